This design comes from an exercise in tuning for small area on the open sky130 flow, not from production work.
Where RTL was checked, it was by simulation tests only, not by an equivalence proof against the original.
Order is by start time. A run may have started before the one above it ended, and the first run may already hold edits.
The series may have gaps, and a smaller design here may also do less where the tests do not look.
Only the layout flow was run in runs 9 and 10; the RTL was not checked for function there.
The flow treats the clock pin as an ideal source, which a real chip does not have.
No activity file was given, so power comes from the tool's default toggle rates.

## design/flow/run.sh

```bash
#!/bin/bash
# synth_recipe.tcl (not shown) runs the flow's synth.tcl, then flattens the netlist and writes it again
# the make line also repeats each setting of config.mk as NAME=value (left out here)
make -C /OpenROAD-flow-scripts/flow DESIGN_CONFIG=/design/flow/config.mk WORK_HOME=/design/flow/orfs CLKGATE_MAP_FILE= SYNTH_SCRIPT=/design/flow/synth_recipe.tcl finish
```

## design/flow/config.mk

```make
export PLATFORM = sky130hd
export DESIGN_NAME = top
export DESIGN_NICKNAME = top
export VERILOG_FILES = /design/flow/design.v
export SDC_FILE = /design/flow/constraint.sdc
export NUM_CORES = 8
export LEC_CHECK = 0
export CAP_MARGIN = 20
export CORE_MARGIN = 2
export CORE_UTILIZATION = 40
export SLEW_MARGIN = 20
```

## design/flow/constraint.sdc

```tcl
create_clock -name core_clock -period 10.0 [get_ports {clk}]
set_input_delay 2.0000 -clock core_clock [delete_from_list [all_inputs] [get_ports {clk}]]
set_output_delay 2.0000 -clock core_clock [all_outputs]
set_load 0.01 [all_outputs]
```

## design/flow/design.v

```verilog
`timescale 1ns / 1ps
module secondTest(
input clk,
input rst,
output ledtest, pulse
    );
    reg [7:0] pwm;
    reg[28:0] count;
    reg pwmm;
    reg flag;
    always @(posedge clk)
    if (rst)
    begin
      count <= 0;
      pwm <= 0;
      pwmm <= 0;
      flag <= 0;
    end
    else
    begin
      count <= count+3;
      if(0 <   count && count <5_000)
     begin
      pwmm <= (pwm < 2)? 1:0;
      end 
      else if(5_001 <   count && count <10_000)
          begin
      pwmm <= (pwm < 4)? 1:0;
      end 
        else if(10_001 <   count && count <15_000)
          begin
      pwmm <= (pwm < 6)? 1:0;
      end 
            else if(15_001 <   count && count <20_000)
          begin
      pwmm <= (pwm < 8)? 1:0;
      end 
            else if(20_001 <   count && count <25_000)
          begin
      pwmm <= (pwm < 10)? 1:0;
      end 
          else if(25_001 <   count && count <30_000)
          begin
      pwmm <= (pwm < 12)? 1:0;
      end 
          else if(30_001 <   count && count <35_000)
          begin
      pwmm <= (pwm < 15)? 1:0;
      end 
          else if(35_001 <   count && count <40_000)
          begin
      pwmm <= (pwm < 17)? 1:0;
      end 
          else if(40_001 <   count && count <45_000)
          begin
      pwmm <= (pwm < 20)? 1:0;
      end 
          else if(45_001 <   count && count <50_000)
          begin
      pwmm <= (pwm < 23)? 1:0;
      end 
          else if(50_001 <   count && count <55_000)
          begin
      pwmm <= (pwm < 25)? 1:0;
      end 
          else if(55_001 <   count && count <60_000)
          begin
      pwmm <= (pwm < 35)? 1:0;
      end 
          else if(60_001 <   count && count <65_000)
          begin
      pwmm <= (pwm < 45)? 1:0;
      end 
          else if(65_001 <   count && count <70_000)
          begin
      pwmm <= (pwm < 55)? 1:0;
      end 
          else if(70_001 <   count && count <75_000)
          begin
      pwmm <= (pwm < 65)? 1:0;
      end 
          else if(75_001 <   count && count <80_000)
          begin
      pwmm <= (pwm < 75)? 1:0;
      end 
          else if(80_001 <   count && count <85_000)
          begin
      pwmm <= (pwm < 85)? 1:0;
      end 
          else if(85_001 <   count && count <90_000)
          begin
      pwmm <= (pwm < 95)? 1:0;
      end 
          else if(90_001 <   count && count <95_000)
          begin
      pwmm <= (pwm < 99)? 1:0;
      end 
          else if(95_001 <   count && count <100_000)
          begin
      pwmm <= (pwm < 99)? 1:0;
      end 
          else if(100_001 <   count && count <105_000)
          begin
      pwmm <= (pwm < 95)? 1:0;
      end 
          else if(105_001 <   count && count <110_000)
          begin
      pwmm <= (pwm < 85)? 1:0;
      end 
          else if(110_001 <   count && count <115_000)
          begin
      pwmm <= (pwm < 75)? 1:0;
      end 
          else if(115_001 <   count && count <120_000)
          begin
      pwmm <= (pwm < 65)? 1:0;
      end 
          else if(120_001 <   count && count <125_000)
          begin
      pwmm <= (pwm < 55)? 1:0;
      end
           else if(125_001 <   count && count <130_000)
          begin
      pwmm <= (pwm < 45)? 1:0;
      end 
          else if(130_001 <   count && count <135_000)
          begin
      pwmm <= (pwm < 35)? 1:0;
      end 
          else if(135_001 <   count && count <140_000)
          begin
      pwmm <= (pwm < 25)? 1:0;
      end 
          else if(140_001 <   count && count <145_000)
          begin
      pwmm <= (pwm < 22)? 1:0;
      end     
      else if(145_001 <   count && count <150_000)
          begin
      pwmm <= (pwm < 20)? 1:0;
      end 
          else if(150_001 <   count && count <155_000)
          begin
      pwmm <= (pwm < 17)? 1:0;
      end
           else if(155_001 <   count && count <160_000)
          begin
      pwmm <= (pwm < 15)? 1:0;
      end    
       else if(160_001 <   count && count <165_000)
          begin
      pwmm <= (pwm < 13)? 1:0;
      end     else if(165_001 <   count && count <170_000)
          begin
      pwmm <= (pwm < 10)? 1:0;
      end     else if(170_001 <   count && count <175_000)
          begin
      pwmm <= (pwm < 7)? 1:0;
      end     else if(175_001 <   count && count <180_000)
          begin
      pwmm <= (pwm < 5)? 1:0;
      end     else if(180_001 <   count && count <185_000)
          begin
      pwmm <= (pwm < 4)? 1:0;
      end     else if(185_001 <   count && count <190_000)
          begin
      pwmm <= (pwm < 2)? 1:0;
      end 
          else if(190_001 <   count && count <195_000)
          begin
      pwmm <= (pwm < 1)? 1:0;
      end 
      else
      begin
      pwmm <= 0;
      end
    if(count == 300_000)
    begin
    count <= 0;
    flag <= 1;
    end
    else 
    begin
     flag <= 0;
    end 
    if(pwm < 100) pwm <= pwm+1;
    else pwm <= 0;
    end
    assign ledtest=pwmm;
   assign pulse = flag;
endmodule
`timescale 1ns / 1ps
module Temp(
input clk, rst,
input pulse, minplus, hrplus,
output [3:0] min, min2, hr1, hr2, plustest
    );
  reg [6:0]seg;
  reg [3:0]interiorMin;
  reg [3:0]interiorMinDos;
  reg [3:0]interiorHour;
  reg [3:0]interiorHourDos;
  reg flag;
  wire mintest = 1'b0;
  reg flag3;
  wire [6:0]segNext = seg+1;
  reg [4:0]hour;
  reg [1:0]hourInc;
  wire step = (flag | minplus) & ~flag3;
  always@(posedge clk)
  begin
  if (rst)
  begin
  seg <= 0;
  flag <= 0;
  end
  else if (pulse)
  begin
  if (segNext == 60)
  begin
 seg  <=0;
  flag <=1;
  end
else
begin
seg <= segNext;
flag <=0;
end
  end
  end
  always@(posedge clk)
  begin
  if (rst)
  flag3 <= 1;
  else
  flag3 <= flag | minplus;
  end
  always@(*)
  begin
  hourInc = {1'b0, hrplus};
  if(interiorMinDos == 5 && interiorMin == 9 )
  hourInc = hourInc + 1;
  hour = interiorHourDos*10 + interiorHour + hourInc;
  if (hour > 12)
  hour = hour - 12;
  end
   always@(posedge clk)
  begin
  if (rst)
  begin
  interiorMin <= 0;
  interiorMinDos <= 0;
  interiorHour <= 1;
  interiorHourDos <= 0;
  end
  else if (step)
  begin
  interiorMin <= interiorMin +1;
  if(interiorMin == 9)
  begin
interiorMin <= 0;
  interiorMinDos <= interiorMinDos +1;
  end
  if(interiorMinDos == 5 && interiorMin == 9 )
  begin
interiorMinDos <= 0;
interiorMin <=0;
end
 if(hour >= 10 )
  begin
interiorHour<= hour - 10;
  interiorHourDos <= 1;
  end
 else
  begin
interiorHour<= hour;
interiorHourDos<= 0;
  end
 end
 end
  assign min = interiorMin;
assign min2 = interiorMinDos;
  assign hr1 = interiorHour;
assign hr2 = interiorHourDos;
assign  plustest = mintest;
endmodule
`timescale 1ns / 1ps
module SevenSegDrive(
input [3:0]min, min2, hr1, hr2,
output [6:0]seg, seg2, seg3, seg4
    );
    reg [6:0]disp;
    reg [6:0]disp2;
      reg [6:0]disp3;
    reg [6:0]disp4;
       always @(*)
    begin
    case(min)
    4'b0000: disp=7'b0000001;  
    4'b0001: disp=7'b1001111;  
    4'b0010: disp=7'b0010010; 
           4'b0011: disp=7'b0000110; 
               4'b0100: disp=7'b1001100; 
                4'b0101: disp=7'b0100100; 
                 4'b0110: disp=7'b0100000; 
                  4'b0111: disp=7'b0001111; 
                   4'b1000: disp=7'b0000000; 
                    4'b1001: disp=7'b0001100; 
       default : disp= 7'b0110000;
                    endcase
                    end
        always @(*)
    begin
    case(min2)
    4'b0000: disp2 =7'b0000001;  
    4'b0001: disp2 =7'b1001111;  
    4'b0010: disp2 =7'b0010010; 
           4'b0011: disp2 =7'b0000110; 
               4'b0100: disp2 =7'b1001100; 
                4'b0101: disp2 =7'b0100100; 
                 4'b0110: disp2 =7'b0100000; 
                       4'b0111: disp2 =7'b0001111; 
                   4'b1000: disp2 =7'b0000000; 
                    4'b1001: disp2 =7'b0001100; 
  default : disp2= 7'b0110000;
                    endcase
                    end    
           always @(*)
    begin
    case(hr1)
    4'b0000: disp3=7'b0000001;  
    4'b0001: disp3=7'b1001111;  
    4'b0010: disp3=7'b0010010; 
           4'b0011: disp3=7'b0000110; 
               4'b0100: disp3=7'b1001100; 
                4'b0101: disp3=7'b0100100; 
                 4'b0110: disp3=7'b0100000; 
                  4'b0111: disp3=7'b0001111; 
                   4'b1000: disp3=7'b0000000; 
                    4'b1001: disp3=7'b0001100; 
       default : disp3= 7'b0110000;
                    endcase
                    end
              always @(*)
    begin
    case(hr2)
    4'b0000: disp4=7'b0000001;  
    4'b0001: disp4=7'b1001111;  
    4'b0010: disp4=7'b0010010; 
           4'b0011: disp4=7'b0000110; 
               4'b0100: disp4=7'b1001100; 
                4'b0101: disp4=7'b0100100; 
                 4'b0110: disp4=7'b0100000; 
                  4'b0111: disp4=7'b0001111; 
                   4'b1000: disp4=7'b0000000; 
                    4'b1001: disp4=7'b0001100; 
       default : disp4= 7'b0110000;
                    endcase
                    end
    assign seg = disp;
     assign seg2 = disp2;
        assign seg3 = disp3;
     assign seg4 = disp4;
endmodule
`timescale 1ns / 1ps
module Habilitador(
input clk,
input rst,
output [3:0]out
    );
    reg [26:0]count;
    reg [0:1]mov;
    reg [0:3]mov2;
   always@(posedge clk)
  begin
   if (rst)
   begin
   count <= 0;
   mov <= 0;
   end
   else if(count + 1 == 100)
   begin
   mov <= mov+1;
   count <= 0;
   end
   else
   count <= count+1;
   end
   always@(*)
   begin
   case(mov)
   2'b00 : mov2 = 7;
    2'b01 : mov2 = 11;
  2'b10 : mov2 = 13;
    2'b11 : mov2 = 14;
default : mov2 = 7;
  endcase
  end
    assign out = mov2;
endmodule
`timescale 1ns / 1ps
module EnableDisplay(
input [3:0]out,
input [6:0]seg1, seg2, seg3, seg4,
output [6:0]Display
    );
    reg [6:0]Interior;
     always@(*)
   begin
   case(out)
 14 : Interior = seg3;  
    13: Interior = seg2 ;  
11 : Interior = seg1;   
   7 : Interior = seg4;  
    default : Interior = 7'b0110000;
    endcase
   end
    assign Display = Interior;
endmodule
`timescale 1ns / 1ps
module top(
input clk,
input rst,
input minplus, hrplus,
output [3:0]out,
output [6:0]Display,
output ledtest,
output plustest
    );
 wire [3:0]min, min2, hr1, hr2;
 wire [6:0]seg, seg2, seg3, seg4;
 wire pulse;
 secondTest u_second(clk, rst, ledtest, pulse);
 Temp u_temp(clk, rst, pulse, minplus, hrplus,  min, min2, hr1, hr2, plustest);
 SevenSegDrive u_sevenseg(min, min2, hr1, hr2,  seg, seg2, seg3, seg4);
 Habilitador u_habil(clk, rst, out);
 EnableDisplay u_enable(out,seg, seg2, seg3, seg4, Display);
endmodule
```

==> summary.txt, run 1 <==
Buffers on Ports = 15
Root Buffer = clkbuf_16
most common library cells after synthesis = nor2_1, dfxtp_1, nand2_1
layout filler cell count = 2,156
crit path from = hrplus
Worst Skew = 15.0 ps
Via density = 6.06
Pwr per Cell Area = 102 mW/mm2
slew margin rel. = 0.352
Async SR Flop Fraction = 0
worst endpoint data arrival time = 6720 ps
critical path cell sequence = clkdlybuf4s50_1, ha_1, fa_1, ha_1, inv_1, fa_1, xor2_1, inv_1, ha_1, inv_1, a32oi_1, nand2_1, a21oi_1, a21oi_1, a211oi_1, inv_1, ha_1, nand2b_1, o31ai_1
Starting Density = 0.404
RR Startpoint = u_temp.interiorMinDos[1]
final net count = 1,153
# IOs = 17
CP required = 10,270 ps
Net Switching = 0.250 mW
first-pass GRT wire length = 41,400 um
warnings from Yosys = 6
Clk network pwr share = 0.401
Setup-failing EPs final = 0
combinational share of power = 0.089
Slowest cell on crit path = a211oi_1
dpl ws = 3230 ps
number of diodes = 0
CP Max Fanout = 6
DR pass1 iterations = 6
Sink Count = 112
Row Count = 53
worst hold path type = flop to flop
share of power burned in registers = 0.510
initial antenna violation count = 0
vias in the first global route = 7,813
main flop type after synthesis = dfxtp_1
nature of the critical path endpoint = flop
Post-synth EDFFs = 0
Hold Path Origin = u_second.count[0]
Design Power = 0.919 mW
postcts setup bufs = 0
Synth area leader = dfxtp_1
Slew Limit Fails = 0
setup_tns = 0 ps
slowest stage delay, CP = 660 ps
cell with the most instances after synthesis = nor2_1
total number of vias = 8,408
CTS tree = yes
syn_area_per_cell = 7.36 um2
gr usage total = 0.231
residual DRC count = 0
Max clock buf depth = 2
Buf/Inv on CP = 5
Routability Congestion = 1.04
Routed WL = 25,400 um
DR WL/cell = 18.3 um
final count of hold timing violations = 0
sw frac = 0.272
Layout Area Growth over Synthesis = 6.57%
worst vdd ir = 0.0000707 V
Crit Path Category = primary input to flop
#FFs+latches synth = 112
largest net degree at the start of global routing = 48
fin crit period = 6450 ps
Die Width = 149 um
clock latency on the worst-skew pair = 360 ps
CP delay by family, top = adder cells
Seq. cell area = 0.00224 mm2
synthesized area = 0.00844 mm2
Internal = 0.669 mW
Max-Cap Viols = 0
outcome = no timing/DRC/antenna violations
DRT iter0 DRCs = 882
fin crit share = 0.645
Leak Pwr = 3.20 nW
cells taking the most area after synthesis = dfxtp_1, nor2_1, ha_1
Synth cell types = 86
core area = 0.0209 mm2
CTS clk-pin slew, worst paths = 80 ps
Post-Syn Instances = 1,146
H-Tree Depth = 3
register area share after synthesis = 0.266
die height = 149 um
share of cells above drive strength 1 = 0.0486
cts repair resizes = 0
fmax = 155 MHz
GR Overflow Total = 0
Yosys top cell area share = 0.266
multi-input logic area = 0.00566 mm2
Final WS setup = 3550 ps
Die Area = 0.0223 mm2
hold buffer count at cts = 0
RSZ-0062 raised after global routing = false
Worst setup SP type = primary input
CTS buffer count = 9
Least-Margin Pin Slew = 969 ps
Antenna Nets Post-Route = 0
Detail Placement HPWL = 18,300 um
==> worst reg2reg max path: stages (launching register included) <==
cell	delay, ps
dfxtp_1	390
inv_1	60
ha_1	170
and3b_1	210
nor3b_1	160
ha_1	190
fa_1	480
ha_1	190
inv_1	60
fa_1	370
xor2_1	310
inv_1	100
ha_1	300
inv_1	40
a32oi_1	380
nand2_1	100
a21oi_1	150
a21oi_1	70
a211oi_1	660
inv_1	210
ha_1	320
nand2b_1	160
o31ai_1	210
==> final timing paths <==
path         cells after the start           endpoint  slack (ps)
min                              1  u_second.count[0]         450
min reg2reg                      1  u_second.count[0]         450
max                             19   u_enable.seg3[3]        3550
max reg2reg                     22   u_enable.seg3[3]        4620
==> cells in the final DEF (no fill, tap or decap), types with 6 or more instances in the layout <==
master and n:
clkbuf_16 9, nor3_1 34, or2_2 6, nor2b_1 13, nand2_1 91, clkdlybuf4s50_1 15, nand3_1 52, o211ai_1 17
o311ai_0 6, nor4_1 18, a2111oi_0 7, dfxtp_1 112, a21oi_1 78, xnor2_1 29, a22oi_1 7, buf_4 13
xor2_1 29, ha_1 40, nand2b_1 16, o21ai_0 62, a211oi_1 16, o21a_1 8, o31ai_1 12, inv_1 50
o22ai_1 6, or3_1 15, nand4_1 21, and3_1 22, mux2i_1 7, nor2_1 157, a21o_1 7, a31oi_1 15
==> sequential cells by signal, indices dropped and copies added, names as in the netlist, 2 cells and up <==
register               count
u_temp.seg                 7
u_second.pwm               8
u_temp.interiorMinDos      4
u_enable.seg3              7
u_habil.count             27
u_temp.interiorMin         4
u_enable.seg2              7
u_temp.interiorHour        4
u_habil.mov                2
u_second.count            29
u_enable.seg1              7
==> power groups by stage <==
stage / clock network (mW) / logic [mW] / registers [mW]
after CTS: 0.385 / 0.0802 / 0.468
after global placement: 0 / 0.0800 / 0.479
after global routing: 0.400 / 0.0917 / 0.470
final: 0.369 / 0.0821 / 0.469
after detailed placement: 0 / 0.0797 / 0.479
after floorplan: 0 / 0.0633 / 0.471
==> routing by layer <==
metal / vias to the layer above / part of all wire / global-route usage
li1: 4065 / - / -
met2: 418 / 0.43 / 0.362
met1: 3829 / 0.44 / 0.307
met4: 0 / 0.050 / 0.102
met3: 96 / 0.084 / 0.0480
met5: - / 0 / 0
==> cell families after synthesis <==
kind of cell,count (synthesis),share of synthesized area
AOI/OAI and AO/OA,296,0.233
and+or+nand+nor,500,0.301
xor gates and xnor gates,58,0.0602
other,1,0.000444
buffers and inverters,129,0.0645
muxes,8,0.0110
DFF,112,0.266
adders and majority gates,42,0.0640
==> stage by stage <==
stage               std cells   util  hold slack [ps]  instance area, um2
floorplan                1147      -              409                8440
global placement         1371  0.415              420                8680
detailed placement       1371  0.415              433                8680
CTS                      1387  0.430              450                8990
global route             1387  0.431              459                8990
finish                   1387  0.431              449                8990
==> area by class of cell <==
type | count | area share
flip-flops and latches | 112 | 0.249
clock inverters | 6 | 0.00779
multi-input cells | 906 | 0.630
inverters | 50 | 0.0209
clock buffers | 10 | 0.0266
repair buffers | 28 | 0.0275
well taps | 275 | 0.0383
==> inputs of run 2 (changes only) <==
==> design/flow/design.v (replaced) <==
`timescale 1ns / 1ps
module secondTest(
input clk,
input rst,
output ledtest, pulse
    );
    localparam [10:0] M    = 11'b01010101010;
    localparam [10:0] PREV = 11'd137;     
    localparam [10:0] POS0 = 11'd275;     
    localparam [10:0] POS1 = 11'd550;     
    localparam [10:0] LAST = 11'd1467;    
    localparam [10:0] M0   = 11'b01111110111;  
    localparam [10:0] ML   = 11'b10110111011;  
    reg [5:0] k;
    reg [10:0] y;
    reg [6:0] q;
    wire [10:0] b = y ^ M;
    wire [10:0] bn = {b[9:0], ~(b[10] ^ b[8])};
    wire at0 = (b & M0) == (POS0 & M0);
    wire segend = (b & ML) == (LAST & ML);
    wire kend = k[5] & k[4] & k[3] & k[2];    
    localparam [63:0] T0 = 64'h0000004dcffffec0;
    localparam [63:0] T1 = 64'h00000026955eaa55;
    localparam [63:0] T2 = 64'h0000001db3333366;
    localparam [63:0] T3 = 64'h000000038a529478;
    localparam [63:0] T4 = 64'h0000000079332780;
    localparam [63:0] T5 = 64'h00000000070c3800;
    localparam [63:0] T6 = 64'h0000000000ffc000;
    localparam [63:0] GS = 64'hb6db6db6db6db6db;  
    localparam [63:0] NN = 64'h2492492492492492;  
    wire [6:0] t = {T6[k], T5[k], T4[k], T3[k], T2[k], T1[k], T0[k]};
    wire gapseg = GS[k];
    wire nextnogap = NN[k];
    wire [5:0] kc = {k[4:0] & kc[4:0], segend};
    wire [5:0] kn = k ^ kc;
    wire qw = q[6] & q[5] & q[2];
    wire [6:0] qc = {q[5:0] & qc[5:0], 1'b1};
    wire [6:0] qn = q ^ qc;
    always @(posedge clk)
      if (rst) begin
        k <= 6'd0;
        y <= PREV ^ M;
        q <= 7'd100;
      end else begin
        k <= kend ? 6'd0 : kn;
        if (kend) y <= POS0 ^ M;
        else if (segend) y <= (nextnogap ? POS1 : POS0) ^ M;
        else y <= bn ^ M;
        q <= qw ? 7'd0 : qn;
      end
    function lt7(input [6:0] a, input [6:0] c);
      integer i;
      reg r;
      begin
        r = 1'b0;
        for (i = 0; i < 7; i = i + 1)
          r = (~a[i] & c[i]) | (~(a[i] ^ c[i]) & r);
        lt7 = r;
      end
    endfunction
    assign ledtest = ~(at0 & gapseg) & lt7(q, t);
    assign pulse = kend;
endmodule
`timescale 1ns / 1ps
module Temp(
input clk, rst,
input pulse, minplus, hrplus,
output reg [3:0] mu,
output reg [2:0] mt,
output reg [3:0] hr
    );
  reg [5:0] s;
  reg r;
  wire flag = s[5] & s[4] & s[3] & s[2];  
  wire src = flag | minplus;
  wire step = src & ~r;
  wire [5:0] sc = {s[4:0] & sc[4:0], pulse};
  wire [5:0] sn = s ^ sc;
  wire sclr = pulse & flag;
  wire mu9 = mu[3] & mu[0];
  wire mt5 = mt[2] & mt[0];
  wire e = step & mu9;
  wire [3:0] mun = {mu[3] ? ~(step & mu[0]) : (step & mu[0] & mu[1] & mu[2]),
                    mu[2] ^ (step & mu[0] & mu[1]),
                    mu[1] ^ (step & mu[0] & ~mu[3]),
                    mu[0] ^ step};
  wire [2:0] mtn = {mt[2] ? ~(e & mt[0]) : (e & mt[0] & mt[1]),
                    mt[1] ^ (e & mt[0] & ~mt[2]),
                    mt[0] ^ e};
  wire c1 = mu9 & mt5;
  reg [3:0] hn;
  always @(*)
    case ({hrplus, c1})
      2'b00: hn = hr;
      2'b11:
        case (hr)
          4'd11: hn = 4'd1;
          4'd12: hn = 4'd2;
          default: hn = {hr[3:1] + 3'd1, hr[0]};
        endcase
      default:
        case (hr)
          4'd12: hn = 4'd1;
          default: hn = hr + 4'd1;
        endcase
    endcase
  always @(posedge clk)
    if (rst) begin
      s <= 6'd0;
      r <= 1'b1;
      mu <= 4'd0;
      mt <= 3'd0;
      hr <= 4'd1;
    end else begin
      s <= {sn[5:2] & {4{~sclr}}, sn[1:0]};
      r <= src;
      mu <= mun;
      mt <= mtn;
      if (step) hr <= hn;
    end
endmodule
`timescale 1ns / 1ps
module SevenSegDrive(
input [3:0] d,
output reg [6:0] seg
    );
    always @(*)
      case (d)
        4'd0, 4'd10: seg = 7'b0000001;
        4'd1, 4'd11: seg = 7'b1001111;
        4'd2, 4'd12: seg = 7'b0010010;
        4'd3: seg = 7'b0000110;
        4'd4: seg = 7'b1001100;
        4'd5: seg = 7'b0100100;
        4'd6: seg = 7'b0100000;
        4'd7: seg = 7'b0001111;
        4'd8: seg = 7'b0000000;
        4'd9: seg = 7'b0001100;
        default: seg = 7'b1111111;
      endcase
endmodule
`timescale 1ns / 1ps
module Habilitador(
input clk,
input rst,
output reg [1:0] m
    );
    localparam [6:0] M     = 7'b0101010;
    localparam [6:0] FIRST = 7'd31;
    localparam [6:0] LAST  = 7'd104;      
    localparam [6:0] ML    = 7'b0111101;  
    reg [6:0] y;
    wire [6:0] b = y ^ M;
    wire wrap = (b & ML) == (LAST & ML);
    always @(posedge clk)
      if (rst) begin
        y <= FIRST ^ M;
        m <= 2'd0;
      end else begin
        y <= wrap ? FIRST ^ M : {b[5:0], ~(b[6] ^ b[5])} ^ M;
        m <= {m[1] ^ (wrap & m[0]), m[0] ^ wrap};
      end
endmodule
`timescale 1ns / 1ps
module EnableDisplay(
input [1:0] m,
input [3:0] mu,
input [2:0] mt,
input [3:0] hr,
output reg [3:0] out,
output reg [3:0] d
    );
    always @(*)
      case (m)
        2'd0: begin out = 4'b0111; d = {3'd0, hr >= 4'd10}; end
        2'd1: begin out = 4'b1011; d = mu; end
        2'd2: begin out = 4'b1101; d = {1'b0, mt}; end
        default: begin out = 4'b1110; d = hr; end
      endcase
endmodule
`timescale 1ns / 1ps
module top(
input clk,
input rst,
input minplus, hrplus,
output [3:0]out,
output [6:0]Display,
output ledtest,
output plustest
    );
 wire pulse;
 wire [3:0] mu, hr, d;
 wire [2:0] mt;
 wire [1:0] m;
 secondTest u_second(.clk(clk), .rst(rst), .ledtest(ledtest), .pulse(pulse));
 Temp u_temp(.clk(clk), .rst(rst), .pulse(pulse), .minplus(minplus), .hrplus(hrplus),
             .mu(mu), .mt(mt), .hr(hr));
 Habilitador u_habil(.clk(clk), .rst(rst), .m(m));
 EnableDisplay u_enable(.m(m), .mu(mu), .mt(mt), .hr(hr), .out(out), .d(d));
 SevenSegDrive u_sevenseg(.d(d), .seg(Display));
 assign plustest = 1'b0;
endmodule
--- a/design/flow/config.mk
+++ b/design/flow/config.mk
@@ -7,2 +7,3 @@
 export LEC_CHECK = 0
+export ABC_AREA = 1
 export CAP_MARGIN = 20
==> run 2 against run 1 <==
  * Clock power decreased by 61%
  * Global-route usage decreased by 7.1 points
  * Via count decreased by 68%
  * Largest power group unchanged
  * Highest routed layer unchanged
==> summary.txt, run 2 <==
outcome = no timing/DRC/antenna violations
multi-input logic area = 0.00179 mm2
Antenna Nets Post-Route = 0
Via density = 4.86
Final WS setup = 4300 ps
Design Power = 0.393 mW
commonest non-fill, non-tap cell in the layout = nand2_1
DRT iter0 DRCs = 114
fin crit period = 5700 ps
Die Area = 0.00868 mm2
Post-synth EDFFs = 0
Sink Count = 51
Async SR Flop Fraction = 0
largest net degree at the start of global routing = 20
Yosys top cell area share = 0.321
slowest stage delay, CP = 550 ps
mux cell area share after synthesis = 0
Largest register FFs = 11
DR WL/cell = 11.4 um
Max-Cap Viols = 0
most frequent cells in the layout = nand2_1, inv_1, dfxtp_1
CP most frequent cell = nand2_1
Regs by FF count = u_second.y: 11 flops, u_habil.y: 7 flops, u_second.q: 7 flops
core area = 0.00773 mm2
Routed WL = 6330 um
Buffers on Ports = 15
Root Buffer = clkbuf_8
clock latency on the worst-skew pair = 300 ps
hold buffer count at cts = 0
fin crit share = 0.570
slew margin rel. = 0.501
initial antenna violation count = 0
CP delay by family, top = buffers and inverters
final count of hold timing violations = 0
Layout Area Growth over Synthesis = 10.6%
Slowest cell on crit path = dfxtp_1
worst endpoint data arrival time = 3700 ps
Post-Synth XOR/XNOR Area = 0.0165
worst hold path type = flop to flop
cell with the most instances after synthesis = nand2_1
GR Overflow Total = 0
fmax = 175 MHz
main flop type after synthesis = dfxtp_1
# IOs = 17
number of diodes = 0
Leak Pwr = 1.62 nW
Pwr per Cell Area = 112 mW/mm2
Slew Limit Fails = 0
gr usage total = 0.160
dpl ws = 4670 ps
total number of vias = 2,698
warnings from Yosys = 5
register area share after synthesis = 0.321
Starting Density = 0.411
H-Tree Depth = 2
vias in the first global route = 2,535
cells taking the most area after synthesis = dfxtp_1, ha_1, nand2_1
die height = 93.2 um
share of cells above drive strength 1 = 0.0706
#FFs+latches synth = 51
Detail Placement HPWL = 4910 um
Setup-failing EPs final = 0
Buf/Inv on CP = 3
first-pass GRT wire length = 11,200 um
simple-gate share of the synthesized area = 0.226
RSZ-0062 raised after global routing = false
synthesized area = 0.00318 mm2
CTS buffer count = 5
Worst Skew = 6.82 ps
critical path cell sequence = inv_1, ha_1, inv_1, nand2_1, o211ai_1, a31oi_1, o22ai_1, ha_1, nand2_1, a21oi_1, nand2_1, nand2_1, nand2_1, nand2_1, nand2_1, nand2_1, nand2_1, nand2_1, nand2_1, nand2_1, nand2_1, a21oi_2, clkdlybuf4s50_1
final net count = 499
syn_area_per_cell = 7.24 um2
Least-Margin Pin Slew = 746 ps
nature of the critical path endpoint = output pin
worst vdd ir = 0.0000831 V
Synth Area in Compound Gates = 0.150
CTS clk-pin slew, worst paths = 90 ps
Die Width = 93.2 um
Synth cell types = 45
layout filler cell count = 809
setup_tns = 0 ps
CP required = 8000 ps
CTS tree = yes
Biggest register = u_second.y
Crit Path Category = flop to output pin
most common library cells after synthesis = nand2_1, inv_1, dfxtp_1
CP Max Fanout = 10
cts repair resizes = 0
postcts setup bufs = 0
Routability Congestion = 0.891
residual DRC count = 0
Synth Area in Adders = 0.169
Row Count = 32
Seq. cell area = 0.00102 mm2
Post-Syn Instances = 439
Synth area leader = dfxtp_1
Max clock buf depth = 2
largest family of logic cells by synthesized area = simple AND/OR/NAND/NOR gates
Worst setup SP type = flop
DR pass1 iterations = 4
[run 2: worst paths after layout]
check           startpoint       endpoint  slack (ps)  cells after the start
max          u_second.k[1]        ledtest        4300                     23
min           u_habil.y[1]   u_habil.y[2]         380                      1
max reg2reg  u_second.k[1]  u_second.y[0]        7580                     12
min reg2reg   u_habil.y[1]   u_habil.y[2]         380                      1
[run 2: cell families (layout without fill, tap and decap cells)]
| family | Yosys count | count (layout) |
|---|---|---|
| buf+inv | 93 | 107 |
| other cells | 1 | 1 |
| simple gates | 169 | 169 |
| fa+ha+maj | 43 | 43 |
| flops | 51 | 51 |
| compound gates | 76 | 76 |
| xor+xnor | 6 | 6 |
[run 2: area by class of cell]
cell class / instances / share of cell area
clock inverter: 2 / 0.0110
timing repair buffer: 15 / 0.0427
inverter: 84 / 0.0904
clock buffer: 6 / 0.0206
multi-input combinational: 295 / 0.509
tap: 102 / 0.0363
sequential: 51 / 0.290
[run 2: layer usage]
layer	up-vias	global-route usage	wire (um)
met1	1200	0.218	3290
met2	49	0.258	2720
met3	11	0.0290	231
met4	0	0.0478	87
met5	-	0	0
li1	1438	-	-
[run 2: metrics by stage]
step / area [um2] / hold slack, ps / utilization / std cells
CTS: 3520 / 387 / 0.455 / 555
finish: 3520 / 381 / 0.455 / 555
floorplan: 3180 / 351 / - / 439
global placement: 3410 / 356 / 0.441 / 547
detailed placement: 3410 / 367 / 0.441 / 547
global route: 3520 / 404 / 0.455 / 555
[run 2: power breakdown]
part	internal, mW	total [mW]	switching (mW)	leakage [nW]
Sequential	0.212	0.218	0.00601	0.417
Clock	0.0756	0.144	0.0679	0.0558
Combinational	0.0127	0.0316	0.0189	1.14
==> inputs of run 3 (changes only) <==
==> design/flow/flow/run.sh (new file) <==
#!/bin/bash
# Own layout flow: the standard ORFS flow, with two changes:
#  - synthesis: the standard flow's synthesis script, but without the adder extraction
#    (ADDER_MAP_FILE empty) and with an area-only ABC script (flow/area.abc)
#    in place of ORFS's delay-driven one;
#  - port buffers: sky130_fd_sc_hd__buf_1 instead of the resizer's default.
# Each tool's output goes to the ORFS logs under orfs/logs; make's own output
# goes to flow_make.log in this folder.
set -euo pipefail
W=$(pwd)
{
  printf 'set own_abc_script {%s}\n' "$W/flow/area.abc"
  cat "$W/flow/abc_override.tcl"
  cat "$W/synth_recipe.tcl"
} > "$W/own_synth.tcl"
bash "$W/standard.sh" "SYNTH_SCRIPT=$W/own_synth.tcl" "ADDER_MAP_FILE=" \
  "BUFFER_PORTS_ARGS=-buffer_cell sky130_fd_sc_hd__buf_1" finish > "$W/flow_make.log" 2>&1
==> design/flow/flow/abc_override.tcl (new file) <==
# Runs Yosys's abc pass with own_abc_script in place of the script ORFS
# gives it, and without the delay target.
proc abc {args} {
  global own_abc_script
  set i [lsearch -exact $args -script]
  if { $i >= 0 } { set args [lreplace $args [expr { $i + 1 }] [expr { $i + 1 }] $own_abc_script] }
  set i [lsearch -exact $args -D]
  if { $i >= 0 } { set args [lreplace $args $i [expr { $i + 1 }]] }
  yosys abc {*}$args
}
==> design/flow/flow/area.abc (new file) <==
strash
&get -n
&deepsyn -J 50 -T 300
&put
dch -f
map -a
topo
dnsize
==> design/flow/standard.sh (new file) <==
#!/bin/bash
# synth_recipe.tcl (not shown) runs the flow's synth.tcl, then flattens the netlist and writes it again
# the make line also repeats each setting of config.mk as NAME=value (left out here)
make -C /OpenROAD-flow-scripts/flow DESIGN_CONFIG=/design/flow/config.mk WORK_HOME=/design/flow/orfs CLKGATE_MAP_FILE= SYNTH_SCRIPT=/design/flow/synth_recipe.tcl "${@:-finish}"
--- a/design/flow/config.mk
+++ b/design/flow/config.mk
@@ -7,3 +7,2 @@
 export LEC_CHECK = 0
-export ABC_AREA = 1
 export CAP_MARGIN = 20
removed: design/flow/run.sh
==> run 3 against run 2 <==
  * Still clean
  * Utilization is 0.37 points higher
  * Setup slack improved by 760 ps
  * Total power shrank 6.6%
  * Critical endpoint unchanged
  * Largest power group unchanged
==> summary.txt, run 3 <==
outcome = no timing/DRC/antenna violations
Worst Skew = 14.8 ps
Die Area = 0.00688 mm2
critical path cell sequence = clkinv_1, nor2_1, clkinv_1, nor2_1, clkinv_1, nor2_1, a21oi_1, o2111ai_1, o211ai_1, o21ai_0, o22ai_1, a21oi_1, o221ai_1, a21oi_1, buf_1
final count of hold timing violations = 0
Largest register FFs = 11
CTS buffer count = 5
CP required = 8000 ps
Antenna Nets Post-Route = 0
hold buffer count at cts = 0
# IOs = 17
gr usage total = 0.159
H-Tree Depth = 2
cts repair resizes = 0
Internal = 0.273 mW
die height = 83.0 um
Layout Area Growth over Synthesis = 9.58%
Buffers on Ports = 15
nature of the critical path endpoint = output pin
Most Used Layer, Global Route = met2
CTS tree = yes
CP delay by family, top = compound AO/OA/AOI/OAI gates
worst endpoint data arrival time = 2940 ps
initial antenna violation count = 0
DR WL/cell = 11.3 um
core area = 0.00596 mm2
number of diodes = 0
postcts setup bufs = 0
setup_tns = 0 ps
slowest stage delay, CP = 470 ps
GRT met3 Usage = 0.0268
DRT iter0 DRCs = 249
met1 GRT Util = 0.222
combinational share of power = 0.068
Regs by FF count = u_second.y: 11 flops, u_habil.y: 7 flops, u_second.q: 7 flops
CTS clk-pin slew, worst paths = 100 ps
Clk network pwr share = 0.334
share of cells above drive strength 1 = 0.0252
DR pass1 iterations = 5
synthesized area = 0.00249 mm2
fin crit share = 0.494
largest net degree at the start of global routing = 19
GR Overflow Total = 0
hold path depth = 1
most common library cells after synthesis = nor2_1, clkinv_1, dfxtp_1
Crit Path Category = flop to output pin
Die Width = 83.0 um
sw frac = 0.257
cell with the most instances after synthesis = nor2_1
Least-Margin Pin Slew = 604 ps
Root Buffer = clkbuf_8
most frequent cells in the layout = nor2_1, clkinv_1, dfxtp_1
total number of vias = 2,432
clock latency on the worst-skew pair = 310 ps
Routability Congestion = 0.951
Async SR Flop Fraction = 0
CP Max Fanout = 8
warnings from Yosys = 5
Row Count = 28
Synth cell types = 29
vias in the first global route = 2,076
Via density = 5.15
commonest non-fill, non-tap cell in the layout = nor2_1
Synth area leader = dfxtp_1
Net Switching = 0.0944 mW
Worst setup SP type = flop
fin crit period = 4940 ps
Leak Pwr = 0.948 nW
final non-filler cell area = 0.00273 mm2
cells taking the most area after synthesis = dfxtp_1, nor2_1, clkinv_1
Yosys top cell area share = 0.409
residual DRC count = 0
Routed WL = 5340 um
Buf/Inv on CP = 4
syn_area_per_cell = 6.65 um2
Slew Limit Fails = 0
Setup-failing EPs final = 0
GR Util met2 = 0.249
Post-Syn Instances = 375
number of cells on the critical path = 15
main flop type after synthesis = dfxtp_1
R2R depth = 14
Max-Cap Viols = 0
#FFs+latches synth = 51
Design Power = 0.367 mW
Post-synth EDFFs = 0
RSZ-0062 raised after global routing = false
Biggest register = u_second.y
share of power burned in registers = 0.598
worst hold path type = flop to flop
Starting Density = 0.419
Pwr per Cell Area = 134 mW/mm2
Max clock buf depth = 2
first-pass GRT wire length = 9200 um
final net count = 400
placed cell area = 0.00264 mm2
fmax = 203 MHz
Sink Count = 51
slew margin rel. = 0.597
Detail Placement HPWL = 4250 um
Slowest cell on crit path = dfxtp_1
worst vdd ir = 0.0000678 V
register area share after synthesis = 0.409
[run 3: layout make-up]
cell class                      instances  area [um2]
Fill cell                             627        3220
Multi-Input combinational cell        254        1210
Sequential cell                        51        1020
Inverter                               69         259
Tap cell                               75        93.8
Clock buffer                            5        68.8
Timing Repair Buffer                   15        56.3
Clock inverter                          3        27.5
[run 3: kinds of logic after synthesis]
kind of cell / Yosys count / share of synthesized area
and+or+nand+nor: 167 / 0.279
AOI/OAI and AO/OA: 85 / 0.200
buffers and inverters: 70 / 0.107
DFF: 51 / 0.409
xor gates and xnor gates: 1 / 0.00351
other: 1 / 0.00150
[run 3: per-layer routing]
| metal | routed length [um] | vias up | part of all wire |
|---|---|---|---|
| met3 | 223 | 12 | 0.042 |
| met4 | 89 | 0 | 0.017 |
| met2 | 2350 | 74 | 0.44 |
| li1 | - | 1285 | - |
| met5 | 0 | - | 0 |
| met1 | 2690 | 1061 | 0.50 |
[run 3: worst paths after layout]
path                       from           end  slack [ps]
hold / removal     u_habil.y[1]  u_habil.y[2]         380
hold reg to reg    u_habil.y[1]  u_habil.y[2]         380
setup reg to reg  u_second.k[2]   u_temp.s[4]        7590
setup / recovery  u_second.k[1]       ledtest        5060
[run 3: power groups by stage]
stage	clock [mW]	combinational [mW]	sequential, mW
6_report	0.123	0.0251	0.220
5_1_grt	0.136	0.0297	0.221
4_1_cts	0.129	0.0256	0.219
3_5_place_dp	0	0.0255	0.224
3_3_place_gp	0	0.0252	0.224
2_1_floorplan	0	0.0202	0.222
[run 3: per-stage QoR]
stage | setup WS, ps | util | instances | hold slack (ps)
3_3_place_gp | 5520 | 0.443 | 464 | 356
3_5_place_dp | 5430 | 0.443 | 464 | 356
2_1_floorplan | 5840 | - | 375 | 351
4_1_cts | 5060 | 0.459 | 472 | 381
6_report | 5060 | 0.459 | 472 | 378
5_1_grt | 4680 | 0.459 | 472 | 392
==> inputs of run 4 (changes only) <==
==> design/flow/flow/run.sh (replaced) <==
#!/bin/bash
# Own layout flow: the standard ORFS flow, with these changes:
#  - synthesis: the standard flow's synthesis script, but without the adder extraction
#    (ADDER_MAP_FILE empty) and with an area-only ABC script (flow/area.abc)
#    in place of ORFS's delay-driven one;
#  - port buffers: sky130_fd_sc_hd__buf_1 instead of the resizer's default;
#  - clock: instead of an H-tree, flow/pre_cts.tcl (run by ORFS's CTS step
#    before clock_tree_synthesis, which then leaves the buffered clock alone)
#    drives the registers from a few clock buffers fed by the clock port.
# Each tool's output goes to the ORFS logs under orfs/logs; make's own output
# goes to flow_make.log in this folder.
set -euo pipefail
W=$(pwd)
{
  printf 'set own_abc_script {%s}\n' "$W/flow/area.abc"
  cat "$W/flow/abc_override.tcl"
  cat "$W/synth_recipe.tcl"
} > "$W/own_synth.tcl"
export OWN_CLK_GROUPS=2
export OWN_CLK_BUF=sky130_fd_sc_hd__clkbuf_16
bash "$W/standard.sh" "SYNTH_SCRIPT=$W/own_synth.tcl" "ADDER_MAP_FILE=" \
  "BUFFER_PORTS_ARGS=-buffer_cell sky130_fd_sc_hd__buf_1" \
  "PRE_CTS_TCL=$W/flow/pre_cts.tcl" finish > "$W/flow_make.log" 2>&1
==> design/flow/flow/pre_cts.tcl (new file) <==
# Clock distribution without CTS: the registers are split into
# OWN_CLK_GROUPS groups by position (k-means), and each group's clock pins
# are driven by one OWN_CLK_BUF buffer at the group's centroid, fed straight
# from the clock port.
set dbu [[ord::get_db_tech] getDbUnitsPerMicron]
set pins {}
set pts {}
foreach p [get_pins -hierarchical */CLK] {
  set bb [[[sta::sta_to_db_pin $p] getInst] getBBox]
  lappend pins $p
  lappend pts [list [expr {([$bb xMin] + [$bb xMax]) / 2.0 / $dbu}] [expr {([$bb yMin] + [$bb yMax]) / 2.0 / $dbu}]]
}
set k $::env(OWN_CLK_GROUPS)
set n [llength $pins]
# initial centres: registers spread along the sorted x order
set order [lsort -real -indices [lmap q $pts {lindex $q 0}]]
set cent {}
for {set i 0} {$i < $k} {incr i} {
  lappend cent [lindex $pts [lindex $order [expr {int(($i + 0.5) * $n / $k)}]]]
}
for {set it 0} {$it < 50} {incr it} {
  set asg {}
  foreach q $pts {
    set best 0; set bd 1e30
    for {set i 0} {$i < $k} {incr i} {
      set c [lindex $cent $i]
      set d [expr {abs([lindex $q 0] - [lindex $c 0]) + abs([lindex $q 1] - [lindex $c 1])}]
      if {$d < $bd} { set bd $d; set best $i }
    }
    lappend asg $best
  }
  set new {}
  for {set i 0} {$i < $k} {incr i} {
    set sx 0; set sy 0; set m 0
    foreach q $pts a $asg { if {$a == $i} { set sx [expr {$sx + [lindex $q 0]}]; set sy [expr {$sy + [lindex $q 1]}]; incr m } }
    if {$m > 0} { lappend new [list [expr {$sx / $m}] [expr {$sy / $m}]] } else { lappend new [lindex $cent $i] }
  }
  set cent $new
}
for {set i 0} {$i < $k} {incr i} {
  set grp {}
  foreach p $pins a $asg { if {$a == $i} { lappend grp $p } }
  if {[llength $grp] == 0} { continue }
  puts "clock buffer $i at [lindex $cent $i] for [llength $grp] registers"
  insert_buffer -buffer_cell $::env(OWN_CLK_BUF) -net clk -load_pins $grp -buffer_name clkbuf_own_$i -location [lindex $cent $i]
}
==> run 4 against run 3 <==
  * Design area decreased by 1.7%
  * Via count is 0.82% lower
  * Total power shrank 10%
  * Area after synthesis unchanged
  * Combinational power about the same
  * Clock skew fell by 6.2 ps
  * Sequential share of layout area increased by 0.64 points
  * Register-to-register slack is essentially flat
  * Still clean
  * Synthesized cell count unchanged
  * Sequential cell count did not move
  * Maximum frequency is 1.8% higher
  * Global-route usage fell by 0.87 points
==> summary.txt, run 4 <==
DR pass1 iterations = 5
syn_area_per_cell = 6.65 um2
r2r endpoint = u_temp.s[4]
CP required = 8000 ps
register area share after synthesis = 0.409
clock latency on the worst-skew pair = 160 ps
warnings from Yosys = 5
Buffers on Ports = 15
Slew Limit Fails = 0
die height = 83.0 um
commonest non-fill, non-tap cell in the layout = nor2_1
Die Width = 83.0 um
Post-synth EDFFs = 0
Least-Margin Pin Slew = 578 ps
synthesized area = 0.00249 mm2
Max-Cap Viols = 0
Routability Congestion = 0.951
Net Switching = 0.0717 mW
Buf/Inv on CP = 4
Leak Pwr = 0.926 nW
main flop type after synthesis = dfxtp_1
Post-Syn Instances = 375
RSZ-0062 raised after global routing = false
worst hold path type = flop to flop
flop2flop setup slack = 7590 ps
setup_tns = 0 ps
#FFs+latches synth = 51
CP Max Fanout = 8
CP delay by family, top = compound AO/OA/AOI/OAI gates
Worst Setup EP = ledtest
core area = 0.00596 mm2
Internal = 0.258 mW
Routed WL = 5290 um
Routed met3 length = 247 um
Yosys top cell area share = 0.409
postcts setup bufs = 0
final net count = 397
slowest stage delay, CP = 470 ps
worst vdd ir = 0.0000996 V
hold buffer count at cts = 0
final count of hold timing violations = 0
largest net degree at the start of global routing = 28
Via density = 5.18
Synth cell types = 29
Setup-failing EPs final = 0
Regs by FF count = u_second.y: 11 flops, u_habil.y: 7 flops, u_second.q: 7 flops
critical path cell sequence = clkinv_1, nor2_1, clkinv_1, nor2_1, clkinv_1, nor2_1, a21oi_1, o2111ai_1, o211ai_1, o21ai_0, o22ai_1, a21oi_1, o221ai_1, a21oi_1, buf_1
DR WL/cell = 11.4 um
multi-input logic area = 0.00121 mm2
number of diodes = 0
residual DRC count = 0
first-pass GRT wire length = 9100 um
share of cells above drive strength 1 = 0.0102
Worst setup SP type = flop
share of power burned in registers = 0.665
initial antenna violation count = 0
Pwr per Cell Area = 123 mW/mm2
# IOs = 17
Async SR Flop Fraction = 0
Layout Area Growth over Synthesis = 7.73%
Slowest cell on crit path = dfxtp_1
worst endpoint data arrival time = 2850 ps
most frequent cells in the layout = nor2_1, clkinv_1, dfxtp_1
cell with the most instances after synthesis = nor2_1
Crit Path Category = flop to output pin
Worst Skew = 8.56 ps
Die Area = 0.00688 mm2
total number of vias = 2,412
Row Count = 28
cells taking the most area after synthesis = dfxtp_1, nor2_1, clkinv_1
Clk network pwr share = 0.258
fin crit period = 4850 ps
cts repair resizes = 0
R2R depth = 14
GR Overflow Total = 0
Seq. cell area = 0.00102 mm2
outcome = no timing/DRC/antenna violations
most common library cells after synthesis = nor2_1, clkinv_1, dfxtp_1
sw frac = 0.217
Detail Placement HPWL = 4250 um
WL met2 = 2280 um
slew margin rel. = 0.614
fmax = 206 MHz
crit path from = u_second.k[1]
Largest register FFs = 11
Starting Density = 0.419
Antenna Nets Post-Route = 0
DRT iter0 DRCs = 297
combinational share of power = 0.076
number of cells on the critical path = 15
CTS clk-pin slew, worst paths = 100 ps
RR Startpoint = u_second.k[2]
gr usage total = 0.150
Design Power = 0.330 mW
Synth area leader = dfxtp_1
routed metal-1 wirelength = 2650 um
layout filler cell count = 633
Biggest register = u_second.y
Top Layer Used = met4
nature of the critical path endpoint = output pin
hold path depth = 1
fin crit share = 0.485
vias in the first global route = 2,064
[run 4: cell counts after synthesis]
No cell type changed its count.
[run 4: worst min-delay path by stage]
stage / start / to / slack, ps
final: u_habil.y[1] / u_habil.y[2] / 380
after global routing: u_habil.y[1] / u_habil.y[2] / 390
after CTS: u_habil.y[1] / u_habil.y[2] / 360
after detailed placement: u_habil.y[1] / u_habil.y[2] / 360
after global placement: u_habil.y[1] / u_habil.y[2] / 360
after floorplan: u_habil.y[1] / u_habil.y[2] / 350
[run 4: kinds of logic (layout without fill, tap and decap cells)]
| family | Yosys count | in the layout | share of synthesized area |
|---|---|---|---|
| buffers and inverters | 70 | 86 | 0.107 |
| AOI/OAI and AO/OA | 85 | 85 | 0.200 |
| DFF | 51 | 51 | 0.409 |
| other | 1 | 1 | 0.00150 |
| and+or+nand+nor | 167 | 167 | 0.279 |
| xor gates and xnor gates | 1 | 1 | 0.00351 |
[run 4: layer usage]
| layer | GRT usage | vias up |
|---|---|---|
| met5 | 0 | - |
| met3 | 0.00795 | 14 |
| met2 | 0.248 | 76 |
| li1 | - | 1272 |
| met1 | 0.221 | 1050 |
| met4 | 0.0224 | 0 |
[run 4: cell type report, clock buffers not listed]
class                   instances  share of cell area
multi-input cells             254               0.449
flip-flops and latches         51               0.380
inverters                      69              0.0964
well taps                      75              0.0349
repair buffers                 15              0.0210
[run 4: stage by stage]
| stage | cell area (um2) | instances | utilization | hold slack (ps) | worst slack (ps) |
|---|---|---|---|---|---|
| after CTS | 2690 | 466 | 0.451 | 355 | 5420 |
| final | 2690 | 466 | 0.451 | 377 | 5150 |
| after floorplan | 2490 | 375 | - | 351 | 5840 |
| after detailed placement | 2640 | 464 | 0.443 | 356 | 5430 |
| after global placement | 2640 | 464 | 0.443 | 356 | 5520 |
| after global routing | 2690 | 466 | 0.451 | 390 | 4840 |
[run 4: power by group through the flow]
stage	combinational [mW]	sequential [mW]	clock (mW)
2_1_floorplan	0.0202	0.222	0
3_3_place_gp	0.0252	0.224	0
3_5_place_dp	0.0255	0.224	0
4_1_cts	0.0256	0.224	0.0670
5_1_grt	0.0297	0.221	0.0963
6_report	0.0252	0.219	0.0853
==> inputs of run 5 (changes only) <==
--- a/design/flow/flow/run.sh
+++ b/design/flow/flow/run.sh
@@ -3,4 +3,5 @@
 #  - synthesis: the standard flow's synthesis script, but without the adder extraction
-#    (ADDER_MAP_FILE empty) and with an area-only ABC script (flow/area.abc)
-#    in place of ORFS's delay-driven one;
+#    (ADDER_MAP_FILE empty) and with area-only ABC scripts (deepsyn with a
+#    few seeds, then amap) in place of ORFS's delay-driven one; the smallest
+#    mapping is kept (flow/abc_override.tcl);
 #  - port buffers: sky130_fd_sc_hd__buf_1 instead of the resizer's default;
@@ -13,4 +14,11 @@
 W=$(pwd)
+mkdir -p "$W/abc_scripts"
+scripts=""
+for seed in 0 1 2 3 4 5 6 7; do
+  f="$W/abc_scripts/deepsyn_$seed.abc"
+  printf '%s\n' strash '&get -n' "&deepsyn -S $seed -J 50 -T 120" '&put' 'dch -f' amap > "$f"
+  scripts="$scripts $f"
+done
 {
-  printf 'set own_abc_script {%s}\n' "$W/flow/area.abc"
+  printf 'set own_abc_scripts {%s}\n' "$scripts"
   cat "$W/flow/abc_override.tcl"
==> design/flow/flow/abc_override.tcl (replaced) <==
# Yosys's abc pass as ORFS calls it, but run once per ABC script in
# own_abc_scripts (in place of the script ORFS gives it, and without the
# delay target); the mapping with the smallest cell area is kept.
proc own_area {} {
  global own_liberty
  set s [tee -q -s result.string stat -liberty $own_liberty]
  if { [regexp {Chip area for module '[^']*': ([0-9.eE+-]+)} $s -> a] } {
    return $a
  }
  return 1e30
}
proc abc {args} {
  global own_abc_scripts own_liberty
  set i [lsearch -exact $args -D]
  if { $i >= 0 } { set args [lreplace $args $i [expr { $i + 1 }]] }
  set own_liberty [lindex $args [expr { [lsearch -exact $args -liberty] + 1 }]]
  set i [expr { [lsearch -exact $args -script] + 1 }]
  yosys design -save own_pre_abc
  set best 1e30
  set n 0
  foreach script $own_abc_scripts {
    if { $n > 0 } { yosys design -load own_pre_abc }
    yosys abc {*}[lreplace $args $i $i $script]
    set a [own_area]
    puts "own abc: $script gives cell area $a"
    if { $a < $best } {
      set best $a
      yosys design -save own_best_abc
    }
    incr n
  }
  yosys design -load own_best_abc
  puts "own abc: kept cell area $best"
}
removed: design/flow/flow/area.abc
==> run 5 against run 4 <==
  * Still clean on timing, DRC and antenna
  * First-iteration DRC count fell by 50%
  * Sequential share of layout area rose by 2.2 points
  * Routed wire length fell by 1.1%
==> summary.txt, run 5 <==
fin crit share = 0.526
main flop type after synthesis = dfxtp_1
CP required = 8000 ps
Least-Margin Pin Slew = 698 ps
Row Count = 27
warnings from Yosys = 5
worst endpoint data arrival time = 3260 ps
fmax = 190 MHz
final count of hold timing violations = 0
final net count = 352
commonest non-fill, non-tap cell in the layout = nor2_1
CP delay by family, top = compound AO/OA/AOI/OAI gates
critical path cell sequence = clkinv_1, o21ai_0, clkinv_1, nor2_1, o21ai_0, a222oi_1, o221ai_1, a221oi_1, o21bai_1, o311a_1, buf_1
Die Area = 0.00650 mm2
Routed WL = 5230 um
Die Width = 80.6 um
multi-input logic area = 0.00116 mm2
layout filler cell count = 608
nature of the critical path endpoint = output pin
Buffers on Ports = 15
Async SR Flop Fraction = 0
Buf/Inv on CP = 3
first-pass GRT wire length = 8960 um
DR WL/cell = 12.5 um
hold buffer count at cts = 0
Leak Pwr = 0.865 nW
Detail Placement HPWL = 4060 um
Crit Path Category = flop to output pin
Routability Congestion = 0.918
Biggest register = u_second.y
Synth area leader = dfxtp_1
Post-Syn Instances = 330
DRT iter0 DRCs = 149
clock latency on the worst-skew pair = 160 ps
initial antenna violation count = 0
DR pass1 iterations = 5
Max-Cap Viols = 0
slew margin rel. = 0.530
Layout Area Growth over Synthesis = 8.04%
outcome = no timing/DRC/antenna violations
Yosys top cell area share = 0.435
register area share after synthesis = 0.435
Util after Layout = 0.455
largest net degree at the start of global routing = 27
cts repair resizes = 0
Regs by FF count = u_second.y: 11 flops, u_habil.y: 7 flops, u_second.q: 7 flops
worst hold path type = flop to flop
Slew Limit Fails = 0
vias in the first global route = 1,954
cell with the most instances after synthesis = nor2_1
total number of vias = 2,255
setup_tns = 0 ps
#FFs+latches synth = 51
die height = 80.6 um
# IOs = 17
residual DRC count = 0
CP Max Fanout = 12
most frequent cells in the layout = nor2_1, dfxtp_1, clkinv_1, nand2_1, o21ai_0
Antenna Nets Post-Route = 0
Largest register FFs = 11
Slowest cell on crit path = o21ai_0
final hold slack = 379 ps
syn_area_per_cell = 7.12 um2
slowest stage delay, CP = 630 ps
gr usage total = 0.165
GR Overflow Total = 0
synthesized area = 0.00235 mm2
Final WS setup = 4740 ps
Starting Density = 0.422
cells taking the most area after synthesis = dfxtp_1, nor2_1, clkinv_1
share of cells above drive strength 1 = 0.00578
core area = 0.00557 mm2
fin crit period = 5260 ps
worst vdd ir = 0.000120 V
number of diodes = 0
Seq. cell area = 0.00102 mm2
Pwr per Cell Area = 132 mW/mm2
RSZ-0062 raised after global routing = false
CTS clk-pin slew, worst paths = 90 ps
Synth cell types = 34
Via density = 5.39
postcts setup bufs = 0
most common library cells after synthesis = nor2_1, dfxtp_1, clkinv_1, nand2_1, o21ai_0
Worst Skew = 3.52 ps
Setup-failing EPs final = 0
Worst setup SP type = flop
dpl ws = 5020 ps
Post-synth EDFFs = 0
## run 5: power breakdown
part           internal, mW  switching (mW)  leakage, nW
Combinational        0.0106          0.0167        0.423
Sequential            0.213         0.00757        0.417
Clock                0.0368          0.0496       0.0246
## run 5: final timing paths
check | startpoint | to | slack, ps | depth (start not counted)
setup / recovery | u_second.k[4] | ledtest | 4740 | 11
hold / removal | u_habil.y[1] | u_habil.y[2] | 380 | 1
setup reg to reg | u_second.k[4] | u_second.y[8] | 7330 | 9
hold reg to reg | u_habil.y[1] | u_habil.y[2] | 380 | 1
## run 5: final cells by class, clock buffers not listed
type,count,share of cell area
well taps,72,0.0355
flip-flops and latches,51,0.402
inverters,43,0.0636
multi-input cells,235,0.457
repair buffers,15,0.0222
## run 5: cells by family (layout without fill, tap and decap cells)
| family | after synthesis | in the layout | share of synthesized area |
|---|---|---|---|
| compound gates | 83 | 83 | 0.220 |
| flops | 51 | 51 | 0.435 |
| other cells | 1 | 1 | 0.00160 |
| buf+inv | 44 | 60 | 0.0719 |
| simple gates | 151 | 151 | 0.272 |
## run 5: worst reg2reg max path: cells and delay by family (launching register included)
| kind | cells | cell delay [ps] |
|---|---|---|
| flops | 1 | 410 |
| buf+inv | 3 | 700 |
| compound gates | 4 | 1160 |
| simple gates | 2 | 290 |
## run 5: metal layers
layer | track usage | part of all wire | vias up
met3 | 0.0157 | 0.046 | 10
met4 | 0.0153 | 0.012 | 0
li1 | - | - | 1184
met5 | 0 | 0 | -
met1 | 0.248 | 0.50 | 1013
met2 | 0.264 | 0.44 | 48
## run 5: stage by stage
| stage | power [mW] | instances | area, um2 |
|---|---|---|---|
| final | 0.335 | 418 | 2540 |
| after global routing | 0.352 | 418 | 2540 |
| after CTS | 0.321 | 418 | 2540 |
| after detailed placement | 0.253 | 416 | 2490 |
| after global placement | 0.253 | 416 | 2490 |
| after floorplan | 0.245 | 330 | 2350 |
==> inputs of run 6 (changes only) <==
--- a/design/flow/design.v
+++ b/design/flow/design.v
@@ -28,6 +28,4 @@
     localparam [63:0] T6 = 64'h0000000000ffc000;
-    localparam [63:0] GS = 64'hb6db6db6db6db6db;  
     localparam [63:0] NN = 64'h2492492492492492;  
     wire [6:0] t = {T6[k], T5[k], T4[k], T3[k], T2[k], T1[k], T0[k]};
-    wire gapseg = GS[k];
     wire nextnogap = NN[k];
@@ -60,3 +58,3 @@
     endfunction
-    assign ledtest = ~(at0 & gapseg) & lt7(q, t);
+    assign ledtest = ~at0 & lt7(q, t);
     assign pulse = kend;
@@ -90,18 +88,7 @@
   wire c1 = mu9 & mt5;
-  reg [3:0] hn;
-  always @(*)
-    case ({hrplus, c1})
-      2'b00: hn = hr;
-      2'b11:
-        case (hr)
-          4'd11: hn = 4'd1;
-          4'd12: hn = 4'd2;
-          default: hn = {hr[3:1] + 3'd1, hr[0]};
-        endcase
-      default:
-        case (hr)
-          4'd12: hn = 4'd1;
-          default: hn = hr + 4'd1;
-        endcase
-    endcase
+  wire i1 = step & (hrplus ^ c1);
+  wire i2 = step & hrplus & c1;
+  wire [4:0] hsum = {1'b0, hr} + {3'd0, i2, i1};
+  wire hwrap = hsum[3] & hsum[2] & (hsum[1] | hsum[0]);
+  wire [3:0] hn = {hsum[3] & ~hwrap, hsum[2] & ~hwrap, hsum[1:0]};
   always @(posedge clk)
@@ -118,3 +105,3 @@
       mt <= mtn;
-      if (step) hr <= hn;
+      hr <= hn;
     end
--- a/design/flow/flow/run.sh
+++ b/design/flow/flow/run.sh
@@ -16,3 +16,3 @@
 scripts=""
-for seed in 0 1 2 3 4 5 6 7; do
+for seed in $(seq 0 15); do
   f="$W/abc_scripts/deepsyn_$seed.abc"
@@ -26,4 +26,4 @@
 } > "$W/own_synth.tcl"
-export OWN_CLK_GROUPS=2
-export OWN_CLK_BUF=sky130_fd_sc_hd__clkbuf_16
+export OWN_CLK_GROUPS=3
+export OWN_CLK_BUF=sky130_fd_sc_hd__clkbuf_8
 bash "$W/standard.sh" "SYNTH_SCRIPT=$W/own_synth.tcl" "ADDER_MAP_FILE=" \
--- a/design/flow/config.mk
+++ b/design/flow/config.mk
@@ -9,3 +9,4 @@
 export CORE_MARGIN = 2
-export CORE_UTILIZATION = 40
+export CORE_UTILIZATION = 70
+export PLACE_DENSITY = 0.8
 export SLEW_MARGIN = 20
==> run 6 against run 5 <==
  * Sequential cell count unchanged
  * Synthesized cell count down 3.9%
  * Routed wire length down 0.21%
  * Critical endpoint unchanged
  * Largest power group unchanged
==> summary.txt, run 6 <==
postcts setup bufs = 0
Routed WL = 5220 um
Routability Congestion = 1.00
vias in the first global route = 1,922
DR WL/cell = 13.8 um
final non-filler cell area = 0.00248 mm2
share of power burned in registers = 0.678
Crit Path Category = flop to output pin
Pwr per Cell Area = 131 mW/mm2
final hold slack = 377 ps
slew margin rel. = 0.637
Async SR Flop Fraction = 0
initial antenna violation count = 0
Row Count = 20
commonest non-fill, non-tap cell in the layout = nor2_1
Setup-failing EPs final = 0
outcome = no timing/DRC/antenna violations
Die Area = 0.00380 mm2
syn_area_per_cell = 7.34 um2
Detail Placement HPWL = 4050 um
Layout Area Growth over Synthesis = 6.56%
Synth area leader = dfxtp_1
combinational share of power = 0.090
dpl ws = 5280 ps
Least-Margin Pin Slew = 538 ps
warnings from Yosys = 5
fmax = 200 MHz
Leak Pwr = 0.831 nW
# IOs = 17
share of cells above drive strength 1 = 0.0119
Worst setup SP type = flop
fin crit share = 0.501
worst vdd ir = 0.000132 V
Seq. cell area = 0.00102 mm2
Net Switching = 0.0731 mW
Final WS setup = 4990 ps
CP Max Fanout = 8
fin crit period = 5010 ps
Post-synth EDFFs = 0
Regs by FF count = u_second.y: 11 flops, u_habil.y: 7 flops, u_second.q: 7 flops
Util after Layout = 0.799
DR pass1 iterations = 5
Die Width = 61.7 um
Buffers on Ports = 15
placed cell area = 0.00244 mm2
most frequent cells in the layout = nor2_1, dfxtp_1, clkinv_1
final count of hold timing violations = 0
Antenna Nets Post-Route = 0
worst hold path type = flop to flop
cells taking the most area after synthesis = dfxtp_1, nor2_1, clkinv_1
cell with the most instances after synthesis = nor2_1
most common library cells after synthesis = nor2_1, dfxtp_1, clkinv_1
worst endpoint data arrival time = 3010 ps
multi-input logic area = 0.00114 mm2
Largest register FFs = 11
Post-Layout Cell Count = 379
Max-Cap Viols = 0
Via density = 6.15
register area share after synthesis = 0.439
nature of the critical path endpoint = output pin
largest net degree at the start of global routing = 22
synthesized area = 0.00233 mm2
main flop type after synthesis = dfxtp_1
CTS clk-pin slew, worst paths = 120 ps
Slew Limit Fails = 0
layout filler cell count = 217
Yosys top cell area share = 0.439
cell count after placement = 376
Starting Density = 0.750
die height = 61.7 um
RSZ-0062 raised after global routing = false
final net count = 341
#FFs+latches synth = 51
Design Power = 0.325 mW
total number of vias = 2,329
Clk network pwr share = 0.232
DRT iter0 DRCs = 203
clock latency on the worst-skew pair = 170 ps
Synth cell types = 37
Internal = 0.252 mW
sw frac = 0.225
core area = 0.00310 mm2
residual DRC count = 0
Post-Syn Instances = 317
CP required = 8000 ps
hold buffer count at cts = 0
GR Overflow Total = 0
setup_tns = 0 ps
Biggest register = u_second.y
number of diodes = 0
Worst Skew = 32.0 ps
gr usage total = 0.273
cts repair resizes = 0
first-pass GRT wire length = 8120 um
run 6: changes by cell type in the layout (fill, tap and decap cells not counted), sizes merged, moves of 4 or more:
cell,change
nand2,-4
nor2,-6
nor3,+5
nor4,-4
o21ai,-6
run 6: layer usage:
metal	GRT usage	vias up	wire, um	share of wire
li1	-	1155	-	-
met1	0.375	1071	2320	0.44
met2	0.475	86	2510	0.48
met3	0.0210	17	294	0.056
met4	0.0486	0	95	0.018
met5	0	-	0	0
run 6: final timing paths:
kind	from	cells after the start	to	slack (ps)
hold reg to reg	u_habil.y[1]	1	u_habil.y[2]	380
hold / removal	u_habil.y[1]	1	u_habil.y[2]	380
setup / recovery	u_second.k[3]	13	ledtest	4990
setup reg to reg	u_second.k[3]	10	u_second.y[0]	7120
run 6: critical path: stages, from the launching register on:
cell and delay (ps):
dfxtp_1 440, clkinv_1 230, nor2_1 280, clkinv_1 130, a221oi_1 360, nand2b_1 170, nand3_1 100, o221a_1 280
a21oi_1 100, o21ai_0 90, a222oi_1 220, a21oi_1 70, a311oi_1 190, buf_1 170
run 6: kinds of logic after synthesis:
family | after synthesis | synth area share
AO/OA/AOI/OAI | 78 | 0.224
AND/OR/NAND/NOR | 145 | 0.266
other | 1 | 0.00161
buffers and inverters | 42 | 0.0694
flip-flops | 51 | 0.439
run 6: final cells by class, clock buffers not listed:
class / count / share of cell area
repair buffers: 16 / 0.0257
flip-flops and latches: 51 / 0.412
multi-input cells: 224 / 0.462
well taps: 44 / 0.0222
inverters: 41 / 0.0621
run 6: power groups by stage:
stage / Sequential [mW] / Clock (mW) / Combinational, mW
final: 0.220 / 0.0755 / 0.0292
after global placement: 0.225 / 0 / 0.0276
after detailed placement: 0.225 / 0 / 0.0289
after floorplan: 0.223 / 0 / 0.0223
after CTS: 0.225 / 0.0584 / 0.0290
after global routing: 0.222 / 0.0814 / 0.0333
==> inputs of run 7 (changes only) <==
--- a/design/flow/flow/run.sh
+++ b/design/flow/flow/run.sh
@@ -26,4 +26,4 @@
 } > "$W/own_synth.tcl"
-export OWN_CLK_GROUPS=3
-export OWN_CLK_BUF=sky130_fd_sc_hd__clkbuf_8
+export OWN_CLK_GROUPS=2
+export OWN_CLK_BUF=sky130_fd_sc_hd__clkbuf_16
 bash "$W/standard.sh" "SYNTH_SCRIPT=$W/own_synth.tcl" "ADDER_MAP_FILE=" \
--- a/design/flow/config.mk
+++ b/design/flow/config.mk
@@ -9,4 +9,3 @@
 export CORE_MARGIN = 2
-export CORE_UTILIZATION = 70
-export PLACE_DENSITY = 0.8
+export CORE_UTILIZATION = 40
 export SLEW_MARGIN = 20
==> run 7 against run 6 <==
  * Sequential share of layout area shrank 0.71 points
  * Combinational power decreased by 2%
  * Via count decreased by 7.5%
  * Global-route usage shrank 12 points
  * Sequential power about the same
  * First-iteration DRC count is 39% lower
  * Maximum frequency down 1.5%
  * Total power up 3.2%
  * Sequential cell count unchanged
  * Design area increased by 1.8%
  * Clock power is 14% higher
  * Routed wire length is 5.8% lower
  * Largest cell class unchanged
==> summary.txt, run 7 <==
outcome = no timing/DRC/antenna violations
CP required = 8000 ps
nature of the critical path endpoint = output pin
Buffers on Ports = 15
core area = 0.00557 mm2
gr usage total = 0.151
postcts setup bufs = 0
DR WL/cell = 12.1 um
GR Overflow Total = 0
number of diodes = 0
CTS clk-pin slew, worst paths = 100 ps
Async SR Flop Fraction = 0
most frequent cells in the layout = nor2_1, dfxtp_1, clkinv_1
cts repair resizes = 0
worst hold path type = flop to flop
Least-Margin Pin Slew = 566 ps
setup_tns = 0 ps
R2R depth = 10
Post-synth EDFFs = 0
CP Max Fanout = 8
Design Power = 0.335 mW
hold buffer count at cts = 0
Post-Syn Instances = 317
RR Startpoint = u_second.k[2]
Slew Limit Fails = 0
register area share after synthesis = 0.439
Biggest register = u_second.y
r2r endpoint = u_second.y[0]
synthesized area = 0.00233 mm2
Routed WL = 4920 um
Synth cell types = 37
Via density = 5.31
vias in the first global route = 1,869
Pwr per Cell Area = 133 mW/mm2
cells taking the most area after synthesis = dfxtp_1, nor2_1, clkinv_1
Leak Pwr = 0.834 nW
commonest non-fill, non-tap cell in the layout = nor2_1
Setup-failing EPs final = 0
Post-Layout Cell Count = 406
Regs by FF count = u_second.y: 11 flops, u_habil.y: 7 flops, u_second.q: 7 flops
Die Width = 80.3 um
worst vdd ir = 0.0000962 V
DR pass1 iterations = 4
Worst Skew = 10.1 ps
#FFs+latches synth = 51
slew margin rel. = 0.621
fin crit share = 0.508
warnings from Yosys = 5
# IOs = 17
hold path depth = 1
Max-Cap Viols = 0
most common library cells after synthesis = nor2_1, dfxtp_1, clkinv_1
Yosys top cell area share = 0.439
Row Count = 27
largest net degree at the start of global routing = 29
crit path from = u_second.k[3]
dpl ws = 5270 ps
RSZ-0062 raised after global routing = false
Starting Density = 0.418
Util after Layout = 0.453
Die Area = 0.00644 mm2
Final WS setup = 4920 ps
Largest register FFs = 11
worst endpoint data arrival time = 3080 ps
flop2flop setup slack = 7180 ps
cell with the most instances after synthesis = nor2_1
final net count = 340
Worst setup SP type = flop
first-pass GRT wire length = 8200 um
DRT iter0 DRCs = 123
die height = 80.3 um
Detail Placement HPWL = 3890 um
total number of vias = 2,154
main flop type after synthesis = dfxtp_1
clock latency on the worst-skew pair = 160 ps
Worst Setup EP = ledtest
residual DRC count = 0
Crit Path Category = flop to output pin
share of cells above drive strength 1 = 0.00898
final count of hold timing violations = 0
Synth area leader = dfxtp_1
syn_area_per_cell = 7.34 um2
Layout Area Growth over Synthesis = 8.44%
fmax = 197 MHz
Antenna Nets Post-Route = 0
Routability Congestion = 0.976
cell count after placement = 404
fin crit period = 5080 ps
initial antenna violation count = 0
run 7: cell counts after synthesis:
Identical to the previous run, type by type.
run 7: critical path, cell delays in order, from the launching register on:
cell	delay [ps]
dfxtp_1	410
clkinv_1	220
nor2_1	260
clkinv_1	150
a221oi_1	440
nand2b_1	180
nand3_1	100
o221a_1	270
a21oi_1	100
o21ai_0	90
a222oi_1	240
a21oi_1	70
a311oi_1	210
buf_1	180
run 7: report_power, final:
group          leakage (nW)  internal, mW  switching, mW  total (mW)
Sequential            0.417         0.213        0.00724       0.221
Clock                0.0246        0.0368         0.0494      0.0862
Combinational         0.392        0.0106         0.0179      0.0285
Total                 0.834         0.261         0.0746       0.335
run 7: layout make-up, clock buffers not listed:
| type | instances | area (um2) |
|---|---|---|
| fillers | 580 | 3050 |
| multi-input cells | 224 | 1140 |
| flip-flops and latches | 51 | 1020 |
| inverters | 41 | 154 |
| well taps | 72 | 90.1 |
| repair buffers | 16 | 63.8 |
run 7: metal layers:
layer,global-route usage,part of all wire,routed length [um]
met1,0.209,0.50,2460
met2,0.264,0.43,2120
met3,0.0112,0.053,260
met4,0.0203,0.017,83
met5,0,0,0
run 7: cells by family (layout without fill, tap and decap cells):
logic type | count (synthesis) | count (layout) | share of synthesized area
compound gates | 78 | 78 | 0.224
other cells | 1 | 1 | 0.00161
flops | 51 | 51 | 0.439
simple gates | 145 | 145 | 0.266
buf+inv | 42 | 59 | 0.0694
run 7: worst min-delay path by stage:
stage / endpoint / startpoint
final: u_habil.y[2] / u_habil.y[1]
after global routing: u_habil.y[2] / u_habil.y[1]
after CTS: u_habil.y[2] / u_habil.y[1]
after detailed placement: u_habil.y[2] / u_habil.y[1]
after global placement: u_habil.y[2] / u_habil.y[1]
after floorplan: u_habil.y[2] / u_habil.y[1]
run 7: metrics by stage:
| stage | instance area, um2 | hold slack (ps) |
|---|---|---|
| final | 2520 | 380 |
| after CTS | 2520 | 361 |
| after global routing | 2520 | 399 |
| after detailed placement | 2470 | 367 |
| after global placement | 2470 | 346 |
| after floorplan | 2330 | 343 |
==> inputs of run 8 (changes only) <==
--- a/design/flow/flow/run.sh
+++ b/design/flow/flow/run.sh
@@ -16,3 +16,3 @@
 scripts=""
-for seed in $(seq 0 15); do
+for seed in $(seq 0 31); do
   f="$W/abc_scripts/deepsyn_$seed.abc"
==> run 8 against run 7 <==
  * Still clean on timing, DRC and antenna
  * Sequential share of layout area rose by 0.22 points
  * Routed wire length fell by 2.2%
  * Register-to-register slack improved by 220 ps
  * Critical path depth fell by 1
  * Utilization barely moved
  * Area after synthesis fell by 0.91%
  * Global-route usage rose by 0.43 points
  * Design area fell by 0.55%
  * Clock skew fell by 6.3 ps
  * Die area fell by 0.87%
  * Synthesized cell count fell by 0.32%
==> summary.txt, run 8 <==
CTS clk-pin slew, worst paths = 90 ps
Regs by FF count = u_second.y: 11 flops, u_habil.y: 7 flops, u_second.q: 7 flops
most frequent cells in the layout = nor2_1, dfxtp_1, nand2_1
worst hold path type = flop to flop
Post-Synth XOR/XNOR Area = 0
Hold Path Origin = u_habil.y[1]
postcts setup bufs = 0
Antenna Nets Post-Route = 0
warnings from Yosys = 5
CP Max Fanout = 8
Worst Skew = 3.81 ps
gr usage total = 0.155
Detail Placement HPWL = 3690 um
dpl ws = 5410 ps
commonest non-fill, non-tap cell in the layout = nor2_1
Synth area leader = dfxtp_1
Post-Syn Instances = 316
residual DRC count = 0
Largest register FFs = 11
DR WL/cell = 11.8 um
cell with the most instances after synthesis = nor2_1
syn_area_per_cell = 7.30 um2
Yosys top cell area share = 0.443
Routability Congestion = 0.974
Die Width = 79.9 um
die height = 79.9 um
fmax = 207 MHz
vias in the first global route = 1,968
DRT iter0 DRCs = 148
Synth Area in Adders = 0
Crit Path Category = flop to output pin
number of diodes = 0
CP required = 8000 ps
register area share after synthesis = 0.443
initial antenna violation count = 0
final count of hold timing violations = 0
Leak Pwr = 0.846 nW
total number of vias = 2,179
Row Count = 27
Final WS setup = 5170 ps
mux cell area share after synthesis = 0
first-pass GRT wire length = 8440 um
# IOs = 17
crit path from = u_second.k[2]
Pwr per Cell Area = 134 mW/mm2
synthesized area = 0.00231 mm2
Buffers on Ports = 15
final net count = 340
#FFs+latches synth = 51
RR Startpoint = u_temp.s[2]
worst vdd ir = 0.0000963 V
core area = 0.00554 mm2
Slew Limit Fails = 0
largest family of logic cells by synthesized area = simple AND/OR/NAND/NOR gates
GR Overflow Total = 0
nature of the critical path endpoint = output pin
largest net degree at the start of global routing = 27
Worst Setup EP = ledtest
clock latency on the worst-skew pair = 160 ps
Async SR Flop Fraction = 0
Least-Margin Pin Slew = 557 ps
Setup-failing EPs final = 0
RSZ-0062 raised after global routing = false
Via density = 5.37
cts repair resizes = 0
share of cells above drive strength 1 = 0.0120
DR pass1 iterations = 5
setup_tns = 0 ps
outcome = no timing/DRC/antenna violations
simple-gate share of the synthesized area = 0.279
r2r endpoint = u_temp.hr[2]
fin crit period = 4830 ps
Die Area = 0.00639 mm2
Layout Area Growth over Synthesis = 8.84%
most common library cells after synthesis = nor2_1, dfxtp_1, nand2_1
Starting Density = 0.416
Util after Layout = 0.453
Biggest register = u_second.y
Synth cell types = 36
flop2flop setup slack = 7400 ps
Max-Cap Viols = 0
hold buffer count at cts = 0
Synth Area in Compound Gates = 0.213
R2R depth = 15
Post-synth EDFFs = 0
slew margin rel. = 0.627
Worst setup SP type = flop
cells taking the most area after synthesis = dfxtp_1, nor2_1, nand2_1
main flop type after synthesis = dfxtp_1
Routed WL = 4810 um
fin crit share = 0.483
worst endpoint data arrival time = 2830 ps
-- run 8: cell count changes after synthesis, moves of 3 or more --
cell      previous run  this run
clkinv_1            41        37
o21ai_0             24        19
a31oi_1              4         8
nand2_1             39        42
nor2_1              65        68
nor3_1              21        18
a21oi_1             11        14
-- run 8: metal layers --
layer / routed length, um / track usage
met2: 2160 / 0.274
met1: 2360 / 0.215
met3: 219 / 0.0102
met4: 62 / 0.0169
met5: 0 / 0
-- run 8: worst max-delay path: stages (launching register included) --
cell       delay (ps)
dfxtp_1           460
clkinv_1          220
nor2_1            320
clkinv_1          170
o22ai_1           240
nor2_1             80
o32a_1            150
o21ai_0           210
a222oi_1          140
a2111oi_0         290
a21oi_1            90
nor3_1            140
buf_1             170
-- run 8: logic make-up after synthesis --
| logic type | Yosys count |
|---|---|
| other | 1 |
| and+or+nand+nor | 151 |
| AOI/OAI and AO/OA | 75 |
| buffers and inverters | 38 |
| DFF | 51 |
-- run 8: how the worst min path moves through the flow --
stage | endpoint | slack, ps | cells past startpoint
after floorplan | u_habil.y[2] | 340 | 1
after CTS | u_habil.y[2] | 350 | 1
final | u_habil.y[2] | 370 | 1
after global routing | u_habil.y[2] | 390 | 1
after detailed placement | u_habil.y[2] | 350 | 1
after global placement | u_habil.y[2] | 350 | 1
-- run 8: layout make-up, clock buffers not listed --
type                       instances  area (um2)
multi-input combinational        227        1140
sequential                        51        1020
fill                             579        3030
inverter                          37         139
timing repair buffer              17        71.3
tap                               72        90.1
-- run 8: per-stage QoR --
| step | area (um2) | cells | hold slack [ps] | total power, mW |
|---|---|---|---|---|
| floorplan | 2310 | 316 | 343 | 0.246 |
| global placement | 2460 | 404 | 349 | 0.254 |
| detailed placement | 2460 | 404 | 354 | 0.254 |
| CTS | 2510 | 406 | 354 | 0.322 |
| global route | 2510 | 406 | 388 | 0.355 |
| finish | 2510 | 406 | 373 | 0.335 |
-- run 8: power by group --
| group | internal (mW) | total, mW | leakage, nW | switching, mW |
|---|---|---|---|---|
| Sequential | 0.213 | 0.221 | 0.417 | 0.00741 |
| Clock | 0.0368 | 0.0856 | 0.0246 | 0.0488 |
| Combinational | 0.0109 | 0.0290 | 0.404 | 0.0181 |
| Total | 0.261 | 0.335 | 0.846 | 0.0744 |
==> inputs of run 9 (changes only) <==
--- a/design/flow/design.v
+++ b/design/flow/design.v
@@ -156,12 +156,8 @@
 input [3:0] hr,
-output reg [3:0] out,
-output reg [3:0] d
+output [3:0] out,
+output [3:0] d
     );
-    always @(*)
-      case (m)
-        2'd0: begin out = 4'b0111; d = {3'd0, hr >= 4'd10}; end
-        2'd1: begin out = 4'b1011; d = mu; end
-        2'd2: begin out = 4'b1101; d = {1'b0, mt}; end
-        default: begin out = 4'b1110; d = hr; end
-      endcase
+    assign out = {m[1] | m[0], m[1] | ~m[0], ~m[1] | m[0], ~m[1] | ~m[0]};
+    wire ht = hr[3] & (hr[2] | hr[1]);
+    assign d = m[1] ? (m[0] ? hr : {1'b0, mt}) : (m[0] ? mu : {3'd0, ht});
 endmodule
==> run 9 against run 8 <==
  * Critical path depth grew 5
  * Sequential share of layout area shrank 0.10 points
  * Still clean
  * Maximum frequency shrank 4.7%
  * Critical path type unchanged
  * Total power grew 0.92%
  * Sequential cell count is the same
==> summary.txt, run 9 <==
Crit Path Category = flop to output pin
postcts setup bufs = 0
Largest register FFs = 11
synthesized area = 0.00232 mm2
Die Area = 0.00642 mm2
Synth cell types = 38
hold buffer count at cts = 0
worst endpoint data arrival time = 3070 ps
fin crit period = 5070 ps
final net count = 342
most common library cells after synthesis = nor2_1, dfxtp_1, nand2_1
RSZ-0062 raised after global routing = false
number of diodes = 0
Post-Syn Instances = 319
clock latency on the worst-skew pair = 160 ps
# IOs = 17
core area = 0.00554 mm2
Max-Cap Viols = 0
worst hold path type = flop to flop
Biggest register = u_second.y
Pwr per Cell Area = 135 mW/mm2
Seq. cell area = 0.00102 mm2
vias in the first global route = 1,966
Buffers on Ports = 15
final count of hold timing violations = 0
cells taking the most area after synthesis = dfxtp_1, nor2_1, nand2_1
gr usage total = 0.155
residual DRC count = 0
cell with the most instances after synthesis = nor2_1
Leak Pwr = 0.853 nW
Regs by FF count = u_second.y: 11 flops, u_habil.y: 7 flops, u_second.q: 7 flops
Via density = 5.43
fmax = 197 MHz
syn_area_per_cell = 7.27 um2
register area share after synthesis = 0.440
Setup-failing EPs final = 0
Detail Placement HPWL = 3850 um
fin crit share = 0.507
DR pass1 iterations = 5
Antenna Nets Post-Route = 0
Routability Congestion = 0.926
Slew Limit Fails = 0
worst vdd ir = 0.000138 V
CTS clk-pin slew, worst paths = 100 ps
commonest non-fill, non-tap cell in the layout = nor2_1
Async SR Flop Fraction = 0
cts repair resizes = 0
GR Overflow Total = 0
Yosys top cell area share = 0.440
total number of vias = 2,214
layout filler cell count = 575
share of cells above drive strength 1 = 0.00893
Routed WL = 4930 um
#FFs+latches synth = 51
initial antenna violation count = 0
nature of the critical path endpoint = output pin
final hold slack = 382 ps
main flop type after synthesis = dfxtp_1
DR WL/cell = 12.1 um
Starting Density = 0.419
Synth area leader = dfxtp_1
first-pass GRT wire length = 8470 um
most frequent cells in the layout = nor2_1, dfxtp_1, nand2_1
warnings from Yosys = 4
Die Width = 80.2 um
CP Max Fanout = 8
Post-synth EDFFs = 0
outcome = no timing/DRC/antenna violations
DRT iter0 DRCs = 82
setup_tns = 0 ps
Layout Area Growth over Synthesis = 8.47%
Worst setup SP type = flop
multi-input logic area = 0.00116 mm2
CP required = 8000 ps
Worst Skew = 11.5 ps
Row Count = 27
die height = 80.2 um
largest net degree at the start of global routing = 29
[run 9: changes by cell type in the layout (fill, tap and decap cells not counted), sizes merged, moves of 2 or more]
cell	change
a221oi	+3
nor2	-2
a21oi	-5
or3	-3
o21ai	+10
or2	-2
o32a	-2
nor3	+3
nand4	+2
a22oi	+2
o22ai	-2
o31ai	+2
[run 9: final timing paths]
path | endpoint | slack, ps | startpoint | depth (start not counted)
worst max-delay path | ledtest | 4930 | u_second.k[3] | 17
worst min-delay path | u_habil.y[2] | 380 | u_habil.y[1] | 1
worst max register to register | u_temp.hr[3] | 7340 | u_temp.s[2] | 11
worst min register to register | u_habil.y[2] | 380 | u_habil.y[1] | 1
[run 9: power by group]
| part | switching (mW) | leakage (nW) | internal (mW) |
|---|---|---|---|
| clock network | 0.0487 | 0.0246 | 0.0368 |
| registers | 0.00930 | 0.418 | 0.214 |
| logic | 0.0179 | 0.411 | 0.0118 |
| total | 0.0759 | 0.853 | 0.263 |
[run 9: worst max-delay path, stage by stage, from the launching register on]
cell and delay (ps):
dfxtp_1 430, clkinv_1 240, nor2_1 290, nor2_1 140, nand2_1 110, o21a_1 170, nand2_1 100, nor3_1 160
o21ai_0 110, o21ai_0 70, o21ai_0 100, a221oi_1 240, o21ai_0 140, o21ai_0 80, nor2b_1 140, nor2_1 70
a41oi_1 160, buf_1 170
[run 9: layout make-up, clock buffers not listed]
type                    count  area share
inverters                  36      0.0537
multi-input cells         231       0.459
well taps                  72      0.0358
repair buffers             16      0.0254
flip-flops and latches     51       0.406
[run 9: metrics by stage]
stage	instance area, um2	util	setup WS (ps)	total power, mW	instances
floorplan	2320	-	5570	0.249	319
global placement	2470	0.445	5180	0.258	406
detailed placement	2470	0.445	5150	0.258	406
CTS	2520	0.454	5130	0.325	408
global route	2520	0.454	4520	0.356	408
finish	2520	0.454	4930	0.338	408
[run 9: logic make-up after synthesis]
family	after synthesis	share of synthesized area
compound gates	81	0.224
buf+inv	37	0.0615
flops	51	0.440
other cells	1	0.00162
simple gates	149	0.272
[run 9: per-layer routing]
metal	GRT usage	vias to the layer above	wire, um
met1	0.223	1003	2460
met2	0.263	52	2170
li1	-	1155	-
met5	0	-	0
met3	0.0101	4	250
met4	0.0169	0	50
==> inputs of run 10 (changes only) <==
--- a/design/flow/config.mk
+++ b/design/flow/config.mk
@@ -10,2 +10,3 @@
 export CORE_UTILIZATION = 40
+export GPL_TIMING_DRIVEN = 0
 export SLEW_MARGIN = 20
==> run 10 against run 9 <==
  * First-iteration DRC count shrank 2.4%
  * Clock power increased by 0.8%
  * Global-route usage decreased by 0.14 points
  * Via count down 2.0%
  * Sequential cell count is the same
  * Design area is the same
  * Critical path depth is the same
  * Sequential share of layout area unchanged
  * Largest cell class unchanged
==> summary.txt, run 10 <==
outcome = no timing/DRC/antenna violations
Worst Skew = 13.8 ps
Synth Area in Compound Gates = 0.224
postcts setup bufs = 0
Die Width = 80.2 um
worst endpoint data arrival time = 3180 ps
Least-Margin Pin Slew = 776 ps
Antenna Nets Post-Route = 0
layout filler cell count = 585
Leak Pwr = 0.854 nW
Max-Cap Viols = 0
Setup-failing EPs final = 0
simple-gate share of the synthesized area = 0.272
gr usage total = 0.154
CP Max Fanout = 8
largest family of logic cells by synthesized area = simple AND/OR/NAND/NOR gates
cts repair resizes = 0
Synth Area in Adders = 0
Via density = 5.32
die height = 80.2 um
register area share after synthesis = 0.440
synthesized area = 0.00232 mm2
GR Overflow Total = 0
Row Count = 27
nature of the critical path endpoint = output pin
vias in the first global route = 1,923
clock latency on the worst-skew pair = 160 ps
main flop type after synthesis = dfxtp_1
Slew Limit Fails = 0
Worst setup SP type = flop
mux cell area share after synthesis = 0
initial antenna violation count = 0
Starting Density = 0.419
most frequent cells in the layout = nor2_1, dfxtp_1, nand2_1
cells taking the most area after synthesis = dfxtp_1, nor2_1, nand2_1
Post-Synth XOR/XNOR Area = 0
Pwr per Cell Area = 135 mW/mm2
final count of hold timing violations = 0
number of diodes = 0
Crit Path Category = flop to output pin
Detail Placement HPWL = 3710 um
#FFs+latches synth = 51
setup_tns = 0 ps
Yosys top cell area share = 0.440
Async SR Flop Fraction = 0
Synth area leader = dfxtp_1
hold buffer count at cts = 0
final net count = 342
syn_area_per_cell = 7.27 um2
Design Power = 0.339 mW
final hold slack = 353 ps
total number of vias = 2,170
Die Area = 0.00642 mm2
residual DRC count = 0
RSZ-0062 raised after global routing = false
Buffers on Ports = 15
Layout Area Growth over Synthesis = 8.47%
DR pass1 iterations = 5
warnings from Yosys = 4
Post-Syn Instances = 319
fin crit period = 5180 ps
CP required = 8000 ps
worst hold path type = flop to flop
Post-synth EDFFs = 0
fin crit share = 0.518
CTS clk-pin slew, worst paths = 100 ps
# IOs = 17
Routed WL = 4800 um
Routability Congestion = 0.900
commonest non-fill, non-tap cell in the layout = nor2_1
share of cells above drive strength 1 = 0.00893
DR WL/cell = 11.8 um
core area = 0.00554 mm2
Synth cell types = 38
worst vdd ir = 0.000109 V
fmax = 193 MHz
Largest register FFs = 11
largest net degree at the start of global routing = 29
cell with the most instances after synthesis = nor2_1
DRT iter0 DRCs = 80
first-pass GRT wire length = 8360 um
Biggest register = u_second.y
Regs by FF count = u_second.y: 11 flops, u_habil.y: 7 flops, u_second.q: 7 flops
most common library cells after synthesis = nor2_1, dfxtp_1, nand2_1
slew margin rel. = 0.483
## run 10: cell counts after synthesis
Identical to the previous run, type by type.
## run 10: kinds of logic after synthesis
logic type / after synthesis
flops: 51
simple gates: 149
compound gates: 81
buf+inv: 37
other cells: 1
## run 10: layout make-up, clock buffers not listed
type / instances / area, um2 / area share
Sequential cell: 51 / 1020 / 0.406
Inverter: 36 / 135 / 0.0537
Multi-Input combinational cell: 231 / 1160 / 0.459
Timing Repair Buffer: 15 / 56.3 / 0.0224
Buffer: 1 / 7.51 / 0.00298
Tap cell: 72 / 90.1 / 0.0358
## run 10: stage by stage
stage / utilization / worst slack, ps / instances / instance area (um2)
global route: 0.454 / 4450 / 408 / 2520
CTS: 0.454 / 4990 / 408 / 2520
floorplan: - / 5570 / 319 / 2320
detailed placement: 0.445 / 5010 / 406 / 2470
global placement: 0.445 / 5010 / 406 / 2470
finish: 0.454 / 4820 / 408 / 2520
## run 10: where the power goes
part,switching (mW),internal (mW),leakage (nW)
Sequential,0.00912,0.214,0.418
Clock,0.0495,0.0368,0.0246
Combinational,0.0175,0.0118,0.412
Total,0.0761,0.263,0.854
## run 10: critical path, stage by stage, from the launching register on
cell and delay (ps):
dfxtp_1 440, clkinv_1 250, nor2_1 310, nor2_1 140, nand2_1 100, o21a_1 150, nand2_1 90, nor3_1 170
o21ai_0 120, o21ai_0 80, o21ai_0 100, a221oi_1 250, o21ai_0 160, o21ai_0 90, nor2b_1 140, nor2_1 70
a41oi_1 190, buf_1 180
## run 10: worst paths after layout
kind                      start           end  slack (ps)  cells after the start
setup / recovery  u_second.k[3]       ledtest        4820                     17
hold / removal     u_habil.y[1]  u_habil.y[2]         350                      1
setup reg to reg    u_temp.s[2]  u_temp.hr[3]        7510                     11
hold reg to reg    u_habil.y[1]  u_habil.y[2]         350                      1
## run 10: per-layer routing
metal	vias to the layer above	routed length, um	GRT usage
met5	-	0	0
met4	0	25	0.00678
met3	2	260	0.0112
met2	56	2080	0.270
met1	960	2430	0.217
li1	1152	-	-
==> inputs of run 11 (changes only) <==
--- a/design/flow/design.v
+++ b/design/flow/design.v
@@ -156,8 +156,12 @@
 input [3:0] hr,
-output [3:0] out,
-output [3:0] d
+output reg [3:0] out,
+output reg [3:0] d
     );
-    assign out = {m[1] | m[0], m[1] | ~m[0], ~m[1] | m[0], ~m[1] | ~m[0]};
-    wire ht = hr[3] & (hr[2] | hr[1]);
-    assign d = m[1] ? (m[0] ? hr : {1'b0, mt}) : (m[0] ? mu : {3'd0, ht});
+    always @(*)
+      case (m)
+        2'd0: begin out = 4'b0111; d = {3'd0, hr >= 4'd10}; end
+        2'd1: begin out = 4'b1011; d = mu; end
+        2'd2: begin out = 4'b1101; d = {1'b0, mt}; end
+        default: begin out = 4'b1110; d = hr; end
+      endcase
 endmodule
--- a/design/flow/flow/abc_override.tcl
+++ b/design/flow/flow/abc_override.tcl
@@ -5,2 +5,3 @@
   global own_liberty
+  opt_clean -purge
   set s [tee -q -s result.string stat -liberty $own_liberty]
==> run 11 against run 10 <==
  * Sequential share of layout area rose by 0.22 points
  * Maximum frequency rose by 4.0%
  * Die area down 0.57%
  * Critical path type unchanged
  * Utilization decreased by 0.25 points
  * Cell count is 0.74% lower
  * Clock skew is 4.9 ps lower
==> summary.txt, run 11 <==
Post-synth EDFFs = 0
Util after Layout = 0.452
Async SR Flop Fraction = 0
Starting Density = 0.416
Design Power = 0.335 mW
Largest register FFs = 11
largest net degree at the start of global routing = 28
DR WL/cell = 11.6 um
postcts setup bufs = 0
gr usage total = 0.152
cts repair resizes = 0
Die Width = 79.9 um
r2r endpoint = u_temp.hr[2]
Pwr per Cell Area = 134 mW/mm2
hold buffer count at cts = 0
# IOs = 17
GR Overflow Total = 0
Slew Limit Fails = 0
DRT iter0 DRCs = 116
warnings from Yosys = 5
Hold Path Sink = u_habil.y[2]
most common library cells after synthesis = nor2_1, dfxtp_1, nand2_1
Buffers on Ports = 15
#FFs+latches synth = 51
Worst setup SP type = flop
Detail Placement HPWL = 3630 um
Slowest cell on crit path = dfxtp_1
final count of hold timing violations = 0
worst hold path type = flop to flop
outcome = no timing/DRC/antenna violations
main flop type after synthesis = dfxtp_1
Setup-failing EPs final = 0
core area = 0.00554 mm2
initial antenna violation count = 0
share of cells above drive strength 1 = 0.00901
Routed WL = 4680 um
Die Area = 0.00639 mm2
Least-Margin Pin Slew = 774 ps
placed cell area = 0.00245 mm2
register area share after synthesis = 0.443
synthesized area = 0.00231 mm2
Regs by FF count = u_second.y: 11 flops, u_habil.y: 7 flops, u_second.q: 7 flops
Row Count = 27
Worst Skew = 8.95 ps
fin crit share = 0.498
Biggest register = u_second.y
RSZ-0062 raised after global routing = false
most frequent cells in the layout = nor2_1, dfxtp_1, nand2_1
Hold Path Origin = u_habil.y[1]
total number of vias = 2,133
hold path depth = 1
cell with the most instances after synthesis = nor2_1
number of diodes = 0
flop2flop setup slack = 7340 ps
critical path cell sequence = clkinv_1, nor2_1, clkinv_1, o22ai_1, nor2_1, o32a_1, o21ai_0, a222oi_1, a2111oi_0, a21oi_1, nor3_1, buf_1
setup_tns = 0 ps
final non-filler cell area = 0.00250 mm2
CP Max Fanout = 8
vias in the first global route = 1,965
fin crit period = 4980 ps
Layout Area Growth over Synthesis = 8.52%
worst endpoint data arrival time = 2980 ps
DR pass1 iterations = 4
Buf/Inv on CP = 3
first-pass GRT wire length = 8340 um
Routability Congestion = 0.909
cells taking the most area after synthesis = dfxtp_1, nor2_1, nand2_1
Antenna Nets Post-Route = 0
slew margin rel. = 0.479
Yosys top cell area share = 0.443
CTS clk-pin slew, worst paths = 100 ps
nature of the critical path endpoint = output pin
residual DRC count = 0
slowest stage delay, CP = 490 ps
commonest non-fill, non-tap cell in the layout = nor2_1
Crit Path Category = flop to output pin
die height = 79.9 um
final net count = 339
Synth area leader = dfxtp_1
Via density = 5.27
fmax = 201 MHz
Max-Cap Viols = 0
worst vdd ir = 0.000134 V
CP delay by family, top = compound AO/OA/AOI/OAI gates
CP required = 8000 ps
clock latency on the worst-skew pair = 160 ps
Post-Syn Instances = 316
RR Startpoint = u_temp.s[2]
Leak Pwr = 0.841 nW
R2R depth = 15
Synth cell types = 36
syn_area_per_cell = 7.30 um2
[run 11: cell types whose count changed after synthesis, moves of 3 or more]
cell      delta
o21ai_0     -10
or3_1        +3
a221oi_1     -3
nor3_1       -3
a21oi_1      +5
[run 11: metrics by stage]
stage | worst slack (ps) | hold slack, ps | cells
6_report | 5020 | 381 | 405
5_1_grt | 4670 | 401 | 405
4_1_cts | 5250 | 360 | 405
3_5_place_dp | 5280 | 353 | 403
3_3_place_gp | 5170 | 348 | 403
2_1_floorplan | 5530 | 343 | 316
[run 11: worst max path at each step]
stage | start | to | cells after the start
floorplan | u_habil.m[1] | Display[3] | 10
finish | u_second.k[2] | ledtest | 12
CTS | u_second.k[2] | ledtest | 12
global route | u_second.k[2] | ledtest | 12
global placement | u_second.k[2] | ledtest | 12
detailed placement | u_second.k[2] | ledtest | 12
[run 11: cell type report, clock buffers not listed]
cell class	instances	area (um2)
Sequential cell	51	1020
Inverter	37	139
Fill cell	584	3040
Timing Repair Buffer	15	56.3
Multi-Input combinational cell	227	1140
Buffer	1	7.51
Tap cell	72	90.1
[run 11: layer usage]
layer	part of all wire	routed length, um	track usage
met1	0.50	2350	0.213
met2	0.45	2100	0.266
met3	0.040	185	0.0102
met4	0.011	51	0.0169
met5	0	0	0
[run 11: report_power, final]
| group | internal, mW | switching, mW |
|---|---|---|
| registers | 0.213 | 0.00709 |
| clock network | 0.0368 | 0.0492 |
| logic | 0.0109 | 0.0178 |
| total | 0.261 | 0.0741 |
[run 11: cell families after synthesis]
kind of cell           after synthesis  share of synthesized area
flip-flops                          51                      0.443
AND/OR/NAND/NOR                    151                      0.279
other                                1                    0.00163
AO/OA/AOI/OAI                       75                      0.213
buffers and inverters               38                     0.0635
[run 11: worst register-to-register path, stage by stage, from the launching register on]
cell and delay, ps:
dfxtp_1 320, clkinv_1 120, nor4b_1 430, nor2_1 100, nor2_1 250, nand2_1 120, nor2_1 230, nand2_1 150
nor2_1 160, nand2_1 90, o21ai_0 110, nand2_1 110, clkinv_1 70, nor2_1 50, o221ai_1 200, nor3_1 60
==> inputs of run 12 (changes only) <==
--- a/design/flow/flow/run.sh
+++ b/design/flow/flow/run.sh
@@ -7,2 +7,5 @@
 #  - port buffers: sky130_fd_sc_hd__buf_1 instead of the resizer's default;
+#    the buffers synthesis leaves (the one on the constant output) are
+#    removed at floorplan (REMOVE_ABC_BUFFERS), as the standard flow's
+#    timing-driven placement does;
 #  - clock: instead of an H-tree, flow/pre_cts.tcl (run by ORFS's CTS step
@@ -30,2 +33,2 @@
   "BUFFER_PORTS_ARGS=-buffer_cell sky130_fd_sc_hd__buf_1" \
-  "PRE_CTS_TCL=$W/flow/pre_cts.tcl" finish > "$W/flow_make.log" 2>&1
+  "PRE_CTS_TCL=$W/flow/pre_cts.tcl" "REMOVE_ABC_BUFFERS=1" finish > "$W/flow_make.log" 2>&1
==> run 12 against run 11 <==
  * Global-route usage grew 0.39 points
  * First-iteration DRC count shrank 19%
  * Highest routed layer unchanged
  * Total power shrank 0.31%
  * Critical path depth is the same
  * Routed wire length grew 1.3%
==> summary.txt, run 12 <==
outcome = no timing/DRC/antenna violations
crit path from = u_second.k[2]
worst hold path type = flop to flop
Net Switching = 0.0733 mW
Slew Limit Fails = 0
GR Overflow Total = 0
RR Startpoint = u_second.k[2]
cts repair resizes = 0
worst endpoint data arrival time = 3090 ps
Hold Path Origin = u_habil.y[1]
critical path cell sequence = clkinv_1, nor2_1, clkinv_1, o22ai_1, nor2_1, o32a_1, o21ai_0, a222oi_1, a2111oi_0, a21oi_1, nor3_1, buf_1
share of power burned in registers = 0.659
register area share after synthesis = 0.443
Seq. cell area = 0.00102 mm2
fin crit period = 5090 ps
Biggest register = u_second.y
sw frac = 0.220
DRT iter0 DRCs = 94
Worst setup SP type = flop
Worst Skew = 10.5 ps
Crit Path Category = flop to output pin
warnings from Yosys = 5
Die Width = 79.9 um
Die Area = 0.00639 mm2
Antenna Nets Post-Route = 0
Regs by FF count = u_second.y: 11 flops, u_habil.y: 7 flops, u_second.q: 7 flops
worst vdd ir = 0.000113 V
Least-Margin Pin Slew = 820 ps
Post-Layout Cell Count = 404
Slowest cell on crit path = dfxtp_1
setup_tns = 0 ps
Starting Density = 0.416
residual DRC count = 0
Async SR Flop Fraction = 0
CP Max Fanout = 8
Row Count = 27
most frequent cells in the layout = nor2_1, dfxtp_1, nand2_1
Yosys top cell area share = 0.443
hold buffer count at cts = 0
CTS clk-pin slew, worst paths = 90 ps
Synth cell types = 36
clock latency on the worst-skew pair = 160 ps
multi-input logic area = 0.00114 mm2
Internal = 0.261 mW
Buffers on Ports = 15
die height = 79.9 um
final non-filler cell area = 0.00249 mm2
Routability Congestion = 0.891
core area = 0.00554 mm2
CP required = 8000 ps
synthesized area = 0.00231 mm2
total number of vias = 2,156
DR WL/cell = 11.7 um
first-pass GRT wire length = 8520 um
fmax = 197 MHz
cells taking the most area after synthesis = dfxtp_1, nor2_1, nand2_1
Largest register FFs = 11
vias in the first global route = 1,986
nature of the critical path endpoint = output pin
Synth area leader = dfxtp_1
number of diodes = 0
commonest non-fill, non-tap cell in the layout = nor2_1
DR pass1 iterations = 5
Routed WL = 4740 um
slowest stage delay, CP = 500 ps
Via density = 5.34
final net count = 338
Setup-failing EPs final = 0
final count of hold timing violations = 0
largest net degree at the start of global routing = 29
placed cell area = 0.00244 mm2
slew margin rel. = 0.448
Clk network pwr share = 0.255
syn_area_per_cell = 7.30 um2
Layout Area Growth over Synthesis = 8.19%
layout filler cell count = 590
Detail Placement HPWL = 3680 um
combinational share of power = 0.086
initial antenna violation count = 0
cell with the most instances after synthesis = nor2_1
cell count after placement = 402
Post-Syn Instances = 316
Util after Layout = 0.450
fin crit share = 0.509
Pwr per Cell Area = 134 mW/mm2
Max-Cap Viols = 0
most common library cells after synthesis = nor2_1, dfxtp_1, nand2_1
#FFs+latches synth = 51
main flop type after synthesis = dfxtp_1
share of cells above drive strength 1 = 0.00602
postcts setup bufs = 0
# IOs = 17
gr usage total = 0.156
Post-synth EDFFs = 0
Leak Pwr = 0.835 nW
RSZ-0062 raised after global routing = false
[run 12: cell type report, clock buffers not listed]
class,count,share of cell area
inverters,37,0.0557
flip-flops and latches,51,0.409
multi-input cells,227,0.456
repair buffers,15,0.0226
well taps,72,0.0361
[run 12: final timing paths]
check | cells past startpoint | to | slack [ps]
worst min-delay path | 1 | u_habil.y[2] | 380
worst max-delay path | 12 | ledtest | 4910
worst min register to register | 1 | u_habil.y[2] | 380
worst max register to register | 12 | u_second.y[4] | 7320
[run 12: worst max-delay path, delay by kind of cell (launching register included)]
kind                   cells  cell delay, ps
buffers and inverters      3             640
flip-flops                 1             500
AO/OA/AOI/OAI              6            1170
AND/OR/NAND/NOR            3             620
[run 12: cells by family (layout without fill, tap and decap cells)]
| group | Yosys count | in the layout | synth area share |
|---|---|---|---|
| AO/OA/AOI/OAI | 75 | 75 | 0.213 |
| buffers and inverters | 38 | 54 | 0.0635 |
| flip-flops | 51 | 51 | 0.443 |
| other | 1 | 1 | 0.00163 |
| AND/OR/NAND/NOR | 151 | 151 | 0.279 |
[run 12: power by group through the flow]
stage | Sequential (mW) | Clock [mW] | Combinational, mW
final | 0.220 | 0.0851 | 0.0288
after global routing | 0.222 | 0.0962 | 0.0345
after CTS | 0.225 | 0.0670 | 0.0291
after detailed placement | 0.225 | 0 | 0.0289
after global placement | 0.225 | 0 | 0.0284
after floorplan | 0.223 | 0 | 0.0226
[run 12: per-stage QoR]
step / setup slack [ps] / hold WS, ps / power [mW]
finish: 4910 / 380 / 0.334
detailed placement: 5130 / 367 / 0.254
global placement: 5090 / 355 / 0.253
CTS: 5120 / 367 / 0.321
floorplan: 5530 / 343 / 0.246
global route: 4610 / 398 / 0.352
[run 12: metal layers]
layer	GRT usage	vias up	share of wire
li1	-	1135	-
met1	0.218	972	0.49
met2	0.270	45	0.45
met3	0.0136	4	0.046
met4	0.0203	0	0.0080
met5	0	-	0
==> inputs of run 13 (changes only) <==
--- a/design/flow/flow/run.sh
+++ b/design/flow/flow/run.sh
@@ -3,5 +3,5 @@
 #  - synthesis: the standard flow's synthesis script, but without the adder extraction
-#    (ADDER_MAP_FILE empty) and with area-only ABC scripts (deepsyn with a
-#    few seeds, then amap) in place of ORFS's delay-driven one; the smallest
-#    mapping is kept (flow/abc_override.tcl);
+#    (ADDER_MAP_FILE empty) and with area-only ABC scripts (deepsyn with 32
+#    seeds, each followed by amap) in place of ORFS's delay-driven one; the
+#    smallest mapping is kept (flow/abc_override.tcl);
 #  - port buffers: sky130_fd_sc_hd__buf_1 instead of the resizer's default;
==> run 13 against run 12 <==
  * Still clean
  * Maximum frequency unchanged
  * Register-to-register slack about the same
  * Critical path depth unchanged
  * First-iteration DRC count unchanged
  * Total power unchanged
  * Critical path type unchanged
  * Critical endpoint unchanged
  * Largest cell class unchanged
  * Largest power group unchanged
==> summary.txt, run 13 <==
outcome = no timing/DRC/antenna violations
setup_tns = 0 ps
DRT iter0 DRCs = 94
most frequent cells in the layout = nor2_1, dfxtp_1, nand2_1
Async SR Flop Fraction = 0
GR Overflow Total = 0
RSZ-0062 raised after global routing = false
hold path depth = 1
fmax = 197 MHz
Worst setup SP type = flop
final net count = 338
largest net degree at the start of global routing = 29
Buffers on Ports = 15
crit path from = u_second.k[2]
hold buffer count at cts = 0
synthesized area = 0.00231 mm2
Routed WL = 4740 um
RR Startpoint = u_second.k[2]
cts repair resizes = 0
Post-Syn Instances = 316
Synth cell types = 36
Regs by FF count = u_second.y: 11 flops, u_habil.y: 7 flops, u_second.q: 7 flops
share of cells above drive strength 1 = 0.00602
cells taking the most area after synthesis = dfxtp_1, nor2_1, nand2_1
Layout Area Growth over Synthesis = 8.19%
# IOs = 17
critical path cell sequence = clkinv_1, nor2_1, clkinv_1, o22ai_1, nor2_1, o32a_1, o21ai_0, a222oi_1, a2111oi_0, a21oi_1, nor3_1, buf_1
final count of hold timing violations = 0
DR WL/cell = 11.7 um
most common library cells after synthesis = nor2_1, dfxtp_1, nand2_1
first-pass GRT wire length = 8520 um
commonest non-fill, non-tap cell in the layout = nor2_1
fin crit share = 0.509
Max-Cap Viols = 0
Starting Density = 0.416
worst endpoint data arrival time = 3090 ps
core area = 0.00554 mm2
Slowest cell on crit path = dfxtp_1
Least-Margin Pin Slew = 820 ps
number of diodes = 0
main flop type after synthesis = dfxtp_1
CP delay by family, top = compound AO/OA/AOI/OAI gates
postcts setup bufs = 0
register area share after synthesis = 0.443
Worst Skew = 10.5 ps
fin crit period = 5090 ps
Yosys top cell area share = 0.443
Die Area = 0.00639 mm2
total number of vias = 2,156
Row Count = 27
Largest register FFs = 11
worst hold path type = flop to flop
syn_area_per_cell = 7.30 um2
Die Width = 79.9 um
nature of the critical path endpoint = output pin
warnings from Yosys = 5
layout filler cell count = 590
dpl ws = 5130 ps
Via density = 5.34
Crit Path Category = flop to output pin
Design Power = 0.334 mW
Antenna Nets Post-Route = 0
Final WS setup = 4910 ps
vias in the first global route = 1,986
CP Max Fanout = 8
residual DRC count = 0
Pwr per Cell Area = 134 mW/mm2
Hold Path Origin = u_habil.y[1]
cell with the most instances after synthesis = nor2_1
Leak Pwr = 0.835 nW
slew margin rel. = 0.448
DR pass1 iterations = 5
die height = 79.9 um
Setup-failing EPs final = 0
R2R depth = 12
slowest stage delay, CP = 500 ps
initial antenna violation count = 0
gr usage total = 0.156
worst vdd ir = 0.000113 V
CTS clk-pin slew, worst paths = 90 ps
Detail Placement HPWL = 3680 um
Biggest register = u_second.y
Slew Limit Fails = 0
Synth area leader = dfxtp_1
number of cells on the critical path = 12
clock latency on the worst-skew pair = 160 ps
Buf/Inv on CP = 3
Post-synth EDFFs = 0
Routability Congestion = 0.891
CP required = 8000 ps
#FFs+latches synth = 51
run 13: cell counts in the layout (fill, tap and decap cells not counted):
No cell type changed its count.
run 13: per-layer routing:
layer  GRT usage  vias up  wire length (um)
met5           0        -                 0
met1       0.218      972              2340
met2       0.270       45              2140
met4      0.0203        0                38
li1            -     1135                 -
met3      0.0136        4               220
run 13: worst paths after layout:
check | endpoint | slack [ps]
worst min-delay path | u_habil.y[2] | 380
worst max register to register | u_second.y[4] | 7320
worst max-delay path | ledtest | 4910
worst min register to register | u_habil.y[2] | 380
run 13: kinds of logic (layout without fill, tap and decap cells):
group | after synthesis | after routing | share of synthesized area
simple gates | 151 | 151 | 0.279
compound gates | 75 | 75 | 0.213
flops | 51 | 51 | 0.443
other cells | 1 | 1 | 0.00163
buf+inv | 38 | 54 | 0.0635
run 13: where the power goes:
group	switching, mW	internal (mW)	total [mW]	leakage, nW
clock network	0.0484	0.0367	0.0851	0.0246
registers	0.00684	0.213	0.220	0.417
logic	0.0181	0.0107	0.0288	0.393
total	0.0733	0.261	0.334	0.835
run 13: through the flow:
step           area (um2)  utilization  hold slack, ps  instances
2_1_floorplan        2300            -             343        315
3_3_place_gp         2440        0.441             355        402
3_5_place_dp         2440        0.441             367        402
4_1_cts              2490        0.450             367        404
5_1_grt              2490        0.450             398        404
6_report             2490        0.450             380        404
run 13: cell type report, clock buffers not listed:
class	instances	area, um2	share of cell area
flip-flops and latches	51	1020	0.409
repair buffers	15	56.3	0.0226
multi-input cells	227	1140	0.456
well taps	72	90.1	0.0361
inverters	37	139	0.0557

-- separate check: timing with driven ports --
How much do the figures lean on ideal ports? The routed layouts below were timed once more, with nothing changed but the port constraints.
Step 1 (the two cells are an assumption about what drives the block):
set clk [get_ports {clk}]
set_driving_cell -lib_cell sky130_fd_sc_hd__clkbuf_16 $clk
set_driving_cell -lib_cell sky130_fd_sc_hd__buf_2 [delete_from_list [all_inputs] $clk]
Step 2 adds t to the input delays and takes it off the output delays; t is the mean of the earliest and latest rising clock arrival at the registers after step 1. Input paths then give back, and output paths get back, about the clock's delay inside the block.
a / b / c = ideal ports / drivers / drivers and shift; a / b = the first two.
run	t (ns)	setup WS [ns]	hold slack, ns
run 1	0.403	3.545 / 3.574 / 3.170	0.449 / 0.449 / 0.449
run 2	0.329	4.302 / 4.272 / 4.600	0.381 / 0.381 / 0.381
run 3	0.328	5.062 / 5.033 / 5.361	0.378 / 0.378 / 0.378
run 4	0.202	5.150 / 5.101 / 5.303	0.377 / 0.377 / 0.377
run 5	0.203	4.739 / 4.692 / 4.895	0.379 / 0.379 / 0.379
run 6	0.198	4.993 / 4.948 / 5.146	0.377 / 0.377 / 0.377
run 7	0.204	4.916 / 4.869 / 5.073	0.380 / 0.380 / 0.380
run 8	0.200	5.167 / 5.121 / 5.320	0.373 / 0.373 / 0.373
run 9	0.199	4.928 / 4.884 / 5.083	0.382 / 0.382 / 0.382
run 10	0.201	4.819 / 4.774 / 4.974	0.353 / 0.353 / 0.353
run 11	0.204	5.017 / 4.967 / 5.171	0.381 / 0.381 / 0.381
run 12	0.202	4.913 / 4.866 / 5.067	0.380 / 0.380 / 0.380
run 13	0.202	4.913 / 4.866 / 5.067	0.380 / 0.380 / 0.380
After both steps every run listed still meets setup and hold. The setup slack of run 1, which loses most, moves by +0.029 ns with the drivers and by -0.375 ns with both steps.
